Background: an optimization exercise with open tools, aiming at small area. Do not read the settings as production practice. Only simulation tests tie the RTL to the original design; equivalence was not proved. Order is by start time. A run may have started before the one above it ended, and the first run may already hold edits. The series may have gaps, and a smaller design here may also do less where the tests do not look. In runs 8 to 11 the design's own scripts or RTL, not TritonCTS, make the clock network. The flow treats the clock pin as an ideal source. Dropping or thinning the clock tree relies on that and would not hold on a real chip. Power figures rest on the tool's default switching activity, not on a simulated workload.

$ cat design/flow/design.v
module lcd16x2_ctrl #(
    parameter integer CLK_PERIOD_NS = 20   
)(
    input  logic        clk,
    input  logic        rst,
    output logic        lcd_e,
    output logic        lcd_rs,
    output logic        lcd_rw,
    output logic [7:4]  lcd_db,
    input  logic [127:0] line1_buffer,   
    input  logic [127:0] line2_buffer
);
    localparam integer DELAY_15_MS   = 15 * 1000000 / CLK_PERIOD_NS + 1;
    localparam integer DELAY_1640_US = 1640 * 1000 / CLK_PERIOD_NS + 1;
    localparam integer DELAY_4100_US = 4100 * 1000 / CLK_PERIOD_NS + 1;
    localparam integer DELAY_100_US  = 100 * 1000 / CLK_PERIOD_NS + 1;
    localparam integer DELAY_40_US   = 40 * 1000 / CLK_PERIOD_NS + 1;
    localparam integer DELAY_NIBBLE     = 1000 / CLK_PERIOD_NS + 1;
    localparam integer DELAY_LCD_E      = 230 / CLK_PERIOD_NS + 1;
    localparam integer DELAY_SETUP_HOLD = 40 / CLK_PERIOD_NS + 1;
    localparam integer MAX_DELAY = DELAY_15_MS;
    logic        op_rs;
    logic [7:0]  op_data;
    logic [31:0] op_delay_h;
    logic [31:0] op_delay_l;
    typedef enum logic [3:0] {
        IDLE,
        WAIT_SETUP_H,
        ENABLE_H,
        WAIT_HOLD_H,
        WAIT_DELAY_H,
        WAIT_SETUP_L,
        ENABLE_L,
        WAIT_HOLD_L,
        WAIT_DELAY_L,
        DONE
    } op_state_t;
    op_state_t op_state, next_op_state;
    logic [31:0] cnt, next_cnt;
    typedef enum logic [2:0] {
        RESET,
        CONFIG,
        SELECT_LINE1,
        WRITE_LINE1,
        SELECT_LINE2,
        WRITE_LINE2
    } state_t;
    state_t state, next_state;
    logic [3:0] ptr, next_ptr;
    always_comb begin
        case (state)
            RESET: begin
                op_rs      = 1'b1;
                op_data    = 8'h00;
                op_delay_h = DELAY_NIBBLE;
                op_delay_l = DELAY_40_US;
                next_state = CONFIG;
                next_ptr   = 4'd5;   
            end
            CONFIG: begin
                case (ptr)
                    4'd5: begin op_rs = 1'b0; op_data = 8'h33; op_delay_h = DELAY_4100_US; op_delay_l = DELAY_100_US;  end
                    4'd4: begin op_rs = 1'b0; op_data = 8'h32; op_delay_h = DELAY_40_US;   op_delay_l = DELAY_40_US;   end
                    4'd3: begin op_rs = 1'b0; op_data = 8'h28; op_delay_h = DELAY_NIBBLE;  op_delay_l = DELAY_40_US;   end
                    4'd2: begin op_rs = 1'b0; op_data = 8'h06; op_delay_h = DELAY_NIBBLE;  op_delay_l = DELAY_40_US;   end
                    4'd1: begin op_rs = 1'b0; op_data = 8'h0C; op_delay_h = DELAY_NIBBLE;  op_delay_l = DELAY_40_US;   end
                    default: begin op_rs = 1'b0; op_data = 8'h01; op_delay_h = DELAY_NIBBLE; op_delay_l = DELAY_1640_US; end
                endcase
                next_ptr   = ptr;
                next_state = CONFIG;
                if (op_state == DONE) begin
                    next_ptr = ptr - 1;
                    if (ptr == 0) begin
                        next_state = SELECT_LINE1;
                    end
                end
            end
            SELECT_LINE1: begin
                op_rs      = 1'b0;
                op_data    = 8'h80;
                op_delay_h = DELAY_NIBBLE;
                op_delay_l = DELAY_40_US;
                next_ptr = 4'd15;
                if (op_state == DONE) begin
                    next_state = WRITE_LINE1;
                end else begin
                    next_state = SELECT_LINE1;
                end
            end
            WRITE_LINE1: begin
                op_rs        = 1'b1;
                op_data      = line1_buffer[ptr*8 +: 8];
                op_delay_h   = DELAY_NIBBLE;
                op_delay_l   = DELAY_40_US;
                next_ptr     = ptr;
                next_state   = WRITE_LINE1;
                if (op_state == DONE) begin
                    next_ptr = ptr - 1;
                    if (ptr == 0) begin
                        next_state = SELECT_LINE2;
                    end
                end
            end
            SELECT_LINE2: begin
                op_rs      = 1'b0;
                op_data    = 8'hC0;
                op_delay_h = DELAY_NIBBLE;
                op_delay_l = DELAY_40_US;
                next_ptr = 4'd15;
                if (op_state == DONE) begin
                    next_state = WRITE_LINE2;
                end else begin
                    next_state = SELECT_LINE2;
                end
            end
            WRITE_LINE2: begin
                op_rs        = 1'b1;
                op_data      = line2_buffer[ptr*8 +: 8];
                op_delay_h   = DELAY_NIBBLE;
                op_delay_l   = DELAY_40_US;
                next_ptr     = ptr;
                next_state   = WRITE_LINE2;
                if (op_state == DONE) begin
                    next_ptr = ptr - 1;
                    if (ptr == 0) begin
                        next_state = SELECT_LINE1;
                    end
                end
            end
            default: begin
                op_rs      = 1'b1;
                op_data    = 8'h00;
                op_delay_h = DELAY_NIBBLE;
                op_delay_l = DELAY_40_US;
                next_state = RESET;
                next_ptr   = 4'd0;
            end
        endcase
    end
    always_ff @(posedge clk) begin
        if (rst) begin
            state <= RESET;
            ptr   <= 4'd0;
        end else begin
            state <= next_state;
            ptr   <= next_ptr;
        end
    end
    assign lcd_rw = 1'b0;
    always_comb begin
        case (op_state)
            IDLE: begin
                lcd_db        = 4'b0000;
                lcd_rs        = 1'b0;
                lcd_e         = 1'b0;
                next_op_state = WAIT_SETUP_H;
                next_cnt      = DELAY_SETUP_HOLD;
            end
            WAIT_SETUP_H: begin
                lcd_db = op_data[7:4];
                lcd_rs = op_rs;
                lcd_e  = 1'b0;
                if (cnt == 0) begin
                    next_op_state = ENABLE_H;
                    next_cnt      = DELAY_LCD_E;
                end else begin
                    next_op_state = WAIT_SETUP_H;
                    next_cnt      = cnt - 1;
                end
            end
            ENABLE_H: begin
                lcd_db = op_data[7:4];
                lcd_rs = op_rs;
                lcd_e  = 1'b1;
                if (cnt == 0) begin
                    next_op_state = WAIT_HOLD_H;
                    next_cnt      = DELAY_SETUP_HOLD;
                end else begin
                    next_op_state = ENABLE_H;
                    next_cnt      = cnt - 1;
                end
            end
            WAIT_HOLD_H: begin
                lcd_db = op_data[7:4];
                lcd_rs = op_rs;
                lcd_e  = 1'b0;
                if (cnt == 0) begin
                    next_op_state = WAIT_DELAY_H;
                    next_cnt      = op_delay_h;
                end else begin
                    next_op_state = WAIT_HOLD_H;
                    next_cnt      = cnt - 1;
                end
            end
            WAIT_DELAY_H: begin
                lcd_db = 4'b0000;
                lcd_rs = 1'b0;
                lcd_e  = 1'b0;
                if (cnt == 0) begin
                    next_op_state = WAIT_SETUP_L;
                    next_cnt      = DELAY_SETUP_HOLD;
                end else begin
                    next_op_state = WAIT_DELAY_H;
                    next_cnt      = cnt - 1;
                end
            end
            WAIT_SETUP_L: begin
                lcd_db = op_data[3:0];
                lcd_rs = op_rs;
                lcd_e  = 1'b0;
                if (cnt == 0) begin
                    next_op_state = ENABLE_L;
                    next_cnt      = DELAY_LCD_E;
                end else begin
                    next_op_state = WAIT_SETUP_L;
                    next_cnt      = cnt - 1;
                end
            end
            ENABLE_L: begin
                lcd_db = op_data[3:0];
                lcd_rs = op_rs;
                lcd_e  = 1'b1;
                if (cnt == 0) begin
                    next_op_state = WAIT_HOLD_L;
                    next_cnt      = DELAY_SETUP_HOLD;
                end else begin
                    next_op_state = ENABLE_L;
                    next_cnt      = cnt - 1;
                end
            end
            WAIT_HOLD_L: begin
                lcd_db = op_data[3:0];
                lcd_rs = op_rs;
                lcd_e  = 1'b0;
                if (cnt == 0) begin
                    next_op_state = WAIT_DELAY_L;
                    next_cnt      = op_delay_l;
                end else begin
                    next_op_state = WAIT_HOLD_L;
                    next_cnt      = cnt - 1;
                end
            end
            WAIT_DELAY_L: begin
                lcd_db = 4'b0000;
                lcd_rs = 1'b0;
                lcd_e  = 1'b0;
                if (cnt == 0) begin
                    next_op_state = DONE;
                    next_cnt      = 0;
                end else begin
                    next_op_state = WAIT_DELAY_L;
                    next_cnt      = cnt - 1;
                end
            end
            DONE: begin
                lcd_db        = 4'b0000;
                lcd_rs        = 1'b0;
                lcd_e         = 1'b0;
                next_op_state = IDLE;
                next_cnt      = 0;
            end
            default: begin
                lcd_db        = 4'b0000;
                lcd_rs        = 1'b0;
                lcd_e         = 1'b0;
                next_op_state = IDLE;
                next_cnt      = 0;
            end
        endcase
    end
    always_ff @(posedge clk) begin
        if (state == RESET) begin
            op_state <= IDLE;
        end else begin
            op_state <= next_op_state;
            cnt      <= next_cnt;
        end
    end
endmodule
$ cat design/flow/run.sh
#!/bin/bash
# synth_recipe.tcl (not shown) runs the flow's synth.tcl, then flattens the netlist and writes it again
# the make line also repeats each setting of config.mk as NAME=value (left out here)
make -C /OpenROAD-flow-scripts/flow DESIGN_CONFIG=/design/flow/config.mk WORK_HOME=/design/flow/orfs CLKGATE_MAP_FILE= SYNTH_SCRIPT=/design/flow/synth_recipe.tcl finish
$ cat design/flow/config.mk
export PLATFORM = sky130hd
export DESIGN_NAME = lcd16x2_ctrl
export DESIGN_NICKNAME = lcd16x2_ctrl
export VERILOG_FILES = /design/flow/design.v
export SDC_FILE = /design/flow/constraint.sdc
export NUM_CORES = 4
export LEC_CHECK = 0
export CAP_MARGIN = 20
export CORE_MARGIN = 2
export CORE_UTILIZATION = 40
export SLEW_MARGIN = 20
$ cat design/flow/constraint.sdc
create_clock -name core_clock -period 20.0 [get_ports {clk}]
set_input_delay 4.0000 -clock core_clock [delete_from_list [all_inputs] [get_ports {clk}]]
set_output_delay 4.0000 -clock core_clock [all_outputs]
set_load 0.01 [all_outputs]
==> results.cfg, run 1 <==
[sta]
hold_viol_final = 0
setup_tns_ns = 0
finClkSkew_ns = 0.00547
period_minus_slack_ns = 10.40
slew_headroom = 0.341
rsz0062_at_grt = no
fin_hold_ws_ns = 0.619
clock.fmax_mhz = 96.2
fin_crit_sh = 0.520
tightest_slew_ns = 0.989
final_max_slew_viol_count = 0
setup_violations = 0

[clocking]
cts-hold-fix-buffers = 0
post_cts_buffers = 0
clk_pin_slew_ns = 0.06
cts_resized = 0
cts_root_buf = clkbuf_16
cts_tree = done
clk_latency_ns = 0.29
cts.htree.levels = 2
clk_path_buf_depth = 2
clock-sinks = 43
cts_buffers = 5

[critical_path]
reg2reg_slack_ns = 16.69
r2r_cells = 8
cp_max_fo = 1
arrival_ns = 6.40
path_class = input port to primary output
critPathCaptureType = primary output
r2r-end = cnt[16]
r2r_start = ptr[0]
worstSetupStartpointType = input port
cp.required_ns = 16.00

[floorplan]
die-area_mm2 = 0.0136
die_y_um = 117
core_mm2 = 0.0125
rows = 41
io_pins = 265
die_w_um = 117
start_util = 0.405

[routing]
firstDrtPassIters = 5
routed_wl_mm = 21.5
drt_iter0_drc = 497
wl_per_cell_um = 23.1
viasPerCell = 5.87
antenna_left = 0
drc_errors = 0
wl_met1_mm = 7.70
wl_met3_mm = 1.41
top_layer = met4
wl_met2_mm = 11.5
num_vias = 5474

[power_and_ir_drop]
finalPower_mw = 0.299
power_per_cell_area_mw_per_mm2 = 37.8
power_leakage_nw = 2.74
vdd_drop_max_mv = 0.0340

[placement]
io_buffers = 263
globalplace.congestion = 0.958
dpl.hpwl_mm = 17.9
dp.cells = 923

[yosys]
syn-cell-area_mm2 = 0.00507
yosysTopAreaCellShare = 0.218
yosysWarnings = 1
synthFlopType = edfxtp_1
synth_nets = 791
post_synth_num_cell_types = 70
async_flop_share = 0
synth-seq-cells = 43
yosysTopAreaCell = mux4_2
yosysMostFrequentCell = mux4_2
synth_enable_flop_cells = 32
synth_common_cells = 49 x mux4_2, 35 x nand2_1, 33 x nor2_1
synthCells = 527
syn_area_per_cell_um2 = 9.62
yosys-top-cells-area = mux4_2 22%, edfxtp_1 19%, mux2i_1 5.7%
yosysSeqAreaShare = 0.233

[global_routing]
overflow = 0
grt.total_usage = 0.304
grt_pass1_vias = 5448
grt_max_degree = 57
antenna_found_initial = 1
grt_first_pass_wirelength_mm = 30.6

[hold_path]
min_from = op_state[1]
hold_path.class = flop to flop
hold_depth = 2
hold_path_end = op_state[1]

[layout]
syn2layout_area_growth_pct = 56.1
final_cells = 932
postLayoutCoreUtil = 0.632
num-fill-cells = 1108
drive_gt1_frac = 0.103
final_nets = 1022

[run]
drv_cap = 0

[status]
status = finished clean
-- worst max path at each step --
stage,start,to,slack [ns],cells past startpoint
6_report,line1_buffer[60],lcd_db[4],9.60,7
5_1_grt,line1_buffer[36],lcd_db[4],9.54,7
4_1_cts,line1_buffer[60],lcd_db[4],9.60,7
3_5_place_dp,line1_buffer[60],lcd_db[4],9.61,7
3_3_place_gp,line2_buffer[7],lcd_db[7],9.62,7
2_1_floorplan,line2_buffer[44],lcd_db[4],10.84,5
-- per-stage QoR --
| step | worst slack, ns | area, µm² |
|---|---|---|
| 2_1_floorplan | 10.84 | 5070 |
| 6_report | 9.60 | 7910 |
| 4_1_cts | 9.60 | 7910 |
| 5_1_grt | 9.54 | 7910 |
| 3_3_place_gp | 9.62 | 7770 |
| 3_5_place_dp | 9.61 | 7770 |
-- where the power goes --
part / switching (mW) / internal (mW)
sequential: 0.00942 / 0.101
clock: 0.0333 / 0.0454
combinational: 0.0381 / 0.0712
-- final cells by class --
| cell class | count | area, µm² | share of cell area |
|---|---|---|---|
| clock buffer | 5 | 125 | 0.0158 |
| clock inverter | 3 | 15.0 | 0.00190 |
| sequential | 43 | 1180 | 0.150 |
| multi-input combinational | 428 | 3660 | 0.462 |
| timing repair buffer | 267 | 2660 | 0.336 |
| tap | 172 | 215 | 0.0272 |
| antenna | 1 | 2.50 | 0.000316 |
| inverter | 13 | 48.8 | 0.00617 |
-- worst max-delay path, stage by stage --
cell             delay [ns]
clkdlybuf4s50_1        0.46
mux2i_1                0.08
mux4_2                 0.51
and2_1                 0.17
o31a_1                 0.30
o22ai_1                0.26
clkdlybuf4s50_1        0.62
-- routing by layer --
metal	vias to the layer above	GRT usage
li1	2575	-
met1	2619	0.347
met2	243	0.555
met3	37	0.0535
met4	0	0.132
met5	-	0
-- placed cells by master, fill, tap and decap left out, types with 5 or more instances in the layout --
master	instances
nor2b_1	7
and3_1	11
nor4_1	11
clkbuf_16	5
xnor2_1	12
xor2_1	10
a221oi_1	7
nand2b_1	6
a22oi_1	5
edfxtp_1	32
nor2_1	33
or3_1	12
dfxtp_1	10
nand3_1	13
nor3_1	16
ha_1	6
o22ai_1	9
nand2_1	35
nand4b_1	5
and2_1	9
mux4_2	49
inv_1	11
o21ai_0	25
a211oi_1	12
a21oi_1	25
o31ai_1	7
clkdlybuf4s50_1	263
mux2i_1	29
-- flip-flops by register name, summed over array words and instances (netlist names) --
signal / count
op_state: 4
state: 3
cnt: 32
ptr: 4
-- kinds of logic (layout without fill, tap and decap cells) --
family / Yosys count / in the layout / synth area share
XOR/XNOR: 22 / 22 / 0.0380
adder cells (fa/ha/maj): 7 / 7 / 0.0168
other: 1 / 2 / 0.000740
AND/OR/NAND/NOR: 192 / 192 / 0.216
buffers and inverters: 56 / 288 / 0.0454
AO/OA/AOI/OAI: 125 / 125 / 0.169
flip-flops: 43 / 43 / 0.233
multiplexers: 81 / 81 / 0.282
==> run 2: changes to the inputs <==
==> design/flow/design.v (replaced) <==
module lcd16x2_ctrl #(
    parameter integer CLK_PERIOD_NS = 20   
)(
    input  logic        clk,
    input  logic        rst,
    output logic        lcd_e,
    output logic        lcd_rs,
    output logic        lcd_rw,
    output logic [7:4]  lcd_db,
    input  logic [127:0] line1_buffer,
    input  logic [127:0] line2_buffer
);
    logic [17:0] s;      
    logic        bus;    
    logic        lo;     
    logic        line, wr;
    logic [3:0]  ptr;
    wire is_pre  = ~wr & ~ptr[3] &  ptr[2] &  ptr[1];
    wire is_cfg5 = ~wr & ~ptr[3] &  ptr[2] & ~ptr[1] &  ptr[0];
    wire is_cfg4 = ~wr & ~ptr[3] &  ptr[2] & ~ptr[1] & ~ptr[0];
    wire is_cfg0 = ~wr & ~ptr[3] & ~ptr[2] & ~ptr[1] & ~ptr[0];
    wire d_nib     = (s[1] & s[17]);
    wire d_52      = (s[0] & s[7] & s[17]);
    wire d_2002    = (s[0] & s[1] & ~s[2] & s[3] & s[4] & s[5] & ~s[7] & s[10] & ~s[14]);
    wire d_205002  = (~s[0] & ~s[1] & ~s[2] & s[3] & s[4] & s[5] & s[6] & s[7] & s[8] & ~s[9] & s[10] & ~s[11] & ~s[12] & ~s[13] & s[14] & ~s[15] & s[16] & s[17]);
    wire d_2004    = (~s[0] & s[1] & s[2] & s[3] & ~s[4] & s[6] & ~s[10] & ~s[11] & ~s[16]);
    wire d_5004    = (~s[0] & ~s[3] & ~s[4] & s[6] & ~s[7] & s[8] & s[9] & s[11] & s[12] & s[14] & s[15] & s[17]);
    wire d_82004   = (~s[0] & s[1] & s[2] & ~s[3] & s[4] & s[5] & s[6] & ~s[7] & s[8] & ~s[11] & ~s[13] & ~s[14] & s[15] & s[16] & ~s[17]);
    wire d_2       = (s[0]);
    logic term;
    always_comb begin
        if (bus)            term = d_nib;
        else if (!lo) begin
            if (is_cfg5)      term = d_205002;
            else if (is_cfg4) term = d_2002;
            else              term = d_52;
        end else begin
            if (is_pre)       term = d_2;
            else if (is_cfg5) term = d_5004;
            else if (is_cfg0) term = d_82004;
            else              term = d_2004;
        end
    end
    always_ff @(posedge clk) begin
        if (rst) begin
            s    <= 18'd0;
            bus  <= 1'b0;
            lo   <= 1'b1;
            line <= 1'b0;
            wr   <= 1'b0;
            ptr  <= 4'd6;
        end else if (term) begin
            s   <= 18'd0;
            bus <= ~bus;
            if (!bus) lo <= ~lo;
            if (!bus && lo) begin
                if (!wr && ptr == 4'hF) begin
                    wr <= 1'b1;
                end else begin
                    ptr <= ptr - 4'd1;
                    if (ptr == 4'd0) begin
                        wr   <= 1'b0;
                        line <= line ^ wr;
                    end
                end
            end
        end else begin
            s <= {s[16:0], ~(s[17] ^ s[10])};
        end
    end
    logic [3:0] ch_nib, cmd_nib;
    logic [7:0] byte_sel;
    assign byte_sel = line ? line2_buffer[ptr*8 +: 8] : line1_buffer[ptr*8 +: 8];
    assign ch_nib = lo ? byte_sel[3:0] : byte_sel[7:4];
    always_comb begin
        case (ptr)
            4'd5:    cmd_nib = lo ? 4'h3 : 4'h3;
            4'd4:    cmd_nib = lo ? 4'h2 : 4'h3;
            4'd3:    cmd_nib = lo ? 4'h8 : 4'h2;
            4'd2:    cmd_nib = lo ? 4'h6 : 4'h0;
            4'd1:    cmd_nib = lo ? 4'hC : 4'h0;
            4'd0:    cmd_nib = lo ? 4'h1 : 4'h0;
            default: cmd_nib = lo ? 4'h0 : {1'b1, line, 2'b00};
        endcase
    end
    assign lcd_rw = 1'b0;
    assign lcd_e  = bus & ((s[3] & ~s[5]) | (s[3] & s[5]) | (~s[3] & s[5]));
    assign lcd_rs = bus & wr;
    assign lcd_db = bus ? (wr ? ch_nib : cmd_nib) : 4'b0000;
endmodule
==> run 2 against run 1 <==
  * Largest power group is now combinational cells
  * Cell count down 26%
  * Critical path type unchanged
  * Maximum frequency rose by 1.3%
  * Worst hold slack got worse by 0.12 ns
  * Clock power down 45%
  * Highest routed layer unchanged
==> results.cfg, run 2 <==
[floorplan]
die_y_um = 97.3
io_pins = 265
start_util = 0.405
rows = 34
die-area_mm2 = 0.00946
die_w_um = 97.3
core_mm2 = 0.00859

[yosys]
synth-seq-cells = 26
yosysTopAreaCellShare = 0.382
yosys-top-cells-area = mux4_2 38%, dfxtp_1 15%, mux2i_1 7.8%
synth_enable_flop_cells = 0
yosysMostFrequentCell = mux4_2
post_synth_num_cell_types = 62
yosysSeqAreaShare = 0.150
async_flop_share = 0
synthFlopType = dfxtp_1
yosysTopAreaCell = mux4_2
synth_nets = 600
synth_common_cells = 59 x mux4_2, 27 x mux2i_1, 26 x dfxtp_1
yosysWarnings = 1
synthCells = 338
syn-cell-area_mm2 = 0.00348
syn_area_per_cell_um2 = 10.3

[routing]
wl_per_cell_um = 23.0
viasPerCell = 5.84
firstDrtPassIters = 5
num_vias = 4012
routed_wl_mm = 15.8
drc_errors = 0
antenna_left = 0
drt_iter0_drc = 263

[clocking]
cts_buffers = 3
clock-sinks = 26
cts_tree = done
clk_latency_ns = 0.27
cts_root_buf = clkbuf_8
clk_pin_slew_ns = 0.09
cts_resized = 0
cts.htree.levels = 1
cts-hold-fix-buffers = 0
post_cts_buffers = 0
clk_path_buf_depth = 2

[power_and_ir_drop]
seqPwrFrac = 0.223
switchingPower_mw = 0.144
power_leakage_nw = 2.09
vdd_drop_max_mv = 0.0376
clockPowerShare = 0.120
finalPower_mw = 0.362
p_sw_frac = 0.397
pwr-share-comb = 0.657
power_per_cell_area_mw_per_mm2 = 58.3
internal_power_mw = 0.218

[global_routing]
grt_pass1_vias = 4248
grt_max_degree = 50
grt_first_pass_wirelength_mm = 23.7
antenna_found_initial = 2
overflow = 0
grt.total_usage = 0.323

[hold_path]
hold_depth = 1
hold_path.class = flop to flop

[sta]
clock.fmax_mhz = 97.4
slew_headroom = 0.321
hold_viol_final = 0
period_minus_slack_ns = 10.27
tightest_slew_ns = 1.02
finClkSkew_ns = 0.00154
setup_ws_ns = 9.73
fin_crit_sh = 0.513
fin_hold_ws_ns = 0.495
rsz0062_at_grt = no
setup_tns_ns = 0
setup_violations = 0
final_max_slew_viol_count = 0

[critical_path]
arrival_ns = 6.27
critPathCaptureType = primary output
cp.required_ns = 16.00
cp_max_fo = 1
r2r_cells = 6
path_class = input port to primary output
worstSetupStartpointType = input port

[layout]
drive_gt1_frac = 0.140
final_cell_mix = 263 x clkdlybuf4s50_1, 59 x mux4_2, 27 x mux2i_1, 24 x dfxtp_1
syn2layout_area_growth_pct = 78.3
num-fill-cells = 691
final_nets = 840
postLayoutCoreUtil = 0.722
reg.largest.list = s: 18 flops, ptr: 4 flops
top_register = s
largest_reg_flops = 18
mostFrequentLayoutCell = clkdlybuf4s50_1

[placement]
dpl.hpwl_mm = 13.3
io_buffers = 263
dp_slack_ns = 9.72
globalplace.congestion = 0.922

[status]
status = finished clean

[run]
drv_cap = 0
## run 2: changes by cell type after synthesis, moves of 12 or more
cell,delta
edfxtp_1,-32
clkbuf_1,-18
nand2_1,-17
nor2_1,-17
dfxtp_1,+15
o21ai_0,-14
or3_1,-12
## run 2: area by class of cell
class	instances	area, µm²	area share
well taps	108	135	0.0218
clock inverters	1	30.0	0.00484
multi-input cells	273	2780	0.448
diodes	2	5.00	0.000806
clock buffers	3	41.3	0.00665
repair buffers	267	2660	0.429
flip-flops and latches	26	528	0.0851
inverters	7	26.3	0.00423
## run 2: power groups by stage
| stage | Combinational [mW] | Sequential (mW) | Clock, mW |
|---|---|---|---|
| floorplan | 0.163 | 0.0634 | 0 |
| global placement | 0.231 | 0.0811 | 0 |
| detailed placement | 0.235 | 0.0812 | 0 |
| CTS | 0.236 | 0.0801 | 0.0436 |
| global route | 0.255 | 0.0822 | 0.0454 |
| finish | 0.238 | 0.0806 | 0.0436 |
## run 2: critical path, stage by stage
cell	delay, ns
clkdlybuf4s50_1	0.42
mux4_2	0.50
mux4_2	0.50
nor2_1	0.11
a31oi_1	0.05
a2bb2oi_1	0.16
clkdlybuf4s50_1	0.52
## run 2: routing by layer
metal | GRT usage | vias to the layer above | wire, µm
met3 | 0.0547 | 28 | 1030
met4 | 0.110 | 0 | 509
li1 | - | 1862 | -
met2 | 0.595 | 184 | 8530
met5 | 0 | - | 0
met1 | 0.379 | 1938 | 5730
## run 2: final timing paths
kind | startpoint | endpoint | slack (ns)
setup / recovery | line1_buffer[108] | lcd_db[4] | 9.73
setup reg to reg | ptr[0] | s[4] | 17.11
hold / removal | s[15] | s[16] | 0.49
hold reg to reg | s[15] | s[16] | 0.49
## run 2: kinds of logic (layout without fill, tap and decap cells)
family,count (synthesis),after routing,synth area share
adders and majority gates,4,4,0.0144
other,1,3,0.00108
AOI/OAI and AO/OA,70,70,0.137
buffers and inverters,39,278,0.0525
DFF,26,26,0.150
and+or+nand+nor,110,110,0.180
muxes,87,87,0.463
xor gates and xnor gates,1,1,0.00252
## run 2: per-stage QoR
stage	instance area [µm²]	cells
floorplan	3480	338
global placement	6130	681
global route	6210	687
finish	6210	687
CTS	6200	685
detailed placement	6130	681
==> run 3: changes to the inputs <==
==> design/flow/flow/run.sh (new file) <==
#!/bin/bash
set -o pipefail
cp standard.sh standard_sh_copy.txt
echo 'export BUFFER_PORTS_ARGS = -buffer_cell sky130_fd_sc_hd__buf_1' >> config.mk
bash standard.sh > standard.log 2>&1
==> design/flow/standard.sh (new file) <==
#!/bin/bash
# synth_recipe.tcl (not shown) runs the flow's synth.tcl, then flattens the netlist and writes it again
# the make line also repeats each setting of config.mk as NAME=value (left out here)
make -C /OpenROAD-flow-scripts/flow DESIGN_CONFIG=/design/flow/config.mk WORK_HOME=/design/flow/orfs CLKGATE_MAP_FILE= SYNTH_SCRIPT=/design/flow/synth_recipe.tcl "${@:-finish}"
--- a/design/flow/config.mk
+++ b/design/flow/config.mk
@@ -9,3 +9,4 @@
 export CORE_MARGIN = 2
 export CORE_UTILIZATION = 40
 export SLEW_MARGIN = 20
+export BUFFER_PORTS_ARGS = -buffer_cell sky130_fd_sc_hd__buf_1
removed: design/flow/run.sh
==> run 3 against run 2 <==
  * Register-to-register slack better by 0.04 ns
  * Non-clock buffer count stayed put
  * Global-route usage is 1.9 points lower
  * Still clean
==> results.cfg, run 3 <==
[clocking]
clk_path_buf_depth = 2
cts_root_buf = clkbuf_8
cts.htree.levels = 1
post_cts_buffers = 0
cts_buffers = 3
cts-hold-fix-buffers = 0
cts_tree = done
clk_latency_ns = 0.27
clk_pin_slew_ns = 0.09
clock-sinks = 26
cts_resized = 0

[layout]
drive_gt1_frac = 0.140
syn2layout_area_growth_pct = 31.0
final_nets = 840
reg.largest.list = s: 18 flops, ptr: 4 flops
largest_reg_flops = 18
num-fill-cells = 874
final_cell_mix = 263 x buf_1, 59 x mux4_2, 27 x mux2i_1, 24 x dfxtp_1
top_register = s
mostFrequentLayoutCell = buf_1

[floorplan]
rows = 34
die_y_um = 97.3
die-area_mm2 = 0.00946
core_mm2 = 0.00859
io_pins = 265
die_w_um = 97.3
start_util = 0.405

[global_routing]
grt_max_degree = 80
met3_usage = 0.0403
grt.total_usage = 0.303
use_met2 = 0.505
met1_usage = 0.391
grt_first_pass_wirelength_mm = 22.1
busiest_layer = met2
overflow = 0
antenna_found_initial = 4
grt_pass1_vias = 4015

[routing]
viasPerCell = 5.90
firstDrtPassIters = 5
routed_wl_mm = 14.8
wl_per_cell_um = 21.4
num_vias = 4062
drt_iter0_drc = 289
antenna_left = 0
drc_errors = 0

[yosys]
yosysWarnings = 1
yosysSeqAreaShare = 0.150
synthFlopType = dfxtp_1
synth_enable_flop_cells = 0
post_synth_num_cell_types = 62
synth_common_cells = 59 x mux4_2, 27 x mux2i_1, 26 x dfxtp_1
yosysMostFrequentCell = mux4_2
synth-seq-cells = 26
async_flop_share = 0
syn-cell-area_mm2 = 0.00348
synth_nets = 600
yosys-top-cells-area = mux4_2 38%, dfxtp_1 15%, mux2i_1 7.8%
syn_area_per_cell_um2 = 10.3
synthCells = 338
yosysTopAreaCellShare = 0.382
yosysTopAreaCell = mux4_2

[placement]
io_buffers = 263
globalplace.congestion = 0.916
dp_slack_ns = 10.42
dpl.hpwl_mm = 12.3

[power_and_ir_drop]
power_per_cell_area_mw_per_mm2 = 71.0
power_leakage_nw = 1.37
vdd_drop_max_mv = 0.0697

[sta]
fin_crit_sh = 0.480
setup_tns_ns = 0
setup_ws_ns = 10.39
rsz0062_at_grt = no
final_max_slew_viol_count = 0
hold_viol_final = 0
finClkSkew_ns = 0.00374
period_minus_slack_ns = 9.61
tightest_slew_ns = 1.09
slew_headroom = 0.272
setup_violations = 0
clock.fmax_mhz = 104

[critical_path]
r2r_start = ptr[0]
cp_max_fo = 1
cp_num_buf_inv = 2
crit_family = multiplexers
endpoint = lcd_db[4]
r2r_cells = 5
critPathCaptureType = primary output
max_stage_delay_ns = 0.51
path_class = input port to primary output
startpoint = line1_buffer[108]
arrival_ns = 5.61
worstSetupStartpointType = input port
crit_chain = buf_1 > mux4_2 > mux4_2 > nor2_1 > a31oi_1 > a2bb2oi_1 > buf_1
r2r-end = s[14]
cp.required_ns = 16.00
reg2reg_slack_ns = 17.15
path_depth = 7
slowest_stage = mux4_2

[run]
drv_cap = 0

[hold_path]
hold_path.class = flop to flop

[status]
status = finished clean
==> run 3: final cells by class <==
cell class | count | area, µm² | area share
sequential | 26 | 528 | 0.116
tap | 108 | 135 | 0.0296
timing repair buffer | 267 | 1020 | 0.223
clock buffer | 4 | 66.3 | 0.0145
inverter | 7 | 26.3 | 0.00576
multi-input combinational | 273 | 2780 | 0.609
antenna | 4 | 10.0 | 0.00219
==> run 3: how the worst min path moves through the flow <==
stage	from	endpoint	slack, ns	depth (start not counted)
after global placement	s[15]	s[16]	0.46	1
after detailed placement	s[15]	s[16]	0.47	1
after global routing	s[8]	s[9]	0.51	1
final	s[15]	s[16]	0.49	1
after CTS	s[15]	s[16]	0.49	1
after floorplan	s[13]	s[14]	0.44	1
==> run 3: worst register-to-register path: stages, from the launching register on <==
cell	delay, ns
dfxtp_4	1.07
inv_1	0.42
o211ai_1	0.37
o2111ai_1	0.19
a21oi_2	0.54
and2_1	0.21
==> run 3: cells by family after synthesis <==
| kind of cell | Yosys count | share of synthesized area |
|---|---|---|
| AND/OR/NAND/NOR | 110 | 0.180 |
| multiplexers | 87 | 0.463 |
| AO/OA/AOI/OAI | 70 | 0.137 |
| buffers and inverters | 39 | 0.0525 |
| flip-flops | 26 | 0.150 |
| adder cells (fa/ha/maj) | 4 | 0.0144 |
| other | 1 | 0.00108 |
| XOR/XNOR | 1 | 0.00252 |
==> run 3: metal layers <==
| layer | vias to the layer above | share of wire |
|---|---|---|
| met5 | - | 0 |
| met4 | 0 | 0.045 |
| met3 | 33 | 0.062 |
| met2 | 195 | 0.51 |
| met1 | 1978 | 0.39 |
| li1 | 1856 | - |
==> run 3: where the power goes <==
part	internal (mW)	switching (mW)
clock network	0.0218	0.0172
logic	0.101	0.0854
registers	0.0583	0.0402
==> run 3: stage by stage <==
step	cell area (µm²)	total power [mW]	hold slack [ns]	std cells	util
2_1_floorplan	3480	0.227	0.436	338	-
3_3_place_gp	4480	0.282	0.459	681	0.522
3_5_place_dp	4480	0.284	0.466	681	0.522
4_1_cts	4550	0.323	0.491	685	0.530
5_1_grt	4560	0.345	0.508	688	0.530
6_report	4560	0.324	0.488	689	0.531
==> run 4: changes to the inputs <==
--- a/design/flow/design.v
+++ b/design/flow/design.v
@@ -69,9 +69,23 @@
         end
     end
     logic [3:0] ch_nib, cmd_nib;
-    logic [7:0] byte_sel;
-    assign byte_sel = line ? line2_buffer[ptr*8 +: 8] : line1_buffer[ptr*8 +: 8];
-    assign ch_nib = lo ? byte_sel[3:0] : byte_sel[7:4];
+    logic [3:0] pa;
+    logic [7:0] pb;
+    logic [31:0] seln;
+    logic [7:0] nb;
+    always_comb for (int i = 0; i < 4; i++) pa[i] = ({line, ptr[3]} == i[1:0]);
+    always_comb for (int i = 0; i < 8; i++) pb[i] = (ptr[2:0] == i[2:0]);
+    always_comb for (int i = 0; i < 4; i++) for (int j = 0; j < 8; j++) seln[8*i+j] = ~(pa[i] & pb[j]);
+    always_comb for (int b = 0; b < 8; b++) begin
+        logic [15:0] p;
+        logic [3:0]  q;
+        for (int t = 0; t < 16; t++)
+            p[t] = ~(((t < 8 ? line1_buffer[8*(2*t)+b]   : line2_buffer[8*(2*t-16)+b])   | seln[2*t]) &
+                     ((t < 8 ? line1_buffer[8*(2*t+1)+b] : line2_buffer[8*(2*t+1-16)+b]) | seln[2*t+1]));
+        for (int u = 0; u < 4; u++) q[u] = ~(p[4*u] | p[4*u+1] | p[4*u+2] | p[4*u+3]);
+        nb[b] = ~(q[0] & q[1] & q[2] & q[3]);
+    end
+    assign ch_nib = ~(lo ? nb[3:0] : nb[7:4]);
     always_comb begin
         case (ptr)
             4'd5:    cmd_nib = lo ? 4'h3 : 4'h3;
==> design/flow/flow/run.sh (replaced) <==
#!/bin/bash
# Layout flow: the standard ORFS flow (standard.sh) with two changes:
#  - synthesis maps with an area-oriented ABC script (own_abc.script) that keeps
#    the RTL's gate structure; everything else in synthesis is the standard flow's script;
#  - the port buffers are the smallest buffer cell (buf_1).
# The standard synthesis is also run (in orfs_std/) and its registers are
# compared with ours: same instance names and cell types, or the flow stops.
set -euo pipefail
W=$(pwd)
F=$W/flow
R=orfs/results/$FLOW_PLATFORM/lcd16x2_ctrl/base
echo 'export BUFFER_PORTS_ARGS = -buffer_cell sky130_fd_sc_hd__buf_1' >> config.mk

mk=$(grep '^make ' standard.sh)
own=$(echo "$mk" | sed -e "s#SYNTH_SCRIPT=[^ ]*#SYNTH_SCRIPT=$F/own_synth.tcl#" -e 's#"${@:-finish}"#synth#')
std=$(echo "$mk" | sed -e "s#WORK_HOME=[^ ]*#WORK_HOME=$W/orfs_std#" -e 's#"${@:-finish}"#synth#')

# standard synthesis, for its register list
eval "$std" > std_synth.log 2>&1
# own synthesis, into the work folder the rest of the flow uses
OWN_ABC_SCRIPT=$F/own_abc.script eval "$own" > own_synth.log 2>&1

regs() { grep -oE '^ *sky130_fd_sc_hd__(df|edf|sdf|dl)[a-z0-9_]+ +[^ ]+' "$1" | awk '{print $1, $2}' | sort; }
regs orfs_std/results/$FLOW_PLATFORM/lcd16x2_ctrl/base/1_2_yosys.v > regs_std.txt
regs $R/1_2_yosys.v > regs_own.txt
if ! cmp -s regs_std.txt regs_own.txt; then
  echo "register mismatch between standard and own synthesis" >&2
  diff regs_std.txt regs_own.txt >&2 || true
  exit 1
fi
echo "registers match: $(wc -l < regs_own.txt)"

bash standard.sh > standard.log 2>&1
==> design/flow/flow/own_abc.script (new file) <==
strash
&get -n
&st
&nf -R 1000
&put
==> design/flow/flow/own_synth.tcl (new file) <==
# synth_recipe.tcl with the ABC mapping script replaced by OWN_ABC_SCRIPT
proc synth {args} { yosys synth -nofsm -noshare {*}$args }
proc abc {args} {
  set i [lsearch -exact $args -script]
  if { $i >= 0 } { lset args [expr { $i + 1 }] $::env(OWN_ABC_SCRIPT) }
  yosys abc {*}$args
}
source $::env(SCRIPTS_DIR)/synth.tcl
# left out here: clear keep_hierarchy, flatten, clean up, hide names made inside functions, write 1_2_yosys.v
==> run 4 against run 3 <==
  * Highest routed layer unchanged
  * Worst hold slack got worse by 0.043 ns
  * Count of clock-buffer cells in the layout shrank 1
  * Cell area down 18%
  * Synthesized cell count grew 11%
  * Maximum frequency is 0.93% lower
  * Setup slack lost 0.091 ns
  * Critical path type unchanged
  * Cell count grew 4.4%
  * Via count increased by 15%
  * Area after synthesis decreased by 26%
  * Critical endpoint is now lcd_db[5]
  * Routed wire length is 7.1% higher
  * Still clean
  * Clock skew about the same
  * Core utilization grew 6.2 points
==> results.cfg, run 4 <==
[sta]
slew_headroom = 0.354
final_max_slew_viol_count = 0
finClkSkew_ns = 0.00407
period_minus_slack_ns = 9.70
tightest_slew_ns = 0.970
rsz0062_at_grt = no
clock.fmax_mhz = 103
fin_crit_sh = 0.485
hold_viol_final = 0
setup_tns_ns = 0
setup_violations = 0

[yosys]
yosysWarnings = 1
synth-seq-cells = 26
yosysTopAreaCellShare = 0.309
yosysSeqAreaShare = 0.201
yosysMostFrequentCell = o22ai_1
yosys-top-cells-area = o22ai_1 31%, dfxtp_1 20%, nor4_1 9.7%
synth_compound_area_frac = 0.405
post_synth_num_cell_types = 35
syn-cell-area_mm2 = 0.00259
synthMuxAreaShare = 0.0193
synthFlopType = dfxtp_1
synthCells = 376
synth_common_cells = 128 x o22ai_1, 40 x nor4_1, 28 x nor2_1
yosysTopAreaCell = o22ai_1
synth_enable_flop_cells = 0
synth_nets = 639
async_flop_share = 0
syn_area_per_cell_um2 = 6.89
synth_fa_ha_area_frac = 0.0241
yosys.area_share.simple = 0.295
synth_xor_area_frac = 0.0203
synth_top_family_by_area = compound AO/OA/AOI/OAI gates

[placement]
globalplace.congestion = 1.02
dpl.hpwl_mm = 13.3
io_buffers = 263
dp.cells = 715

[routing]
num_vias = 4674
routed_wl_mm = 15.8
firstDrtPassIters = 7
drt_iter0_drc = 700
viasPerCell = 6.50
antenna_left = 0
wl_per_cell_um = 22.0
drc_errors = 0

[layout]
mostFrequentLayoutCell = buf_1
final_cells = 719
top_register = s
num-fill-cells = 651
antennaDiodeCount = 0
final_nets = 906
final_cell_mix = 263 x buf_1, 128 x o22ai_1, 40 x nor4_1, 28 x nor2_1, 26 x dfxtp_1
drive_gt1_frac = 0.00623
reg.largest.list = s: 18 flops, ptr: 4 flops
largest_reg_flops = 18
syn2layout_area_growth_pct = 44.3

[critical_path]
max_stage_delay_ns = 0.64
cp_max_fo = 1
cpMostUsedCell = buf_1
critPathCaptureType = primary output
arrival_ns = 5.70
slowest_stage = nor4_1
cp.required_ns = 16.00
worstSetupStartpointType = input port
path_class = input port to primary output
crit_chain = buf_1 > o22ai_1 > nor4_1 > a41oi_1 > o21ai_0 > and3b_1 > buf_1

[power_and_ir_drop]
p_sw_frac = 0.425
seqPwrFrac = 0.316
power_per_cell_area_mw_per_mm2 = 58.8
clockPowerShare = 0.197
vdd_drop_max_mv = 0.0521
power_leakage_nw = 1.11
pwr-share-comb = 0.488
switchingPower_mw = 0.0935
internal_power_mw = 0.126

[floorplan]
rows = 29
die_w_um = 84.5
core_mm2 = 0.00631
start_util = 0.411
io_pins = 265
die-area_mm2 = 0.00714
die_y_um = 84.5

[clocking]
cts_tree = done
clk_path_buf_depth = 2
post_cts_buffers = 0
clock-sinks = 26
cts-hold-fix-buffers = 0
cts_buffers = 3
cts_root_buf = clkbuf_8
cts_resized = 0
cts.htree.levels = 1
clk_latency_ns = 0.27
clk_pin_slew_ns = 0.09

[global_routing]
grt_max_degree = 31
antenna_found_initial = 0
grt.total_usage = 0.417
overflow = 0
grt_pass1_vias = 4312
grt_first_pass_wirelength_mm = 23.0

[status]
status = finished clean

[run]
drv_cap = 0

[hold_path]
hold_path.class = flop to flop
-- run 4: logic make-up after synthesis --
kind of cell / count (synthesis)
compound gates: 164
fa+ha+maj: 5
xor+xnor: 6
flops: 26
other cells: 1
buf+inv: 22
mux: 5
simple gates: 147
-- run 4: metal layers --
| metal | share of wire | vias up | track usage |
|---|---|---|---|
| met5 | 0 | - | 0 |
| met4 | 0.054 | 0 | 0.190 |
| met3 | 0.12 | 63 | 0.100 |
| met2 | 0.45 | 363 | 0.659 |
| met1 | 0.38 | 2114 | 0.538 |
| li1 | - | 2134 | - |
-- run 4: metrics by stage --
stage / setup WS [ns] / utilization / instance area, µm² / power (mW) / hold WS, ns
after floorplan: 11.19 / - / 2590 / 0.128 / 0.417
after global placement: 10.37 / 0.581 / 3670 / 0.173 / 0.431
after detailed placement: 10.38 / 0.581 / 3670 / 0.173 / 0.434
after CTS: 10.37 / 0.592 / 3740 / 0.216 / 0.447
after global routing: 10.23 / 0.592 / 3740 / 0.231 / 0.463
final: 10.30 / 0.592 / 3740 / 0.220 / 0.445
-- run 4: final cells by class --
type	instances	area, µm²	area share
flip-flops and latches	26	520	0.139
inverters	21	78.8	0.0211
well taps	77	96.3	0.0258
clock inverters	1	30.0	0.00803
clock buffers	3	41.3	0.0110
repair buffers	263	987	0.264
multi-input cells	328	1990	0.531
-- run 4: power groups by stage --
| stage | combinational, mW | sequential (mW) | clock [mW] |
|---|---|---|---|
| after floorplan | 0.0622 | 0.0663 | 0 |
| after global placement | 0.103 | 0.0699 | 0 |
| after detailed placement | 0.103 | 0.0699 | 0 |
| after CTS | 0.104 | 0.0688 | 0.0436 |
| after global routing | 0.116 | 0.0703 | 0.0456 |
| final | 0.107 | 0.0694 | 0.0433 |
-- run 4: worst paths after layout --
| kind | start | endpoint | slack (ns) | cells past startpoint |
|---|---|---|---|---|
| worst min-delay path | s[12] | s[13] | 0.44 | 2 |
| worst max-delay path | line1_buffer[97] | lcd_db[5] | 10.30 | 7 |
| worst max register to register | s[3] | s[11] | 16.58 | 12 |
| worst min register to register | s[12] | s[13] | 0.44 | 2 |
-- run 4: critical path: cells and delay by family --
| family | cells | cell delay [ns] |
|---|---|---|
| and+or+nand+nor | 2 | 0.86 |
| AOI/OAI and AO/OA | 3 | 0.54 |
| buffers and inverters | 2 | 0.29 |
==> run 5: changes to the inputs <==
==> design/flow/design.v (replaced) <==
module lcd16x2_ctrl #(
    parameter integer CLK_PERIOD_NS = 20   
)(
    input  logic        clk,
    input  logic        rst,
    output logic        lcd_e,
    output logic        lcd_rs,
    output logic        lcd_rw,
    output logic [7:4]  lcd_db,
    input  logic [127:0] line1_buffer,   
    input  logic [127:0] line2_buffer
);
    localparam logic [17:0] INV = 18'h15555;
    logic [17:0] r;
    wire  [17:0] s = r ^ INV;
    logic        bus;    
    logic        lo;     
    logic        line, wr;
    logic [3:0]  ptr;
    wire is_pre  = ~wr & ~ptr[3] & ptr[2] & ptr[1];
    wire is_cfg5 = ~wr & ptr[2] & ~ptr[1] &  ptr[0];
    wire is_cfg4 = ~wr & ptr[2] & ~ptr[1] & ~ptr[0];
    wire is_cfg0 = ~wr & ~ptr[2] & ~ptr[1] & ~ptr[0];
    wire d_21      = (s[1] & s[17]);
    wire d_52      = (s[0] & s[7] & s[17]);
    wire d_2002    = (s[0] & s[1] & ~s[2] & s[3] & s[4] & s[5] & ~s[7] & s[10] & ~s[14]);
    wire d_205002  = (~s[0] & ~s[1] & ~s[2] & s[3] & s[4] & s[5] & s[6] & s[7] & s[8] & ~s[9] & s[10] & ~s[11] & ~s[12] & ~s[13] & s[14] & ~s[15] & s[16] & s[17]);
    wire d_2004    = (~s[0] & s[1] & s[2] & s[3] & ~s[4] & s[6] & ~s[10] & ~s[11] & ~s[16]);
    wire d_5004    = (~s[0] & ~s[3] & ~s[4] & s[6] & ~s[7] & s[8] & s[9] & s[11] & s[12] & s[14] & s[15] & s[17]);
    wire d_82004   = (~s[0] & s[1] & s[2] & ~s[3] & s[4] & s[5] & s[6] & ~s[7] & s[8] & ~s[11] & ~s[13] & ~s[14] & s[15] & s[16] & ~s[17]);
    wire d_2       = (s[0]);
    logic term;
    always_comb begin
        if (bus)            term = d_21;                   
        else if (!lo) begin                                
            if (is_cfg5)      term = d_205002;
            else if (is_cfg4) term = d_2002;
            else              term = d_52;
        end else begin                                     
            if (is_pre)       term = d_2;
            else if (is_cfg5) term = d_5004;
            else if (is_cfg0) term = d_82004;
            else              term = d_2004;
        end
    end
    wire ld  = rst | term;
    wire adv = term & ~bus & lo;           
    wire sel = ~wr & ptr[3];               
    always_ff @(posedge clk) begin
        r    <= (ld ? 18'd0 : {s[16:0], ~(s[17] ^ s[10])}) ^ INV;
        bus  <= ~rst & (bus ^ term);
        lo   <= rst | (lo ^ (term & ~bus));
        if (rst) begin
            line <= 1'b0;
            wr   <= 1'b0;
            ptr  <= 4'd6;
        end else if (adv) begin
            wr   <= sel | (wr & (ptr != 4'd0));
            if (!sel) ptr <= ptr - 4'd1;
            if (wr && ptr == 4'd0) line <= ~line;
        end
    end
    logic [3:0] cmd;
    assign cmd[3] = lo ? (ptr[0] & ~ptr[2])          : ptr[3];
    assign cmd[2] = lo ? ((ptr[0] ^ ptr[1]) & ~ptr[2]) : line;
    assign cmd[1] = ~ptr[3] & (ptr[2] | (ptr[1] & (lo ^ ptr[0])));
    assign cmd[0] = ~ptr[3] & (lo ? (ptr[2] & ptr[0]) | ~(ptr[2] | ptr[1] | ptr[0]) : ptr[2]);
    lcd16x2_ctrl_nib u_nib (
        .line1_buffer(line1_buffer), .line2_buffer(line2_buffer),
        .line(line), .ptr(ptr),
        .sel_lo_n(~(bus & wr & lo)), .sel_hi_n(~(bus & wr & ~lo)),
        .cmd_n({4{~(bus & ~wr)}} | ~cmd),
        .db(lcd_db)
    );
    assign lcd_rw = 1'b0;
    assign lcd_e  = bus & (s[3] | s[5]);
    assign lcd_rs = bus & wr;
endmodule
module lcd16x2_ctrl_nib (
    input  logic [127:0] line1_buffer,
    input  logic [127:0] line2_buffer,
    input  logic         line,
    input  logic [3:0]   ptr,
    input  logic         sel_lo_n,
    input  logic         sel_hi_n,
    input  logic [3:0]   cmd_n,
    output logic [3:0]   db
);
    logic [3:0]  pa;
    logic [7:0]  pb;
    logic [31:0] seln;
    logic [7:0]  nb;     
    always_comb for (int i = 0; i < 4; i++) pa[i] = ({line, ptr[3]} == i[1:0]);
    always_comb for (int i = 0; i < 8; i++) pb[i] = (ptr[2:0] == i[2:0]);
    always_comb for (int i = 0; i < 4; i++) for (int j = 0; j < 8; j++) seln[8*i+j] = ~(pa[i] & pb[j]);
    always_comb for (int b = 0; b < 8; b++) begin
        logic [15:0] p;
        logic [3:0]  q;
        for (int t = 0; t < 16; t++)
            p[t] = ~(((t < 8 ? line1_buffer[8*(2*t)+b]   : line2_buffer[8*(2*t-16)+b])   | seln[2*t]) &
                     ((t < 8 ? line1_buffer[8*(2*t+1)+b] : line2_buffer[8*(2*t+1-16)+b]) | seln[2*t+1]));
        for (int u = 0; u < 4; u++) q[u] = ~(p[4*u] | p[4*u+1] | p[4*u+2] | p[4*u+3]);
        nb[b] = ~(q[0] & q[1] & q[2] & q[3]);
    end
    always_comb for (int j = 0; j < 4; j++)
        db[j] = ~((nb[j] | sel_lo_n) & (nb[j+4] | sel_hi_n) & cmd_n[j]);
endmodule
==> design/flow/flow/run.sh (replaced) <==
#!/bin/bash
# Layout flow: the standard ORFS flow (standard.sh) with these changes:
#  - synthesis keeps the character-mux module (lcd16x2_ctrl_nib) apart until
#    mapping and maps it with an ABC script that keeps its gate structure
#    (abc_nib.script); the rest is mapped with an area script (abc_ctl.script).
#    Otherwise it is the standard flow's synthesis script (own_synth.tcl), flattened and
#    renamed as synth_recipe.tcl does;
#  - the port buffers are the smallest buffer cell (buf_1);
#  - clock tree: CTS_ARGS below.
# The standard synthesis is also run (in orfs_std/) and its registers are
# compared with ours: same instance names and cell types, or the flow stops.
set -euo pipefail
W=$(pwd)
F=$W/flow
R=orfs/results/$FLOW_PLATFORM/lcd16x2_ctrl/base
echo 'export BUFFER_PORTS_ARGS = -buffer_cell sky130_fd_sc_hd__buf_1' >> config.mk
if [[ -f $F/cts_args.txt ]]; then echo "export CTS_ARGS = $(cat $F/cts_args.txt)" >> config.mk; fi

mk=$(grep '^make ' standard.sh)
own=$(echo "$mk" | sed -e "s#SYNTH_SCRIPT=[^ ]*#SYNTH_SCRIPT=$F/own_synth.tcl SYNTH_HIERARCHICAL=1#" -e 's#"${@:-finish}"#synth#')
std=$(echo "$mk" | sed -e "s#WORK_HOME=[^ ]*#WORK_HOME=$W/orfs_std#" -e 's#"${@:-finish}"#synth#')

# standard synthesis, for its register list
eval "$std" > std_synth.log 2>&1
# own synthesis, into the work folder the rest of the flow uses
export OWN_ABC_CTL=$F/abc_ctl.script OWN_ABC_NIB=$F/abc_nib.script
eval "$own" > own_synth.log 2>&1

regs() { grep -oE '^ *sky130_fd_sc_hd__(df|edf|sdf|dl)[a-z0-9_]+ +[^ ]+' "$1" | awk '{print $1, $2}' | sort; }
regs orfs_std/results/$FLOW_PLATFORM/lcd16x2_ctrl/base/1_2_yosys.v > regs_std.txt
regs $R/1_2_yosys.v > regs_own.txt
if ! cmp -s regs_std.txt regs_own.txt; then
  echo "register mismatch between standard and own synthesis" >&2
  diff regs_std.txt regs_own.txt >&2 || true
  exit 1
fi
echo "registers match: $(wc -l < regs_own.txt)"

bash standard.sh > standard.log 2>&1
==> design/flow/flow/abc_ctl.script (new file) <==
strash
dch
map -a
==> design/flow/flow/abc_nib.script (new file) <==
strash
&get -n
&st
&nf -R 1000
&put
==> design/flow/flow/cts_args.txt (new file) <==
-sink_clustering_enable -repair_clock_nets -dont_use_dummy_load -buf_list {sky130_fd_sc_hd__clkbuf_4 sky130_fd_sc_hd__clkbuf_8} -root_buf sky130_fd_sc_hd__clkbuf_8
==> design/flow/flow/own_synth.tcl (replaced) <==
# synth_recipe.tcl, with the ABC mapping done per module: the character mux
# (lcd16x2_ctrl_nib) with OWN_ABC_NIB, the top module with OWN_ABC_CTL.
proc synth {args} { yosys synth -nofsm -noshare {*}$args }
proc abc {args} {
  set i [expr { [lsearch -exact $args -script] + 1 }]
  set nib $args
  lset nib $i $::env(OWN_ABC_NIB)
  set ctl $args
  lset ctl $i $::env(OWN_ABC_CTL)
  yosys abc {*}$nib lcd16x2_ctrl_nib
  yosys abc {*}$ctl lcd16x2_ctrl
}
source $::env(SCRIPTS_DIR)/synth.tcl
# left out here: clear keep_hierarchy, flatten, clean up, hide names made inside functions, write 1_2_yosys.v
--- a/design/flow/config.mk
+++ b/design/flow/config.mk
@@ -10,3 +10,4 @@
 export CORE_UTILIZATION = 40
 export SLEW_MARGIN = 20
 export BUFFER_PORTS_ARGS = -buffer_cell sky130_fd_sc_hd__buf_1
+export CTS_ARGS = -sink_clustering_enable -repair_clock_nets -dont_use_dummy_load -buf_list {sky130_fd_sc_hd__clkbuf_4 sky130_fd_sc_hd__clkbuf_8} -root_buf sky130_fd_sc_hd__clkbuf_8
removed: design/flow/flow/own_abc.script
==> run 5 against run 4 <==
  * Still clean on timing, DRC and antenna
  * Maximum frequency decreased by 2.0%
  * Non-clock buffer count unchanged
  * Combinational power up 22%
  * First-iteration DRC count shrank 39%
  * Total power up 5.5%
  * Critical path depth down 1
  * Clock power decreased by 31%
  * Setup slack got worse by 0.20 ns
==> results.cfg, run 5 <==
[status]
status = finished clean

[critical_path]
slowest_stage = nor4_1
cpMostUsedCell = buf_1
cp_max_fo = 1
arrival_ns = 5.90
critPathCaptureType = primary output
path_class = input port to primary output
cp.required_ns = 16.00
worstSetupStartpointType = input port
crit_chain = buf_1 > o22ai_1 > nor4_1 > nand4_1 > o221ai_1 > buf_1
max_stage_delay_ns = 0.84

[sta]
clock.fmax_mhz = 101
rsz0062_at_grt = no
finClkSkew_ns = 0.00617
period_minus_slack_ns = 9.90
setup_violations = 0
setup_ws_ns = 10.10
final_max_slew_viol_count = 0
slew_headroom = 0.361
fin_crit_sh = 0.495
hold_viol_final = 0
setup_tns_ns = 0
tightest_slew_ns = 0.950

[floorplan]
io_pins = 265
start_util = 0.409
die-area_mm2 = 0.00661
core_mm2 = 0.00585
die_w_um = 81.3
rows = 28
die_y_um = 81.3

[yosys]
yosysSeqAreaShare = 0.218
post_synth_num_cell_types = 31
yosysTopAreaCell = o22ai_1
yosys-top-cells-area = o22ai_1 33%, dfxtp_1 22%, nor4_1 9.2%
synthCells = 361
async_flop_share = 0
synthFlopType = dfxtp_1
synth_enable_flop_cells = 0
yosysWarnings = 8
syn-cell-area_mm2 = 0.00239
syn_area_per_cell_um2 = 6.62
synth_nets = 622
yosysTopAreaCellShare = 0.335
synth_common_cells = 128 x o22ai_1, 52 x nand2_1, 35 x nor4_1
yosysMostFrequentCell = o22ai_1
synth-seq-cells = 26

[clocking]
clk_pin_slew_ns = 0.09
clk_path_buf_depth = 2
cts_resized = 0
clock-sinks = 26
clk_latency_ns = 0.27
cts_tree = done
cts_root_buf = clkbuf_8
cts.htree.levels = 1
cts_buffers = 3
post_cts_buffers = 0
cts-hold-fix-buffers = 0

[layout]
seq_area_um2 = 520
multi_input_area_mm2 = 0.00178
postLayoutCoreUtil = 0.599
antennaDiodeCount = 0
drive_gt1_frac = 0.00639
num-fill-cells = 604
largest_reg_flops = 18
reg.largest.list = r: 18 flops, ptr: 4 flops
final_nets = 889
final_cells = 701
mostFrequentLayoutCell = buf_1
top_register = r
syn2layout_area_growth_pct = 46.6
final_cell_mix = 263 x buf_1, 128 x o22ai_1, 52 x nand2_1, 35 x nor4_1

[run]
drv_cap = 0

[global_routing]
grt_pass1_vias = 4106
grt.total_usage = 0.442
overflow = 0
grt_max_degree = 15
grt_first_pass_wirelength_mm = 21.3
antenna_found_initial = 0

[routing]
wl_per_cell_um = 22.0
top_layer = met4
drc_errors = 0
wl_met3_mm = 1.97
viasPerCell = 6.57
wl_met2_mm = 6.46
wl_met1_mm = 5.79
antenna_left = 0
num_vias = 4603
drt_iter0_drc = 430
firstDrtPassIters = 7
routed_wl_mm = 15.4

[hold_path]
hold_path.class = flop to flop

[placement]
dp_slack_ns = 10.25
dp.cells = 698
globalplace.congestion = 1.13
dpl.hpwl_mm = 12.8
io_buffers = 263

[power_and_ir_drop]
vdd_drop_max_mv = 0.0615
finalPower_mw = 0.232
power_leakage_nw = 1.03
power_per_cell_area_mw_per_mm2 = 66.2
run 5: cell types whose count changed after synthesis, sizes merged, moves of 4 or more:
| cell | previous run | this run |
|---|---|---|
| nor4 | 40 | 35 |
| nor3 | 4 | 9 |
| mux2i | 5 | 0 |
| o221ai | 0 | 4 |
| a41oi | 8 | 1 |
| nor2b | 7 | 2 |
| nand3 | 22 | 4 |
| nand2 | 24 | 52 |
run 5: cell families (layout without fill, tap and decap cells):
group	after synthesis	after routing	share of synthesized area
compound gates	159	159	0.420
buf+inv	22	287	0.0361
xor+xnor	1	1	0.00366
fa+ha+maj	3	3	0.0157
flops	26	26	0.218
simple gates	149	149	0.305
other cells	1	1	0.00157
run 5: routing by layer:
layer	up-vias	global-route usage
li1	2041	-
met1	2082	0.557
met2	392	0.634
met3	88	0.119
met4	0	0.336
met5	-	0
run 5: final timing paths:
check,from,depth (start not counted),slack (ns),end
max,line1_buffer[124],6,10.10,lcd_db[4]
min,r[13],1,0.41,r[14]
max reg2reg,ptr[2],10,16.84,r[13]
min reg2reg,r[13],1,0.41,r[14]
run 5: stage by stage:
stage          cell area (µm²)  hold WS (ns)
2_1_floorplan             2390         0.367
3_3_place_gp              3460         0.383
4_1_cts                   3510         0.412
5_1_grt                   3510         0.428
3_5_place_dp              3460         0.393
6_report                  3510         0.408
run 5: final cells by class:
cell class | instances | area share
Clock buffer | 3 | 0.0118
Timing Repair Buffer | 263 | 0.282
Multi-Input combinational cell | 313 | 0.509
Sequential cell | 26 | 0.148
Inverter | 21 | 0.0225
Tap cell | 75 | 0.0268
run 5: modules after synthesis, one instance, submodules excluded:
| module | cells inside | times used | flops+latches |
|---|---|---|---|
| lcd16x2_ctrl | 144 | 1 | 26 |
| lcd16x2_ctrl_nib | 217 | 1 | 0 |
run 5: critical path, delay by kind of cell:
family / cells / cell delay (ns)
AOI/OAI and AO/OA: 2 / 0.47
buffers and inverters: 2 / 0.31
and+or+nand+nor: 2 / 1.11
run 5: power by group:
group          switching, mW  internal, mW
registers             0.0129        0.0580
clock network         0.0164        0.0135
logic                 0.0813        0.0499
==> run 6: changes to the inputs <==
==> design/flow/flow/cts_args.txt (replaced) <==
-sink_clustering_enable -repair_clock_nets -dont_use_dummy_load
--- a/design/flow/config.mk
+++ b/design/flow/config.mk
@@ -10,4 +10,4 @@
 export CORE_UTILIZATION = 40
 export SLEW_MARGIN = 20
 export BUFFER_PORTS_ARGS = -buffer_cell sky130_fd_sc_hd__buf_1
-export CTS_ARGS = -sink_clustering_enable -repair_clock_nets -dont_use_dummy_load -buf_list {sky130_fd_sc_hd__clkbuf_4 sky130_fd_sc_hd__clkbuf_8} -root_buf sky130_fd_sc_hd__clkbuf_8
+export CTS_ARGS = -sink_clustering_enable -repair_clock_nets -dont_use_dummy_load
==> run 6 against run 5 <==
  * Cell area did not move
  * Clock power is essentially flat
  * Routed wire length unchanged
  * Setup slack is the same
  * Clock skew unchanged
  * Critical endpoint unchanged
  * Die area stayed put
  * Critical path type unchanged
  * Largest cell class unchanged
==> results.cfg, run 6 <==
[status]
status = finished clean

[routing]
drc_errors = 0
num_vias = 4603
routed_wl_mm = 15.4
drt_iter0_drc = 430
firstDrtPassIters = 7
wl_per_cell_um = 22.0
viasPerCell = 6.57
antenna_left = 0

[critical_path]
cp_max_fo = 1
crit_family = simple AND/OR/NAND/NOR gates
cp_num_buf_inv = 2
reg2reg_slack_ns = 16.84
cpMostUsedCell = buf_1
startpoint = line1_buffer[124]
r2r_start = ptr[2]
max_stage_delay_ns = 0.84
slowest_stage = nor4_1
critPathCaptureType = primary output
worstSetupStartpointType = input port
cp.required_ns = 16.00
path_class = input port to primary output
crit_chain = buf_1 > o22ai_1 > nor4_1 > nand4_1 > o221ai_1 > buf_1
arrival_ns = 5.90

[global_routing]
grt_pass1_vias = 4106
grt_first_pass_wirelength_mm = 21.3
grt_max_degree = 15
antenna_found_initial = 0
grt.total_usage = 0.442
overflow = 0

[sta]
clock.fmax_mhz = 101
finClkSkew_ns = 0.00617
tightest_slew_ns = 0.950
setup_violations = 0
fin_crit_sh = 0.495
setup_tns_ns = 0
final_max_slew_viol_count = 0
hold_viol_final = 0
rsz0062_at_grt = no
period_minus_slack_ns = 9.90
slew_headroom = 0.361

[clocking]
cts_buffers = 3
cts_resized = 0
post_cts_buffers = 0
clk_latency_ns = 0.27
cts.htree.levels = 1
cts_root_buf = clkbuf_8
clk_pin_slew_ns = 0.09
cts-hold-fix-buffers = 0
cts_tree = done
clk_path_buf_depth = 2
clock-sinks = 26

[hold_path]
hold_path.class = flop to flop
min_from = r[13]

[placement]
globalplace.congestion = 1.13
place_area_mm2 = 0.00346
dpl.hpwl_mm = 12.8
io_buffers = 263
dp.cells = 698

[yosys]
yosysTopAreaCellShare = 0.335
synthCells = 361
synthMuxAreaShare = 0
yosysWarnings = 8
synth_common_cells = 128 x o22ai_1, 52 x nand2_1, 35 x nor4_1
synth_fa_ha_area_frac = 0.0157
synth_enable_flop_cells = 0
synth_xor_area_frac = 0.00366
syn_area_per_cell_um2 = 6.62
synthFlopType = dfxtp_1
yosysSeqAreaShare = 0.218
synth_top_family_by_area = compound AO/OA/AOI/OAI gates
syn-cell-area_mm2 = 0.00239
yosysTopAreaCell = o22ai_1
yosys-top-cells-area = o22ai_1 33%, dfxtp_1 22%, nor4_1 9.2%
synth-seq-cells = 26
yosysMostFrequentCell = o22ai_1
synth_nets = 622
async_flop_share = 0
yosys.area_share.simple = 0.305
synth_compound_area_frac = 0.420
post_synth_num_cell_types = 31

[floorplan]
io_pins = 265
die-area_mm2 = 0.00661
die_w_um = 81.3
die_y_um = 81.3
core_mm2 = 0.00585
rows = 28
start_util = 0.409

[layout]
final_area_mm2 = 0.00351
final_cells = 701
largest_reg_flops = 18
reg.largest.list = r: 18 flops, ptr: 4 flops
drive_gt1_frac = 0.00639
syn2layout_area_growth_pct = 46.6
final_nets = 889
top_register = r
seq_area_um2 = 520
final_cell_mix = 263 x buf_1, 128 x o22ai_1, 52 x nand2_1, 35 x nor4_1
antennaDiodeCount = 0
num-fill-cells = 604
mostFrequentLayoutCell = buf_1
multi_input_area_mm2 = 0.00178

[power_and_ir_drop]
power_leakage_nw = 1.03
vdd_drop_max_mv = 0.0615
power_per_cell_area_mw_per_mm2 = 66.2

[run]
drv_cap = 0
## run 6: cell counts in the layout (fill, tap and decap cells not counted)
Identical to the previous run, type by type.
## run 6: cells by family after synthesis
| group | Yosys count |
|---|---|
| AO/OA/AOI/OAI | 159 |
| XOR/XNOR | 1 |
| adder cells (fa/ha/maj) | 3 |
| buffers and inverters | 22 |
| flip-flops | 26 |
| other | 1 |
| AND/OR/NAND/NOR | 149 |
## run 6: final timing paths
check | cells after the start | to
worst max register to register | 10 | r[13]
worst max-delay path | 6 | lcd_db[4]
worst min-delay path | 1 | r[14]
worst min register to register | 1 | r[14]
## run 6: power by group
part | switching (mW) | total (mW) | internal [mW]
combinational | 0.0813 | 0.131 | 0.0499
sequential | 0.0129 | 0.0709 | 0.0580
clock | 0.0164 | 0.0299 | 0.0135
total | 0.111 | 0.232 | 0.121
## run 6: stage by stage
step / hold WS, ns / utilization / setup slack [ns] / total power [mW]
5_1_grt: 0.428 / 0.599 / 10.07 / 0.244
6_report: 0.408 / 0.599 / 10.10 / 0.232
3_5_place_dp: 0.393 / 0.592 / 10.25 / 0.198
2_1_floorplan: 0.367 / - / 11.29 / 0.144
4_1_cts: 0.412 / 0.599 / 10.25 / 0.226
3_3_place_gp: 0.383 / 0.592 / 10.22 / 0.195
## run 6: cell type report
class	count	area share
Sequential cell	26	0.148
Inverter	21	0.0225
Multi-Input combinational cell	313	0.509
Clock buffer	3	0.0118
Timing Repair Buffer	263	0.282
Tap cell	75	0.0268
## run 6: routing by layer
layer,GRT usage,wire (µm)
met2,0.634,6460
met3,0.119,1970
met5,0,0
met4,0.336,1160
met1,0.557,5790
## run 6: worst reg2reg max path: cells and delay by family (launching register included)
family | cells | cell delay (ns)
buf+inv | 2 | 0.68
simple gates | 5 | 1.35
flops | 1 | 0.57
compound gates | 3 | 0.50
## run 6: Yosys stat by module (local to each module, per instance)
module / area, µm² / cells / flops+latches
lcd16x2_ctrl_nib: 1290 / 217 / 0
lcd16x2_ctrl: 1100 / 144 / 26
==> run 7: changes to the inputs <==
--- a/design/flow/design.v
+++ b/design/flow/design.v
@@ -13,21 +13,22 @@
     localparam logic [17:0] INV = 18'h15555;
     logic [17:0] r;
     wire  [17:0] s = r ^ INV;
-    logic        bus;    
-    logic        lo;     
-    logic        line, wr;
+    localparam logic [7:0] QINV = 8'h02;
+    logic [7:0]  q;
+    logic        bus, lo, line, wr;
     logic [3:0]  ptr;
+    assign {bus, lo, line, wr, ptr} = q ^ QINV;
     wire is_pre  = ~wr & ~ptr[3] & ptr[2] & ptr[1];
     wire is_cfg5 = ~wr & ptr[2] & ~ptr[1] &  ptr[0];
     wire is_cfg4 = ~wr & ptr[2] & ~ptr[1] & ~ptr[0];
     wire is_cfg0 = ~wr & ~ptr[2] & ~ptr[1] & ~ptr[0];
-    wire d_21      = (s[1] & s[17]);
-    wire d_52      = (s[0] & s[7] & s[17]);
-    wire d_2002    = (s[0] & s[1] & ~s[2] & s[3] & s[4] & s[5] & ~s[7] & s[10] & ~s[14]);
-    wire d_205002  = (~s[0] & ~s[1] & ~s[2] & s[3] & s[4] & s[5] & s[6] & s[7] & s[8] & ~s[9] & s[10] & ~s[11] & ~s[12] & ~s[13] & s[14] & ~s[15] & s[16] & s[17]);
-    wire d_2004    = (~s[0] & s[1] & s[2] & s[3] & ~s[4] & s[6] & ~s[10] & ~s[11] & ~s[16]);
-    wire d_5004    = (~s[0] & ~s[3] & ~s[4] & s[6] & ~s[7] & s[8] & s[9] & s[11] & s[12] & s[14] & s[15] & s[17]);
-    wire d_82004   = (~s[0] & s[1] & s[2] & ~s[3] & s[4] & s[5] & s[6] & ~s[7] & s[8] & ~s[11] & ~s[13] & ~s[14] & s[15] & s[16] & ~s[17]);
+    wire d_21      = (s[1] & s[14]);
+    wire d_52      = (s[10] & ~s[14] & s[15]);
+    wire d_2002    = (s[0] & ~s[2] & s[3] & s[4] & s[5] & s[10] & ~s[14] & ~s[15]);
+    wire d_205002  = (~s[1] & ~s[2] & s[3] & s[4] & s[5] & s[6] & s[7] & s[8] & ~s[9] & s[10] & ~s[11] & ~s[12] & ~s[13] & s[14] & ~s[15] & s[16] & s[17]);
+    wire d_2004    = (~s[0] & s[1] & s[7] & ~s[11] & s[12] & s[14] & ~s[16] & ~s[17]);
+    wire d_5004    = (~s[0] & s[1] & s[2] & ~s[3] & ~s[5] & s[8] & s[12] & s[13] & s[14]);
+    wire d_82004   = (~s[0] & s[1] & ~s[3] & s[4] & s[5] & s[6] & ~s[7] & s[8] & s[10] & s[12] & ~s[13] & ~s[14] & s[15] & ~s[17]);
     wire d_2       = (s[0]);
     logic term;
     always_comb begin
@@ -48,16 +49,24 @@
     wire sel = ~wr & ptr[3];               
     always_ff @(posedge clk) begin
         r    <= (ld ? 18'd0 : {s[16:0], ~(s[17] ^ s[10])}) ^ INV;
-        bus  <= ~rst & (bus ^ term);
-        lo   <= rst | (lo ^ (term & ~bus));
+        q    <= {bus_n, lo_n, line_n, wr_n, ptr_n} ^ QINV;
+    end
+    logic       bus_n, lo_n, line_n, wr_n;
+    logic [3:0] ptr_n;
+    always_comb begin
+        bus_n  = ~rst & (bus ^ term);
+        lo_n   = rst | (lo ^ (term & ~bus));
+        line_n = line;
+        wr_n   = wr;
+        ptr_n  = ptr;
         if (rst) begin
-            line <= 1'b0;
-            wr   <= 1'b0;
-            ptr  <= 4'd6;
+            line_n = 1'b0;
+            wr_n   = 1'b0;
+            ptr_n  = 4'd6;
         end else if (adv) begin
-            wr   <= sel | (wr & (ptr != 4'd0));
-            if (!sel) ptr <= ptr - 4'd1;
-            if (wr && ptr == 4'd0) line <= ~line;
+            wr_n = sel | (wr & (ptr != 4'd0));
+            if (!sel) ptr_n = ptr - 4'd1;
+            if (wr && ptr == 4'd0) line_n = ~line;
         end
     end
     logic [3:0] cmd;
--- a/design/flow/flow/run.sh
+++ b/design/flow/flow/run.sh
@@ -5,6 +5,7 @@
 #    (abc_nib.script); the rest is mapped with an area script (abc_ctl.script).
 #    Otherwise it is the standard flow's synthesis script (own_synth.tcl), flattened and
 #    renamed as synth_recipe.tcl does;
+#    Yosys's adder mapping (ADDER_MAP_FILE) is off, so ABC maps the counters too;
 #  - the port buffers are the smallest buffer cell (buf_1);
 #  - clock tree: CTS_ARGS below.
 # The standard synthesis is also run (in orfs_std/) and its registers are
@@ -17,7 +18,7 @@
 if [[ -f $F/cts_args.txt ]]; then echo "export CTS_ARGS = $(cat $F/cts_args.txt)" >> config.mk; fi
 
 mk=$(grep '^make ' standard.sh)
-own=$(echo "$mk" | sed -e "s#SYNTH_SCRIPT=[^ ]*#SYNTH_SCRIPT=$F/own_synth.tcl SYNTH_HIERARCHICAL=1#" -e 's#"${@:-finish}"#synth#')
+own=$(echo "$mk" | sed -e "s#SYNTH_SCRIPT=[^ ]*#SYNTH_SCRIPT=$F/own_synth.tcl SYNTH_HIERARCHICAL=1 ADDER_MAP_FILE=#" -e 's#"${@:-finish}"#synth#')
 std=$(echo "$mk" | sed -e "s#WORK_HOME=[^ ]*#WORK_HOME=$W/orfs_std#" -e 's#"${@:-finish}"#synth#')
 
 # standard synthesis, for its register list
==> design/flow/flow/abc_ctl.script (replaced) <==
strash
balance
rewrite -l
refactor -l
balance
rewrite -l
rewrite -z -l
balance
refactor -z -l
rewrite -z -l
balance
dch
map -a
==> run 7 against run 6 <==
  * Critical path type unchanged
  * Core utilization rose by 2.1 points
  * Combinational power fell by 11%
  * Non-clock buffer count increased by 1
  * Clock power is essentially flat
==> results.cfg, run 7 <==
[clocking]
clk_latency_ns = 0.27
post_cts_buffers = 0
cts_root_buf = clkbuf_8
cts_tree = done
clk_pin_slew_ns = 0.09
cts_buffers = 3
cts-hold-fix-buffers = 0
clock-sinks = 26
clk_path_buf_depth = 2
cts_resized = 0
cts.htree.levels = 1

[hold_path]
hold_path.class = flop to flop

[yosys]
synthFlopType = dfxtp_1
yosysTopAreaCellShare = 0.346
yosys-top-cells-area = o22ai_1 35%, dfxtp_1 22%, nor4_1 10%
syn_area_per_cell_um2 = 6.52
yosysSeqAreaShare = 0.223
syn-cell-area_mm2 = 0.00233
synth_enable_flop_cells = 0
post_synth_num_cell_types = 26
synthCells = 358
synth_common_cells = 129 x o22ai_1, 52 x nand2_1, 38 x nor4_1
synth_nets = 616
yosysTopAreaCell = o22ai_1
synth-seq-cells = 26
async_flop_share = 0
yosysWarnings = 8
yosysMostFrequentCell = o22ai_1

[sta]
tightest_slew_ns = 0.734
setup_tns_ns = 0
final_max_slew_viol_count = 0
period_minus_slack_ns = 9.49
fin_crit_sh = 0.474
hold_viol_final = 0
clock.fmax_mhz = 105
finClkSkew_ns = 0.00230
slew_headroom = 0.506
rsz0062_at_grt = no
setup_violations = 0
setup_ws_ns = 10.51

[placement]
io_buffers = 263
globalplace.congestion = 1.06
dpl.hpwl_mm = 12.6
dp_slack_ns = 10.61

[routing]
viasPerCell = 6.47
drt_iter0_drc = 574
routed_wl_mm = 15.0
antenna_left = 0
firstDrtPassIters = 7
num_vias = 4524
drc_errors = 0
wl_per_cell_um = 21.5

[floorplan]
die_w_um = 80.4
start_util = 0.419
die_y_um = 80.4
die-area_mm2 = 0.00646
rows = 27
core_mm2 = 0.00557
io_pins = 265

[run]
drv_cap = 0

[layout]
final_cell_mix = 263 x buf_1, 129 x o22ai_1, 52 x nand2_1, 38 x nor4_1, 33 x nor2_1
largest_reg_flops = 18
final_nets = 884
mostFrequentLayoutCell = buf_1
syn2layout_area_growth_pct = 48.3
reg.largest.list = r: 18 flops, q: 8 flops
top_register = r
drive_gt1_frac = 0.00641

[global_routing]
grt_max_degree = 18
antenna_found_initial = 3
grt_first_pass_wirelength_mm = 20.8
overflow = 0
grt_pass1_vias = 3958
grt.total_usage = 0.434

[critical_path]
arrival_ns = 5.49
worstSetupStartpointType = input port
crit_chain = buf_1 > o22ai_1 > nor4_1 > nand4_1 > o221ai_1 > buf_1
cp.required_ns = 16.00
critPathCaptureType = primary output
max_stage_delay_ns = 0.54
cp_max_fo = 1
path_class = input port to primary output
slowest_stage = nor4_1
cpMostUsedCell = buf_1

[power_and_ir_drop]
power_per_cell_area_mw_per_mm2 = 62.2
vdd_drop_max_mv = 0.0479
power_leakage_nw = 1.01

[status]
status = finished clean
-- run 7: report_power, final --
part	total (mW)	switching, mW	internal, mW
clock	0.0298	0.0163	0.0135
combinational	0.116	0.0713	0.0446
sequential	0.0695	0.0118	0.0577
total	0.215	0.0994	0.116
-- run 7: cells by family after synthesis --
logic type	synth area share
AOI/OAI and AO/OA	0.414
xor gates and xnor gates	0.00375
other	0.00161
buffers and inverters	0.0306
DFF	0.223
and+or+nand+nor	0.327
-- run 7: layer usage --
layer / share of wire / track usage
met2: 0.44 / 0.649
met4: 0.034 / 0.141
met3: 0.17 / 0.167
met5: 0 / 0
met1: 0.36 / 0.571
-- run 7: area by class of cell --
class	instances	area, µm²
diodes	3	7.51
inverters	17	63.8
fillers	600	2110
well taps	72	90.1
multi-input cells	314	1740
repair buffers	264	995
flip-flops and latches	26	520
clock buffers	3	41.3
-- run 7: per-stage QoR --
stage / hold slack (ns) / power (mW) / utilization / std cells / area, µm²
after detailed placement: 0.383 / 0.181 / 0.612 / 693 / 3410
after global routing: 0.434 / 0.226 / 0.619 / 696 / 3450
after global placement: 0.382 / 0.178 / 0.612 / 693 / 3410
after floorplan: 0.366 / 0.133 / - / 358 / 2330
after CTS: 0.405 / 0.210 / 0.619 / 696 / 3450
final: 0.408 / 0.215 / 0.621 / 699 / 3460
-- run 7: modules after synthesis (local to each module, per instance) --
module,cells,area [µm²],times used
lcd16x2_ctrl_nib,217,1290,1
lcd16x2_ctrl,141,1050,1
-- run 7: path summary, 6_finish.rpt --
kind / start / end / slack, ns / cells past startpoint
worst min register to register: r[9] / r[10] / 0.41 / 1
worst max register to register: q[1] / q[4] / 16.82 / 17
worst max-delay path: line2_buffer[45] / lcd_db[5] / 10.51 / 6
worst min-delay path: r[9] / r[10] / 0.41 / 1
-- run 7: worst max-delay path, delay by kind of cell --
family                 cells  cell delay [ns]
buffers and inverters      2             0.33
AOI/OAI and AO/OA          2             0.39
and+or+nand+nor            2             0.77
==> run 8: changes to the inputs <==
--- a/design/flow/flow/run.sh
+++ b/design/flow/flow/run.sh
@@ -4,10 +4,12 @@
 #    mapping and maps it with an ABC script that keeps its gate structure
 #    (abc_nib.script); the rest is mapped with an area script (abc_ctl.script).
 #    Otherwise it is the standard flow's synthesis script (own_synth.tcl), flattened and
-#    renamed as synth_recipe.tcl does;
+#    renamed as synth_recipe.tcl does.
 #    Yosys's adder mapping (ADDER_MAP_FILE) is off, so ABC maps the counters too;
 #  - the port buffers are the smallest buffer cell (buf_1);
-#  - clock tree: CTS_ARGS below.
+#  - clock tree: CTS with the arguments in cts_args.txt, then replaced by one
+#    clkbuf_16 that drives every register (single_clkbuf.tcl, the POST_CTS_TCL
+#    hook).
 # The standard synthesis is also run (in orfs_std/) and its registers are
 # compared with ours: same instance names and cell types, or the flow stops.
 set -euo pipefail
@@ -16,6 +18,7 @@
 R=orfs/results/$FLOW_PLATFORM/lcd16x2_ctrl/base
 echo 'export BUFFER_PORTS_ARGS = -buffer_cell sky130_fd_sc_hd__buf_1' >> config.mk
 if [[ -f $F/cts_args.txt ]]; then echo "export CTS_ARGS = $(cat $F/cts_args.txt)" >> config.mk; fi
+if [[ -f $F/single_clkbuf.tcl ]]; then echo "export POST_CTS_TCL = $F/single_clkbuf.tcl" >> config.mk; fi
 
 mk=$(grep '^make ' standard.sh)
 own=$(echo "$mk" | sed -e "s#SYNTH_SCRIPT=[^ ]*#SYNTH_SCRIPT=$F/own_synth.tcl SYNTH_HIERARCHICAL=1 ADDER_MAP_FILE=#" -e 's#"${@:-finish}"#synth#')
==> design/flow/flow/single_clkbuf.tcl (new file) <==
# POST_CTS_TCL hook: replace the clock tree that CTS built with a single clock
# buffer (clkbuf_16) that drives every register's clock pin directly, placed
# at the registers' centre; then legalise the placement again.
set block [ord::get_db_block]
set sinks {}
set old_bufs {}
foreach inst [$block getInsts] {
  set m [[$inst getMaster] getName]
  if { [string match "sky130_fd_sc_hd__clkbuf_*" $m] } { lappend old_bufs $inst }
  if { [string match "sky130_fd_sc_hd__df*" $m] } { lappend sinks [$inst findITerm CLK] }
}
puts "single_clkbuf: [llength $sinks] clock pins; replacing [llength $old_bufs] clock buffers"
set net [odb::dbNet_create $block clkroot_net]
$net setSigType CLOCK
foreach it $sinks { $it disconnect; $it connect $net }
foreach inst $old_bufs {
  set onet [[$inst findITerm X] getNet]
  odb::dbInst_destroy $inst
  if { $onet ne "NULL" && [llength [$onet getITerms]] == 0 } { odb::dbNet_destroy $onet }
}
set bi [odb::dbInst_create $block [[ord::get_db] findMaster sky130_fd_sc_hd__clkbuf_16] clkroot_buf]
[$bi findITerm A] connect [$block findNet clk]
[$bi findITerm X] connect $net
set sx 0; set sy 0
foreach it $sinks {
  set loc [[$it getInst] getLocation]
  set sx [expr { $sx + [lindex $loc 0] }]; set sy [expr { $sy + [lindex $loc 1] }]
}
$bi setLocation [expr { $sx / [llength $sinks] }] [expr { $sy / [llength $sinks] }]
$bi setPlacementStatus PLACED
detailed_placement
check_placement -verbose
estimate_parasitics -placement
--- a/design/flow/config.mk
+++ b/design/flow/config.mk
@@ -11,3 +11,4 @@
 export SLEW_MARGIN = 20
 export BUFFER_PORTS_ARGS = -buffer_cell sky130_fd_sc_hd__buf_1
 export CTS_ARGS = -sink_clustering_enable -repair_clock_nets -dont_use_dummy_load
+export POST_CTS_TCL = /design/flow/flow/single_clkbuf.tcl
==> run 8 against run 7 <==
  * First-iteration DRC count up 28%
  * Clock power is 24% lower
  * Worst hold slack improved by 0.011 ns
  * Setup slack worse by 0.025 ns
  * Routed wire length shrank 0.32%
  * Highest routed layer is now met5
  * Via count is 0.77% higher
  * Maximum frequency shrank 0.26%
  * Total power down 3.9%
==> results.cfg, run 8 <==
[hold_path]
hold_path.class = flop to flop
hold_depth = 1
min_from = r[9]

[yosys]
synth_enable_flop_cells = 0
synthCells = 358
syn_area_per_cell_um2 = 6.52
yosysMostFrequentCell = o22ai_1
yosys.area_share.simple = 0.327
synthMuxAreaShare = 0
yosysTopAreaCellShare = 0.346
post_synth_num_cell_types = 26
yosys-top-cells-area = o22ai_1 35%, dfxtp_1 22%, nor4_1 10%
synthFlopType = dfxtp_1
synth_nets = 616
synth_compound_area_frac = 0.414
synth_xor_area_frac = 0.00375
synth_fa_ha_area_frac = 0
async_flop_share = 0
synth-seq-cells = 26
yosysSeqAreaShare = 0.223
synth_top_family_by_area = compound AO/OA/AOI/OAI gates
synth_common_cells = 129 x o22ai_1, 52 x nand2_1, 38 x nor4_1
syn-cell-area_mm2 = 0.00233
yosysWarnings = 8
yosysTopAreaCell = o22ai_1

[routing]
firstDrtPassIters = 6
drt_iter0_drc = 736
num_vias = 4559
antenna_left = 0
wl_per_cell_um = 21.5
drc_errors = 0
viasPerCell = 6.56
routed_wl_mm = 15.0

[global_routing]
grt_max_degree = 27
grt_pass1_vias = 3940
grt.total_usage = 0.430
antenna_found_initial = 3
grt_first_pass_wirelength_mm = 20.7
overflow = 0

[layout]
syn2layout_area_growth_pct = 47.3
largest_reg_flops = 18
final_cells = 695
drive_gt1_frac = 0.00322
final_nets = 883
num-fill-cells = 602
top_register = r
mostFrequentLayoutCell = buf_1
seq_area_um2 = 520
reg.largest.list = r: 18 flops, q: 8 flops
final_cell_mix = 263 x buf_1, 129 x o22ai_1, 52 x nand2_1, 38 x nor4_1, 33 x nor2_1
postLayoutCoreUtil = 0.617
multi_input_area_mm2 = 0.00174
final_area_mm2 = 0.00344

[status]
status = finished clean

[sta]
setup_ws_ns = 10.49
clock.fmax_mhz = 105
fin_hold_ws_ns = 0.419
slew_headroom = 0.504
fin_crit_sh = 0.476
setup_violations = 0
hold_viol_final = 0
period_minus_slack_ns = 9.51
final_max_slew_viol_count = 0
setup_tns_ns = 0
tightest_slew_ns = 0.737
finClkSkew_ns = 0.00512
rsz0062_at_grt = no

[critical_path]
cp.required_ns = 16.00
cp_max_fo = 1
startpoint = line1_buffer[125]
critPathCaptureType = primary output
path_class = input port to primary output
worstSetupStartpointType = input port
r2r_start = q[1]
arrival_ns = 5.51
r2r_cells = 17

[floorplan]
die-area_mm2 = 0.00646
die_w_um = 80.4
core_mm2 = 0.00557
start_util = 0.419
rows = 27
io_pins = 265
die_y_um = 80.4

[placement]
dp.cells = 693
globalplace.congestion = 1.06
io_buffers = 263
dpl.hpwl_mm = 12.6
place_area_mm2 = 0.00341
dp_slack_ns = 10.61

[power_and_ir_drop]
power_leakage_nw = 1.00
internal_power_mw = 0.112
clockPowerShare = 0.109
pwr-share-comb = 0.555
p_sw_frac = 0.461
seqPwrFrac = 0.335
finalPower_mw = 0.207
power_per_cell_area_mw_per_mm2 = 60.1
switchingPower_mw = 0.0952
vdd_drop_max_mv = 0.0689

[run]
drv_cap = 0

[clocking]
clock-sinks = 26
clk_latency_ns = 0.16
clk_pin_slew_ns = 0.10
==> run 8: cell counts after synthesis <==
No cell type changed its count.
==> run 8: worst max-delay path, stage by stage <==
cell      delay, ns
buf_1          0.07
o22ai_1        0.08
nor4_1         0.65
nand4_1        0.23
o221ai_1       0.30
buf_1          0.19
==> run 8: final cells by class <==
type	count	area share
timing repair buffer	264	0.289
multi-input combinational	314	0.507
inverter	17	0.0186
tap	72	0.0262
sequential	26	0.151
buffer	1	0.00728
antenna	1	0.000728
==> run 8: per-module statistics from Yosys (local to each module, per instance) <==
module / cell area (µm²) / cells inside
lcd16x2_ctrl_nib: 1290 / 217
lcd16x2_ctrl: 1050 / 141
==> run 8: power groups by stage <==
stage	combinational, mW	sequential [mW]	clock (mW)
after detailed placement	0.111	0.0697	0
after global routing	0.123	0.0702	0.0250
final	0.115	0.0694	0.0226
after floorplan	0.0668	0.0665	0
after global placement	0.109	0.0692	0
==> run 8: cell families (layout without fill, tap and decap cells) <==
logic type,Yosys count,after routing
other cells,1,2
compound gates,155,155
buf+inv,18,282
simple gates,157,157
flops,26,26
xor+xnor,1,1
==> run 8: final timing paths <==
kind | end | slack, ns
worst max-delay path | lcd_db[5] | 10.49
worst min-delay path | r[10] | 0.42
worst max register to register | q[2] | 16.79
worst min register to register | r[10] | 0.42
==> run 8: routing by layer <==
layer	routed length, µm	track usage	vias up
met4	542	0.125	2
met5	13	0	-
met3	2480	0.160	69
met2	6510	0.646	444
met1	5410	0.571	2019
li1	-	-	2025
==> run 9: changes to the inputs <==
==> design/flow/flow/run.sh (replaced) <==
#!/bin/bash
# Layout flow: the standard ORFS flow (standard.sh) with these changes:
#  - synthesis (own_synth.tcl) is the standard flow's synthesis script with the character
#    mux module (lcd16x2_ctrl_nib) kept apart until mapping. ABC maps that
#    module with abc_nib.script, which keeps its gate structure, and the top
#    module with each abc_ctl*.script in turn, keeping the smallest result.
#    The design is then flattened and renamed as synth_recipe.tcl does.
#    Yosys's adder mapping (ADDER_MAP_FILE) is off, so ABC maps the counters
#    too, and the buffer on the constant output lcd_rw is a buf_1;
#  - the port buffers are the smallest buffer cell (buf_1);
#  - clock tree: CTS with the arguments in cts_args.txt, then replaced by one
#    clkbuf_16 that drives every register (single_clkbuf.tcl, the POST_CTS_TCL
#    hook).
# The standard synthesis is also run (in orfs_std/) and its registers are
# compared with ours: same instance names and cell types, or the flow stops.
# Each tool's output goes to its own log here: std_synth.log, own_synth.log,
# standard.log (and ORFS's per-step logs under orfs/logs/).
set -euo pipefail
W=$(pwd)
F=$W/flow
R=orfs/results/$FLOW_PLATFORM/lcd16x2_ctrl/base
echo 'export BUFFER_PORTS_ARGS = -buffer_cell sky130_fd_sc_hd__buf_1' >> config.mk
if [[ -f $F/cts_args.txt ]]; then echo "export CTS_ARGS = $(cat $F/cts_args.txt)" >> config.mk; fi
if [[ -f $F/single_clkbuf.tcl ]]; then echo "export POST_CTS_TCL = $F/single_clkbuf.tcl" >> config.mk; fi

mk=$(grep '^make ' standard.sh)
own=$(echo "$mk" | sed -e "s#SYNTH_SCRIPT=[^ ]*#SYNTH_SCRIPT=$F/own_synth.tcl SYNTH_HIERARCHICAL=1 ADDER_MAP_FILE= MIN_BUF_CELL_AND_PORTS='sky130_fd_sc_hd__buf_1 A X'#" -e 's#"${@:-finish}"#synth#')
std=$(echo "$mk" | sed -e "s#WORK_HOME=[^ ]*#WORK_HOME=$W/orfs_std#" -e 's#"${@:-finish}"#synth#')

# standard synthesis, for its register list
eval "$std" > std_synth.log 2>&1
# own synthesis, into the work folder the rest of the flow uses
export OWN_ABC_DIR=$F
eval "$own" > own_synth.log 2>&1

regs() { grep -oE '^ *sky130_fd_sc_hd__(df|edf|sdf|dl)[a-z0-9_]+ +[^ ]+' "$1" | awk '{print $1, $2}' | sort; }
regs orfs_std/results/$FLOW_PLATFORM/lcd16x2_ctrl/base/1_2_yosys.v > regs_std.txt
regs $R/1_2_yosys.v > regs_own.txt
if ! cmp -s regs_std.txt regs_own.txt; then
  echo "register mismatch between standard and own synthesis" >&2
  diff regs_std.txt regs_own.txt >&2 || true
  exit 1
fi
echo "registers match: $(wc -l < regs_own.txt)"

bash standard.sh > standard.log 2>&1
==> design/flow/flow/abc_ctl1.script (new file) <==
strash
dch
map -a
==> design/flow/flow/abc_ctl2.script (new file) <==
strash
balance
rewrite -l
refactor -l
balance
rewrite -l
rewrite -z -l
balance
refactor -z -l
rewrite -z -l
balance
dch
map -a
==> design/flow/flow/abc_ctl3.script (new file) <==
strash
dch -f
map -a
==> design/flow/flow/abc_ctl4.script (new file) <==
&get -n
&st
&dch
&nf -R 1000
&put
==> design/flow/flow/abc_ctl5.script (new file) <==
strash
dch
map -a
strash
dch
map -a
==> design/flow/flow/abc_ctl6.script (new file) <==
strash
dch
amap
==> design/flow/flow/abc_ctl7.script (new file) <==
strash
dc2
dch
map -a
==> design/flow/flow/abc_ctl8.script (new file) <==
strash
balance
rewrite -l
refactor -l
balance
rewrite -l
rewrite -z -l
balance
refactor -z -l
rewrite -z -l
balance
&get -n
&st
&dch
&nf -R 1000
&put
==> design/flow/flow/abc_ctl9.script (new file) <==
strash
dc2
balance
rewrite -l
dch
map -a
strash
dch
map -a
==> design/flow/flow/abc_ctla.script (new file) <==
strash
ifraig
dc2
dch -f
map -a
==> design/flow/flow/abc_ctlb.script (new file) <==
strash
balance
rewrite -l
refactor -l
balance
rewrite -l
rewrite -z -l
balance
refactor -z -l
rewrite -z -l
balance
dch -f
map -a
strash
balance
rewrite -l
refactor -l
balance
rewrite -z -l
dch
map -a
==> design/flow/flow/own_synth.tcl (replaced) <==
# synth_recipe.tcl, with the ABC mapping done per module: the character mux
# (lcd16x2_ctrl_nib) with abc_nib.script; the top module with each of
# abc_ctl*.script in turn, keeping the mapping of smallest area.
proc synth {args} { yosys synth -nofsm -noshare {*}$args }
proc module_area { mod } {
  set s [tee -q -s result.string stat {*}$::lib_args $mod]
  if { [regexp {Chip area for module[^:]*:\s*([0-9.]+)} $s -> a] } { return $a }
  error "no area for $mod"
}
proc abc {args} {
  set dir $::env(OWN_ABC_DIR)
  set i [expr { [lsearch -exact $args -script] + 1 }]
  set a $args
  lset a $i $dir/abc_nib.script
  yosys abc {*}$a lcd16x2_ctrl_nib
  yosys design -save before_ctl_abc
  set best ""
  set best_area 0
  foreach sc [lsort [glob $dir/abc_ctl*.script]] {
    yosys design -load before_ctl_abc
    lset a $i $sc
    yosys abc {*}$a lcd16x2_ctrl
    set area [module_area lcd16x2_ctrl]
    puts "own_synth: [file tail $sc] gives $area"
    if { $best eq "" || $area < $best_area } { set best $sc; set best_area $area }
  }
  puts "own_synth: using [file tail $best] ($best_area)"
  yosys design -load before_ctl_abc
  lset a $i $best
  yosys abc {*}$a lcd16x2_ctrl
}
source $::env(SCRIPTS_DIR)/synth.tcl
# left out here: clear keep_hierarchy, flatten, clean up, hide names made inside functions, write 1_2_yosys.v
removed: design/flow/flow/abc_ctl.script
==> run 9 against run 8 <==
  * Synthesized cell count did not move
  * Register-to-register slack got worse by 0.04 ns
  * Routed wire length rose by 1.3%
  * Sequential share of layout area barely moved
  * Combinational power barely moved
  * Flip-flop and latch count did not move
  * First-iteration DRC count fell by 2.3%
  * Clock power barely moved
  * Sequential power fell by 1%
==> results.cfg, run 9 <==
[power_and_ir_drop]
power_per_cell_area_mw_per_mm2 = 60.2
switchingPower_mw = 0.0960
p_sw_frac = 0.465
seqPwrFrac = 0.331
clockPowerShare = 0.110
vdd_drop_max_mv = 0.0552
internal_power_mw = 0.111
power_leakage_nw = 0.998
pwr-share-comb = 0.559

[global_routing]
grt_pass1_vias = 3983
antenna_found_initial = 3
grt_first_pass_wirelength_mm = 21.0
grt.total_usage = 0.434
grt_max_degree = 27
overflow = 0

[routing]
viasPerCell = 6.59
drc_errors = 0
firstDrtPassIters = 6
drt_iter0_drc = 719
num_vias = 4571
wl_per_cell_um = 21.8
antenna_left = 0
routed_wl_mm = 15.2

[critical_path]
critPathCaptureType = primary output
cp.required_ns = 16.00
crit_chain = buf_1 > o22ai_1 > nor4_1 > nand4_1 > o221ai_1 > buf_1
path_class = input port to primary output
crit_family = simple AND/OR/NAND/NOR gates
cp_max_fo = 1
max_stage_delay_ns = 0.52
arrival_ns = 5.36
path_depth = 6
r2r_cells = 17
cpMostUsedCell = buf_1
slowest_stage = nor4_1
worstSetupStartpointType = input port
cp_num_buf_inv = 2

[layout]
top_register = r
final_nets = 882
reg.largest.list = r: 18 flops, q: 8 flops
largest_reg_flops = 18
postLayoutCoreUtil = 0.615
final_cell_mix = 263 x buf_1, 129 x o22ai_1, 52 x nand2_1, 38 x nor4_1, 33 x nor2_1
drive_gt1_frac = 0.00161
mostFrequentLayoutCell = buf_1
syn2layout_area_growth_pct = 47.3

[yosys]
yosys-top-cells-area = o22ai_1 35%, dfxtp_1 22%, nor4_1 10%
syn_area_per_cell_um2 = 6.51
synth_enable_flop_cells = 0
yosysTopAreaCellShare = 0.346
synthFlopType = dfxtp_1
async_flop_share = 0
post_synth_num_cell_types = 26
synthCells = 358
yosysSeqAreaShare = 0.223
synth_nets = 616
syn-cell-area_mm2 = 0.00233
yosysTopAreaCell = o22ai_1
yosysWarnings = 8
yosysMostFrequentCell = o22ai_1
synth-seq-cells = 26
synth_common_cells = 129 x o22ai_1, 52 x nand2_1, 38 x nor4_1

[sta]
setup_violations = 0
setup_tns_ns = 0
clock.fmax_mhz = 107
rsz0062_at_grt = no
slew_headroom = 0.563
tightest_slew_ns = 0.653
finClkSkew_ns = 0.00300
period_minus_slack_ns = 9.36
final_max_slew_viol_count = 0
fin_crit_sh = 0.468
hold_viol_final = 0

[run]
drv_cap = 0

[placement]
io_buffers = 263
globalplace.congestion = 1.11
dpl.hpwl_mm = 12.7

[floorplan]
die-area_mm2 = 0.00645
rows = 27
core_mm2 = 0.00557
start_util = 0.418
die_w_um = 80.3
io_pins = 265
die_y_um = 80.3

[status]
status = finished clean

[clocking]
clk_latency_ns = 0.16
clock-sinks = 26
clk_pin_slew_ns = 0.10

[hold_path]
hold_depth = 1
hold_path.class = flop to flop
-- run 9: final timing paths --
kind / startpoint / endpoint / slack [ns]
worst max register to register: q[1] / q[4] / 16.75
worst min-delay path: r[9] / r[10] / 0.41
worst min register to register: r[9] / r[10] / 0.41
worst max-delay path: line2_buffer[124] / lcd_db[4] / 10.64
-- run 9: layout make-up --
| class | count | area [µm²] |
|---|---|---|
| Fill cell | 553 | 2140 |
| Multi-Input combinational cell | 314 | 1740 |
| Timing Repair Buffer | 263 | 987 |
| Sequential cell | 26 | 520 |
| Tap cell | 72 | 90.1 |
| Inverter | 17 | 63.8 |
| Buffer | 1 | 25.0 |
| Antenna cell | 1 | 2.50 |
-- run 9: cells by family (layout without fill, tap and decap cells) --
group                     Yosys count  in the layout  share of synthesized area
DFF                                26             26                      0.223
AOI/OAI and AO/OA                 155            155                      0.415
buffers and inverters              18            281                     0.0290
xor gates and xnor gates            1              1                    0.00376
other                               1              2                    0.00161
and+or+nand+nor                   157            157                      0.328
-- run 9: metrics by stage --
stage	std cells	total power [mW]	setup slack, ns	cell area (µm²)	hold slack, ns
after detailed placement	692	0.179	10.75	3400	0.384
after floorplan	358	0.133	11.29	2330	0.366
after global placement	692	0.176	10.74	3400	0.385
after global routing	693	0.218	10.67	3430	0.425
final	694	0.207	10.64	3430	0.408
-- run 9: power by group through the flow --
stage          logic [mW]  clock network [mW]  registers (mW)
2_1_floorplan      0.0668                   0          0.0665
3_3_place_gp        0.107                   0          0.0690
3_5_place_dp        0.110                   0          0.0690
5_1_grt             0.124              0.0245          0.0698
6_report            0.115              0.0227          0.0684
-- run 9: layer usage --
layer / vias up / track usage / wire length (µm)
met3: 74 / 0.136 / 2240
met1: 2028 / 0.581 / 5850
met5: - / 0 / 24
met4: 4 / 0.147 / 682
met2: 446 / 0.655 / 6360
li1: 2019 / - / -
-- run 9: Yosys stat by module, one instance, submodules excluded --
module / area (µm²) / cells inside
lcd16x2_ctrl_nib: 1290 / 217
lcd16x2_ctrl: 1040 / 141
==> run 10: changes to the inputs <==
--- a/design/flow/design.v
+++ b/design/flow/design.v
@@ -10,10 +10,10 @@
     input  logic [127:0] line1_buffer,   
     input  logic [127:0] line2_buffer
 );
-    localparam logic [17:0] INV = 18'h15555;
-    logic [17:0] r;
-    wire  [17:0] s = r ^ INV;
-    localparam logic [7:0] QINV = 8'h02;
+    localparam logic [16:0] INV = 17'h15555;
+    logic [16:0] r;
+    wire  [16:0] s = r ^ INV;
+    localparam logic [7:0] QINV = 8'h00;
     logic [7:0]  q;
     logic        bus, lo, line, wr;
     logic [3:0]  ptr;
@@ -22,19 +22,19 @@
     wire is_cfg5 = ~wr & ptr[2] & ~ptr[1] &  ptr[0];
     wire is_cfg4 = ~wr & ptr[2] & ~ptr[1] & ~ptr[0];
     wire is_cfg0 = ~wr & ~ptr[2] & ~ptr[1] & ~ptr[0];
-    wire d_21      = (s[1] & s[14]);
-    wire d_52      = (s[10] & ~s[14] & s[15]);
-    wire d_2002    = (s[0] & ~s[2] & s[3] & s[4] & s[5] & s[10] & ~s[14] & ~s[15]);
-    wire d_205002  = (~s[1] & ~s[2] & s[3] & s[4] & s[5] & s[6] & s[7] & s[8] & ~s[9] & s[10] & ~s[11] & ~s[12] & ~s[13] & s[14] & ~s[15] & s[16] & s[17]);
-    wire d_2004    = (~s[0] & s[1] & s[7] & ~s[11] & s[12] & s[14] & ~s[16] & ~s[17]);
-    wire d_5004    = (~s[0] & s[1] & s[2] & ~s[3] & ~s[5] & s[8] & s[12] & s[13] & s[14]);
-    wire d_82004   = (~s[0] & s[1] & ~s[3] & s[4] & s[5] & s[6] & ~s[7] & s[8] & s[10] & s[12] & ~s[13] & ~s[14] & s[15] & ~s[17]);
+    wire d_21      = (s[2] & s[15]);
+    wire d_52      = (s[0] & s[5] & s[11]);
+    wire d_2002    = (~s[1] & ~s[2] & s[5] & ~s[6] & s[7] & s[12] & ~s[14] & s[15]);
+    wire d_102501  = (s[0] & ~s[1] & ~s[2] & ~s[3] & s[4] & s[5] & s[7] & s[8] & s[10] & s[11] & s[12] & s[13] & ~s[14] & s[15] & ~s[16]);
+    wire d_2004    = (~s[4] & ~s[5] & s[7] & s[9] & ~s[10] & s[11] & s[13] & ~s[15]);
+    wire d_5004    = (s[2] & ~s[4] & ~s[5] & s[7] & s[9] & ~s[10] & s[11] & s[13] & s[14]);
+    wire d_82004   = (s[0] & ~s[1] & ~s[2] & s[3] & s[4] & ~s[6] & s[7] & s[9] & ~s[10] & ~s[11] & ~s[12] & s[13] & s[14] & ~s[15]);
     wire d_2       = (s[0]);
     logic term;
     always_comb begin
         if (bus)            term = d_21;                   
         else if (!lo) begin                                
-            if (is_cfg5)      term = d_205002;
+            if (is_cfg5)      term = d_102501;    
             else if (is_cfg4) term = d_2002;
             else              term = d_52;
         end else begin                                     
@@ -44,18 +44,19 @@
             else              term = d_2004;
         end
     end
+    wire half = ~bus & ~lo & is_cfg5 & ~line;
     wire ld  = rst | term;
     wire adv = term & ~bus & lo;           
     wire sel = ~wr & ptr[3];               
     always_ff @(posedge clk) begin
-        r    <= (ld ? 18'd0 : {s[16:0], ~(s[17] ^ s[10])}) ^ INV;
+        r    <= (ld ? 17'd0 : {s[15:0], ~(s[16] ^ s[10])}) ^ INV;
         q    <= {bus_n, lo_n, line_n, wr_n, ptr_n} ^ QINV;
     end
     logic       bus_n, lo_n, line_n, wr_n;
     logic [3:0] ptr_n;
     always_comb begin
-        bus_n  = ~rst & (bus ^ term);
-        lo_n   = rst | (lo ^ (term & ~bus));
+        bus_n  = ~rst & (bus ^ (term & ~half));
+        lo_n   = rst | (lo ^ (term & ~bus & ~half));
         line_n = line;
         wr_n   = wr;
         ptr_n  = ptr;
@@ -67,6 +68,8 @@
             wr_n = sel | (wr & (ptr != 4'd0));
             if (!sel) ptr_n = ptr - 4'd1;
             if (wr && ptr == 4'd0) line_n = ~line;
+        end else if (term & ~bus & ~lo & is_cfg5) begin
+            line_n = ~line;
         end
     end
     logic [3:0] cmd;
==> run 10 against run 9 <==
  * Still clean
  * Global-route usage rose by 1.1 points
  * Sequential power fell by 1%
  * Die area fell by 0.46%
  * First-iteration DRC count rose by 6.8%
  * Register-to-register slack got worse by 0.08 ns
  * Critical path depth did not move
  * Synthesized cell count fell by 0.28%
  * Maximum frequency fell by 0.39%
==> results.cfg, run 10 <==
[critical_path]
slowest_stage = nor4_1
r2r_cells = 18
crit_chain = buf_1 > o22ai_1 > nor4_1 > nand4_1 > o221ai_1 > buf_1
endpoint = lcd_db[6]
r2r-end = q[3]
path_depth = 6
startpoint = line2_buffer[58]
max_stage_delay_ns = 0.59
reg2reg_slack_ns = 16.67
critPathCaptureType = primary output
cpMostUsedCell = buf_1
cp_max_fo = 1
crit_family = simple AND/OR/NAND/NOR gates
path_class = input port to primary output
cp_num_buf_inv = 2
r2r_start = q[2]
arrival_ns = 5.39
cp.required_ns = 16.00
worstSetupStartpointType = input port

[clocking]
clk_latency_ns = 0.16
clk_pin_slew_ns = 0.10
clock-sinks = 25

[yosys]
synthFlopType = dfxtp_1
syn_area_per_cell_um2 = 6.49
synth-seq-cells = 25
synthCells = 357
yosysTopAreaCell = o22ai_1
synth_enable_flop_cells = 0
post_synth_num_cell_types = 28
synth_nets = 615
syn-cell-area_mm2 = 0.00232
async_flop_share = 0
yosysSeqAreaShare = 0.216
yosys-top-cells-area = o22ai_1 35%, dfxtp_1 22%, nor4_1 9.2%
yosysMostFrequentCell = o22ai_1
yosysTopAreaCellShare = 0.345
synth_common_cells = 128 x o22ai_1, 53 x nand2_1, 34 x nor4_1
yosysWarnings = 8

[run]
drv_cap = 0

[layout]
largest_reg_flops = 17
final_area_mm2 = 0.00342
mostFrequentLayoutCell = buf_1
syn2layout_area_growth_pct = 47.4
final_cell_mix = 263 x buf_1, 128 x o22ai_1, 53 x nand2_1, 34 x nor4_1, 26 x nor2_1
reg.largest.list = r: 17 flops, q: 8 flops
drive_gt1_frac = 0.00323
antennaDiodeCount = 0
postLayoutCoreUtil = 0.617
final_nets = 881
top_register = r

[global_routing]
overflow = 0
antenna_found_initial = 0
grt_max_degree = 26
grt_pass1_vias = 4023
grt_first_pass_wirelength_mm = 21.3
grt.total_usage = 0.444

[floorplan]
rows = 27
core_mm2 = 0.00554
die-area_mm2 = 0.00642
start_util = 0.418
io_pins = 265
die_w_um = 80.1
die_y_um = 80.1

[sta]
tightest_slew_ns = 0.605
finClkSkew_ns = 0.00572
period_minus_slack_ns = 9.39
setup_tns_ns = 0
setup_violations = 0
hold_viol_final = 0
rsz0062_at_grt = no
slew_headroom = 0.593
clock.fmax_mhz = 106
fin_crit_sh = 0.470
final_max_slew_viol_count = 0

[placement]
place_area_mm2 = 0.00339
globalplace.congestion = 1.09
dpl.hpwl_mm = 12.4
io_buffers = 263

[power_and_ir_drop]
power_leakage_nw = 0.986
power_per_cell_area_mw_per_mm2 = 65.2
finalPower_mw = 0.223
vdd_drop_max_mv = 0.0584

[hold_path]
hold_path.class = flop to flop
hold_depth = 1

[routing]
drc_errors = 0
drt_iter0_drc = 768
routed_wl_mm = 15.1
wl_per_cell_um = 21.9
firstDrtPassIters = 7
num_vias = 4533
antenna_left = 0
viasPerCell = 6.55

[status]
status = finished clean
[run 10: report_power, final]
| group | switching (mW) | internal, mW |
|---|---|---|
| clock | 0.0131 | 0.00923 |
| sequential | 0.0112 | 0.0562 |
| combinational | 0.0837 | 0.0492 |
[run 10: per-module statistics from Yosys (local to each module, per instance)]
| module | times used | cell area (µm²) |
|---|---|---|
| lcd16x2_ctrl | 1 | 1030 |
| lcd16x2_ctrl_nib | 1 | 1290 |
[run 10: per-stage QoR]
step | worst slack, ns | hold slack (ns) | cells
after global routing | 10.56 | 0.417 | 692
after detailed placement | 10.71 | 0.376 | 691
after floorplan | 11.29 | 0.366 | 357
after global placement | 10.71 | 0.374 | 691
final | 10.61 | 0.400 | 692
[run 10: layout make-up]
type | count | area [µm²]
Multi-Input combinational cell | 312 | 1740
Fill cell | 535 | 2120
Buffer | 1 | 25.0
Inverter | 19 | 71.3
Tap cell | 72 | 90.1
Timing Repair Buffer | 263 | 987
Sequential cell | 25 | 500
[run 10: layer usage]
metal | wire [µm] | track usage
met3 | 2110 | 0.111
met5 | 0 | 0
met4 | 1090 | 0.231
met2 | 6680 | 0.713
met1 | 5260 | 0.547
[run 10: cells by family after synthesis]
logic type	after synthesis	synth area share
AO/OA/AOI/OAI	164	0.441
AND/OR/NAND/NOR	147	0.309
flip-flops	25	0.216
buffers and inverters	20	0.0324
other	1	0.00162
[run 10: how the worst min path moves through the flow]
| stage | startpoint | endpoint | slack [ns] |
|---|---|---|---|
| global placement | r[1] | r[2] | 0.37 |
| finish | r[1] | r[2] | 0.40 |
| floorplan | r[9] | r[10] | 0.37 |
| detailed placement | r[1] | r[2] | 0.38 |
| global route | r[1] | r[2] | 0.42 |
==> run 11: changes to the inputs <==
--- a/design/flow/design.v
+++ b/design/flow/design.v
@@ -98,22 +98,23 @@
     input  logic [3:0]   cmd_n,
     output logic [3:0]   db
 );
-    logic [3:0]  pa;
-    logic [7:0]  pb;
-    logic [31:0] seln;
-    logic [7:0]  nb;     
+    logic [3:0]  pa;      
+    logic [7:0]  pbn;     
+    logic [7:0]  ga, gb;  
     always_comb for (int i = 0; i < 4; i++) pa[i] = ({line, ptr[3]} == i[1:0]);
-    always_comb for (int i = 0; i < 8; i++) pb[i] = (ptr[2:0] == i[2:0]);
-    always_comb for (int i = 0; i < 4; i++) for (int j = 0; j < 8; j++) seln[8*i+j] = ~(pa[i] & pb[j]);
+    always_comb for (int i = 0; i < 8; i++) pbn[i] = ~(ptr[2:0] == i[2:0]);
     always_comb for (int b = 0; b < 8; b++) begin
-        logic [15:0] p;
-        logic [3:0]  q;
-        for (int t = 0; t < 16; t++)
-            p[t] = ~(((t < 8 ? line1_buffer[8*(2*t)+b]   : line2_buffer[8*(2*t-16)+b])   | seln[2*t]) &
-                     ((t < 8 ? line1_buffer[8*(2*t+1)+b] : line2_buffer[8*(2*t+1-16)+b]) | seln[2*t+1]));
-        for (int u = 0; u < 4; u++) q[u] = ~(p[4*u] | p[4*u+1] | p[4*u+2] | p[4*u+3]);
-        nb[b] = ~(q[0] & q[1] & q[2] & q[3]);
+        logic [3:0] r;    
+        for (int g = 0; g < 4; g++) begin
+            logic [3:0] p;
+            for (int t = 0; t < 4; t++)
+                p[t] = ~(((g < 2 ? line1_buffer[8*(8*(g%2)+2*t)+b]   : line2_buffer[8*(8*(g%2)+2*t)+b])   | pbn[2*t]) &
+                         ((g < 2 ? line1_buffer[8*(8*(g%2)+2*t+1)+b] : line2_buffer[8*(8*(g%2)+2*t+1)+b]) | pbn[2*t+1]));
+            r[g] = ~(p[0] | p[1] | p[2] | p[3]);
+        end
+        ga[b] = ~((pa[0] & r[0]) | (pa[1] & r[1]));
+        gb[b] = ~((pa[2] & r[2]) | (pa[3] & r[3]));
     end
     always_comb for (int j = 0; j < 4; j++)
-        db[j] = ~((nb[j] | sel_lo_n) & (nb[j+4] | sel_hi_n) & cmd_n[j]);
+        db[j] = ~(((ga[j] | sel_lo_n) & (gb[j] | sel_lo_n)) & ((ga[j+4] | sel_hi_n) & (gb[j+4] | sel_hi_n)) & cmd_n[j]);
 endmodule
==> run 11 against run 10 <==
  * Die area is 0.61% lower
  * Register-to-register slack got worse by 0.04 ns
  * Sequential power grew 0.6%
  * Critical path type unchanged
  * Largest cell class unchanged
  * Highest routed layer unchanged
==> results.cfg, run 11 <==
[sta]
fin_hold_ws_ns = 0.406
finClkSkew_ns = 0.00730
clock.fmax_mhz = 107
final_max_slew_viol_count = 0
tightest_slew_ns = 0.925
fin_crit_sh = 0.467
setup_tns_ns = 0
setup_violations = 0
rsz0062_at_grt = no
slew_headroom = 0.382
period_minus_slack_ns = 9.34
hold_viol_final = 0

[critical_path]
cp_max_fo = 1
cp_num_buf_inv = 2
slowest_stage = nor4_1
path_class = input port to primary output
critPathCaptureType = primary output
arrival_ns = 5.34
worstSetupStartpointType = input port
crit_chain = buf_1 > o22ai_1 > nor4_1 > a22oi_1 > a21oi_1 > nor2_1 > nand2_1 > buf_1
cpMostUsedCell = buf_1
cp.required_ns = 16.00
crit_family = compound AO/OA/AOI/OAI gates
max_stage_delay_ns = 0.29

[global_routing]
antenna_found_initial = 0
overflow = 0
grt_first_pass_wirelength_mm = 20.8
grt_max_degree = 33
grt_pass1_vias = 4124
grt.total_usage = 0.441

[yosys]
synthCells = 345
yosysMostFrequentCell = o22ai_1
yosysSeqAreaShare = 0.217
syn-cell-area_mm2 = 0.00230
synth_nets = 603
async_flop_share = 0
synth_common_cells = 128 x o22ai_1, 34 x nor4_1, 30 x nor2_1
synth-seq-cells = 25
post_synth_num_cell_types = 27
yosysWarnings = 8
synthFlopType = dfxtp_1
synth_enable_flop_cells = 0
yosys-top-cells-area = o22ai_1 35%, dfxtp_1 22%, nor4_1 9.2%
yosysTopAreaCell = o22ai_1
yosysTopAreaCellShare = 0.348
syn_area_per_cell_um2 = 6.68

[routing]
num_vias = 4482
drt_iter0_drc = 569
wl_per_cell_um = 21.8
firstDrtPassIters = 5
antenna_left = 0
drc_errors = 0
routed_wl_mm = 15.0
viasPerCell = 6.52

[layout]
largest_reg_flops = 17
postLayoutCoreUtil = 0.624
final_nets = 876
multi_input_area_mm2 = 0.00173
seq_area_um2 = 500
syn2layout_area_growth_pct = 50.0
num-fill-cells = 567
final_area_mm2 = 0.00346
mostFrequentLayoutCell = buf_1
reg.largest.list = r: 17 flops, q: 8 flops
final_cell_mix = 263 x buf_1, 128 x o22ai_1, 34 x nor4_1, 30 x nor2_1
drive_gt1_frac = 0.0163
antennaDiodeCount = 0
top_register = r

[floorplan]
die_w_um = 79.9
io_pins = 265
start_util = 0.416
core_mm2 = 0.00554
die_y_um = 79.9
rows = 27
die-area_mm2 = 0.00638

[placement]
globalplace.congestion = 1.04
dpl.hpwl_mm = 11.7
place_area_mm2 = 0.00343
io_buffers = 263

[power_and_ir_drop]
clockPowerShare = 0.071
vdd_drop_max_mv = 0.0509
pwr-share-comb = 0.717
internal_power_mw = 0.155
switchingPower_mw = 0.164
power_per_cell_area_mw_per_mm2 = 92.5
finalPower_mw = 0.320
seqPwrFrac = 0.212
p_sw_frac = 0.514
power_leakage_nw = 1.01

[clocking]
clk_pin_slew_ns = 0.10
clock-sinks = 25
clk_latency_ns = 0.16

[status]
status = finished clean

[run]
drv_cap = 0

[hold_path]
hold_path.class = flop to flop
[run 11: changes by cell type after synthesis, sizes merged, moves of 3 or more]
cell,previous run,this run
nand3b,1,4
a21oi,12,20
nand2,53,25
nor2,26,30
nor3b,3,0
a22oi,0,16
o221ai,4,0
nand4,11,3
[run 11: kinds of logic (layout without fill, tap and decap cells)]
group           Yosys count  in the layout  share of synthesized area
buf+inv                  20            290                     0.0326
simple gates            115            115                      0.250
flops                    25             25                      0.217
compound gates          184            184                      0.498
other cells               1              1                    0.00163
[run 11: layer usage]
metal / track usage / wire length, µm
met5: 0 / 0
met2: 0.759 / 7150
met3: 0.0758 / 1470
met1: 0.455 / 4880
met4: 0.390 / 1460
[run 11: final timing paths]
check	startpoint	endpoint	slack (ns)	cells after the start
worst max-delay path	line2_buffer[46]	lcd_db[6]	10.66	8
worst min-delay path	r[1]	r[2]	0.41	1
worst max register to register	q[2]	q[3]	16.63	18
worst min register to register	r[1]	r[2]	0.41	1
[run 11: power by group through the flow]
stage | Clock, mW | Sequential (mW) | Combinational (mW)
finish | 0.0227 | 0.0678 | 0.229
global route | 0.0246 | 0.0692 | 0.244
detailed placement | 0 | 0.0682 | 0.222
global placement | 0 | 0.0679 | 0.217
floorplan | 0 | 0.0648 | 0.145
[run 11: area by class of cell]
cell class | count | area share
sequential | 25 | 0.145
inverter | 19 | 0.0206
buffer | 1 | 0.00724
tap | 72 | 0.0261
multi-input combinational | 300 | 0.500
timing repair buffer | 270 | 0.301
[run 11: per-module statistics from Yosys (local to each module, per instance)]
module	cell area [µm²]	copies in the design	cells inside	flops+latches
lcd16x2_ctrl	1030	1	140	25
lcd16x2_ctrl_nib	1270	1	205	0
[run 11: stage by stage]
stage,setup slack [ns],instances
3_3_place_gp,10.74,686
3_5_place_dp,10.71,686
2_1_floorplan,11.23,345
6_report,10.66,687
5_1_grt,10.55,687

[re-timing with driven ports]
How much do the figures lean on ideal ports? The routed layouts below were timed once more, with nothing changed but the port constraints. Step 1: set_driving_cell puts a clkbuf_16 on clk and a buf_2 on each other input, an assumption about the parent block. Step 2 times the ports against the registers' clock, not the clock port: input delays grow and output delays shrink by t, the midpoint of the rising clock arrivals with the driver on. Slacks: ideal / step 1 / step 2; pairs: ideal / step 1.
run	shift t [ns]	setup WS [ns]	hold WS [ns]	worst setup path after step 2	slew at the worst register clock pin (ns)
run 1	0.319	9.602 / 9.572 / 9.572	0.619 / 0.619 / 0.619	input to output	0.06 / 0.06
run 2	0.293	9.734 / 9.711 / 9.711	0.495 / 0.495 / 0.495	input to output	0.09 / 0.09
run 3	0.299	10.394 / 10.361 / 10.361	0.488 / 0.488 / 0.488	input to output	0.09 / 0.09
run 4	0.295	10.303 / 10.281 / 10.281	0.445 / 0.445 / 0.445	input to output	0.09 / 0.09
run 5	0.294	10.104 / 10.075 / 10.075	0.408 / 0.408 / 0.408	input to output	0.09 / 0.09
run 6	0.294	10.104 / 10.075 / 10.075	0.408 / 0.408 / 0.408	input to output	0.09 / 0.09
run 7	0.294	10.511 / 10.485 / 10.485	0.408 / 0.408 / 0.408	input to output	0.09 / 0.09
run 8	0.186	10.486 / 10.460 / 10.460	0.419 / 0.419 / 0.419	input to output	0.10 / 0.10
run 9	0.190	10.644 / 10.620 / 10.620	0.408 / 0.408 / 0.408	input to output	0.10 / 0.10
run 10	0.190	10.607 / 10.567 / 10.567	0.400 / 0.400 / 0.400	input to output	0.10 / 0.10
run 11	0.197	10.664 / 10.638 / 10.638	0.406 / 0.406 / 0.406	input to output	0.10 / 0.10
After both steps every run listed still meets setup and hold. For run 10, which loses most, drivers alone change the setup slack by -0.040 ns; drivers and shift together by -0.040 ns.
